Context: an optimization exercise on an open-source flow, tuned for small area. The choices shown serve that exercise and are no tape-out recipe.
Only simulation tests tie the RTL to the original design; equivalence was not proved.
Order is by start time. A run may have started before the one above it ended, and the first run may already hold edits.
Some runs may be left out. An edit can pass the tests and still lose a function that they never use.
No activity file was given, so power comes from the tool's default toggle rates.

==> config.mk <==
export PLATFORM = sky130hd
export DESIGN_NAME = mic_array_cic
export DESIGN_NICKNAME = mic_array_cic
export VERILOG_FILES = /design/flow/design.v
export SDC_FILE = /design/flow/constraint.sdc
export NUM_CORES = 4
export LEC_CHECK = 0
export CAP_MARGIN = 20
export CORE_MARGIN = 2
export CORE_UTILIZATION = 40
export SLEW_MARGIN = 20
==> constraint.sdc <==
create_clock -name core_clock -period 10.0 [get_ports {clk}]
set_input_delay 2.0000 -clock core_clock [delete_from_list [all_inputs] [get_ports {clk}]]
set_output_delay 2.0000 -clock core_clock [all_outputs]
set_load 0.01 [all_outputs]
==> design.v <==
module cic_filter (
	clk,
	reset_n,
	in_data,
	out_data,
	out_valid);
	input		clk;
	input		reset_n;		 
	input		in_data;		 
	output	[15:0]	out_data;
	output		out_valid;
	localparam W = 17;
	reg [W-1:0] integ1, integ2, integ3, integ4;
	wire [W-1:0] in_ext = {W{in_data}};
	always @(posedge clk) begin
		if (!reset_n) begin
			integ1 <= {W{1'b0}};
			integ2 <= {W{1'b0}};
			integ3 <= {W{1'b0}};
			integ4 <= {W{1'b0}};
		end
		else begin
			integ1 <= integ1 + in_ext;
			integ2 <= integ2 + integ1;
			integ3 <= integ3 + integ2;
			integ4 <= integ4 + integ3;
		end
	end
	reg [3:0] rate_cnt;
	reg       samp_en;
	always @(posedge clk) begin
		if (!reset_n) begin
			rate_cnt <= 4'd0;
			samp_en  <= 1'b0;
		end
		else begin
			if (rate_cnt == 4'd13)
				rate_cnt <= 4'd0;
			else
				rate_cnt <= rate_cnt + 4'd1;
			samp_en <= (rate_cnt == 4'd3);
		end
	end
	reg [W-1:0] comb_in;
	reg [W-1:0] dly1, dly2, dly3, dly4;
	reg [W-1:0] diff1, diff2, diff3, diff4;
	reg [4:0]   vld;
	always @(posedge clk) begin
		if (!reset_n) begin
			comb_in <= {W{1'b0}};
			dly1 <= {W{1'b0}};
			dly2 <= {W{1'b0}};
			dly3 <= {W{1'b0}};
			dly4 <= {W{1'b0}};
			diff1 <= {W{1'b0}};
			diff2 <= {W{1'b0}};
			diff3 <= {W{1'b0}};
			diff4 <= {W{1'b0}};
			vld <= 5'd0;
		end
		else begin
			vld <= {vld[3:0], samp_en};
			if (samp_en)
				comb_in <= integ4;
			if (vld[0]) begin
				diff1 <= comb_in - dly1;
				dly1  <= comb_in;
			end
			if (vld[1]) begin
				diff2 <= diff1 - dly2;
				dly2  <= diff1;
			end
			if (vld[2]) begin
				diff3 <= diff2 - dly3;
				dly3  <= diff2;
			end
			if (vld[3]) begin
				diff4 <= diff3 - dly4;
				dly4  <= diff3;
			end
		end
	end
	reg [15:0] out_reg;
	reg        out_vld;
	always @(posedge clk) begin
		if (!reset_n) begin
			out_reg <= 16'd0;
			out_vld <= 1'b0;
		end
		else begin
			out_vld <= vld[4];
			if (vld[4])
				out_reg <= diff4[W-1:1];
		end
	end
	assign out_data  = out_reg;
	assign out_valid = out_vld;
endmodule
module mic_cicfilter_connection  (clk_in, mic_in, filter_out, switch_reset, out_valid_clk);
	input clk_in;						 
	input mic_in;						 
	output [15:0] filter_out;		 
	input switch_reset;				 
	output out_valid_clk;			 
	reg[0:0] in_data;				 
	wire[15:0] out_data;			 
	wire out_valid;				 
	always @ (posedge clk_in)
	begin
		if (switch_reset == 1'b0)
			in_data <= 1'b0;
		else
			in_data <= mic_in;
	end
	assign filter_out = out_data;
	assign out_valid_clk = out_valid;
	cic_filter cic_filter_inst (
      .clk(clk_in),
      .reset_n(switch_reset),
      .in_data(in_data),
      .out_data(out_data),
      .out_valid(out_valid)
      );
endmodule
module mic_array_cic(clk, rst_n, pdm_in, filter_out, out_valid);
		input clk;				 
		input rst_n;			 
		input [15:0] pdm_in;	 
		output [255:0] filter_out;	 
		output out_valid;
		wire [15:0] valid_ch;
		assign out_valid = valid_ch[0];
		mic_cicfilter_connection  mic_1_cic(clk, pdm_in[0], filter_out[15:0], rst_n, valid_ch[0]);
		mic_cicfilter_connection  mic_2_cic(clk, pdm_in[1], filter_out[31:16], rst_n, valid_ch[1]);
		mic_cicfilter_connection  mic_3_cic(clk, pdm_in[2], filter_out[47:32], rst_n, valid_ch[2]);
		mic_cicfilter_connection  mic_4_cic(clk, pdm_in[3], filter_out[63:48], rst_n, valid_ch[3]);
		mic_cicfilter_connection  mic_5_cic(clk, pdm_in[4], filter_out[79:64], rst_n, valid_ch[4]);
		mic_cicfilter_connection  mic_6_cic(clk, pdm_in[5], filter_out[95:80], rst_n, valid_ch[5]);
		mic_cicfilter_connection  mic_7_cic(clk, pdm_in[6], filter_out[111:96], rst_n, valid_ch[6]);
		mic_cicfilter_connection  mic_8_cic(clk, pdm_in[7], filter_out[127:112], rst_n, valid_ch[7]);
		mic_cicfilter_connection  mic_9_cic(clk, pdm_in[8], filter_out[143:128], rst_n, valid_ch[8]);
		mic_cicfilter_connection  mic_10_cic(clk, pdm_in[9], filter_out[159:144], rst_n, valid_ch[9]);
		mic_cicfilter_connection  mic_11_cic(clk, pdm_in[10], filter_out[175:160], rst_n, valid_ch[10]);
		mic_cicfilter_connection  mic_12_cic(clk, pdm_in[11], filter_out[191:176], rst_n, valid_ch[11]);
		mic_cicfilter_connection  mic_13_cic(clk, pdm_in[12], filter_out[207:192], rst_n, valid_ch[12]);
		mic_cicfilter_connection  mic_14_cic(clk, pdm_in[13], filter_out[223:208], rst_n, valid_ch[13]);
		mic_cicfilter_connection  mic_15_cic(clk, pdm_in[14], filter_out[239:224], rst_n, valid_ch[14]);
		mic_cicfilter_connection  mic_16_cic(clk, pdm_in[15], filter_out[255:240], rst_n, valid_ch[15]);
endmodule
==> run.sh <==
#!/bin/bash
# synth_recipe.tcl (not shown) runs the flow's synth.tcl, then flattens the netlist and writes it again
# the make line also repeats each setting of config.mk as NAME=value (left out here)
make -C /OpenROAD-flow-scripts/flow DESIGN_CONFIG=/design/flow/config.mk WORK_HOME=/design/flow/orfs CLKGATE_MAP_FILE= SYNTH_SCRIPT=/design/flow/synth_recipe.tcl finish
==> results of run 1 <==
## power by group
group / switching (mW) / internal [mW] / leakage [nW]
logic: 4.92 / 4.09 / 56.9
clock network: 6.86 / 10.2 / 7.61
registers: 1.13 / 17.2 / 32.1
## routing by layer
metal	track usage	wire (um)	vias up
met1	0.199	210000	73087
met5	0	0	-
met2	0.252	189000	1406
met4	0.0325	8560	0
met3	0.0207	13200	545
li1	-	-	85035
## worst max-delay path by stage
stage	startpoint	endpoint	cells after the start
2_1_floorplan	rst_n	mic_16_cic.cic_filter_inst.integ4[10]$_SDFF_PN0_	7
3_3_place_gp	rst_n	mic_12_cic.cic_filter_inst.integ4[5]$_SDFF_PN0_	5
3_5_place_dp	rst_n	mic_12_cic.cic_filter_inst.integ4[3]$_SDFF_PN0_	5
4_1_cts	mic_4_cic.cic_filter_inst.out_reg[14]$_SDFFE_PN0P_	filter_out[62]	1
5_1_grt	mic_4_cic.cic_filter_inst.out_reg[14]$_SDFFE_PN0P_	filter_out[62]	1
6_report	mic_4_cic.cic_filter_inst.out_reg[14]$_SDFFE_PN0P_	filter_out[62]	1
## cells in the mapped netlist (all sizes together) (27+ instances only)
| master | number |
|---|---|
| nand3b | 199 |
| clkbuf | 742 |
| o31ai | 67 |
| a41oi | 27 |
| a211o | 58 |
| ha | 2064 |
| nor3b | 45 |
| a221oi | 31 |
| and3 | 113 |
| nor2 | 3986 |
| fa | 128 |
| a21o | 599 |
| o2111ai | 54 |
| nand3 | 415 |
| mux2i | 2134 |
| dfxtp | 3953 |
| or2 | 105 |
| a31o | 76 |
| and4 | 34 |
| o21ai | 963 |
| and2 | 262 |
| a31oi | 229 |
| nand2b | 205 |
| o21bai | 153 |
| nand4 | 201 |
| nand2 | 793 |
| o22ai | 48 |
| o41ai | 32 |
| xnor2 | 1026 |
| nor2b | 284 |
| a2111oi | 65 |
| inv | 1515 |
| a211oi | 265 |
| o311ai | 33 |
| nor3 | 275 |
| o21a | 330 |
| a21oi | 1394 |
| or3 | 109 |
| buf | 99 |
| nand4b | 56 |
| xor2 | 683 |
| o211ai | 136 |
| o31a | 89 |
## area by class of cell
cell class                 instances  area (um2)  area share
multi-input combinational      18038      129000       0.533
sequential                      3953       79200       0.327
clock buffer                     617       12800      0.0527
tap                             7208        9020      0.0372
inverter                        1524        5730      0.0237
timing repair buffer             358        3530      0.0146
clock inverter                   195        2840      0.0117
antenna                            3        7.51   0.0000310
## kinds of logic (layout without fill, tap and decap cells)
group,count (synthesis),in the layout,synth area share
AND/OR/NAND/NOR,7130,7130,0.149
flip-flops,3953,3953,0.364
other,0,3,0
AO/OA/AOI/OAI,4861,4861,0.146
adder cells (fa/ha/maj),2192,2192,0.131
buffers and inverters,2365,2694,0.0413
XOR/XNOR,1709,1709,0.0689
multiplexers,2146,2146,0.0990
## metrics by stage
stage	setup slack [ns]	hold WS (ns)
6_report	5.46	0.427
5_1_grt	5.35	0.455
4_1_cts	5.32	0.407
3_5_place_dp	5.01	0.448
3_3_place_gp	5.06	0.440
2_1_floorplan	6.42	0.425
==> impl_results.md, run 1 <==
- R2R depth: 9
- Number of DRC markers in iteration 0: 6675
- Largest net degree at the start of global routing: 209
- FF+latch count, synth: 3953
- Post-route cell area: 242000 um2
- Final HPWL DP: 294000 um
- Num CTS Buffers: 443
- Worst slew pin tran: 1.12 ns
- FFs w/ async S/R, synth: 0
- Slew headroom: 0.252
- Reg-to-Reg End: mic_4_cic.cic_filter_inst.integ1[15]$_SDFF_PN0_
- Final Power: 44.4 mW
- Chip height: 741 um
- CTS max path bufs: 4
- Slowest cell on crit path: clkdlybuf4s50_1
- Ys Warns: 2
- CP Launch Type: flip-flop
- Number of global-route vias before repair: 152930
- Hold-critical path endpoint: mic_6_cic.cic_filter_inst.rate_cnt[3]$_SDFF_PP0_
- Pwr dens: 183 nW/um2
- Post-CTS Setup Repair Bufs: 0
- NumNets Final: 26528
- Fmax: 0.220 GHz
- Core Rows: 270
- Routability cong.: 0.802
- Synth Flop Type: dfxtp_1
- CP required: 8.00 ns
- Number of H-tree levels: 5
- Most frequent cells in the layout: nor2_1, dfxtp_1, mux2i_1, ha_1, inv_1
- CTS Sinks: 3953
- Initial antenna violation count: 5
- Port buffer count: 274
- First-pass GRT wire length: 725000 um
- Fraction of layout cells with a size suffix above 1: 0.0474
- Post-synth EDFFs: 0
- Final period util: 0.454
- Util after Layout: 0.448
- Clock transition at path regs: 0.06 ns
- Critical path buffers and inverters: 1
- ANT nets after route: 0
- Worst Hold Class: reg2reg
- DR vias: 160073
- Synth area leaders: dfxtp_1, ha_1, mux2i_1
- Final setup viols: 0
- Worst hold path startpoint: mic_6_cic.cic_filter_inst.rate_cnt[1]$_SDFF_PP0_
- Root Buffer: clkbuf_16
- Syn Area/Cell: 8.91 um2
- Max Slew Vio Count: 0
- Outcome: timing/DRC/antenna clean
- Initial DRT Pass Iterations: 6
- Delay of the slowest critical-path stage: 0.96 ns
- Sequential fraction of the synthesis area: 0.364
- Die area: 549000 um2
- R2r startpoint: mic_4_cic.in_data$_SDFF_PN0_
- GRT Total Usage: 0.148
- Critical Setup Path Class: reg2out
- DRT Wirelength: 421000 um
- Area Overhead vs Synth: 11.5%
- Top-area cell type share of the netlist area: 0.364
- Clk Latency, worst-skew pair: 1.05 ns
- Worst Path Max Fanout: 2
- Crit path max-delay family: buffers and inverters
- Core Box Area: 541000 um2
- P_leak: 96.6 nW
- Post-synthesis cell area: 217000 um2
- Cells after Synth: 24356
- Tmin final: 4.54 ns
- Worst-path cell chain: clkdlybuf4s50_1
- Initial core utilization: 0.401
- Max-cap violations: 0
- Residual DRC: 0
- RSZ-0062 raised after global routing: no
- Count of cells resized by post-cts repair: 0
- Placed insts: 31081
- Worst reg2reg setup slack: 6.72 ns
- GR Overflow Total: 0
- FILL cells: 52126
- Number of I/O pins: 275
- Crit path capture type: output pin
- Worst VDD drop: 0.165 mV
- WL/cell: 13.2 um
- Finished Layout Cells: 31896
- DIE WIDTH: 741 um
- Placed Area: 227000 um2
- Cell taking the most area after synthesis: dfxtp_1
- Post-CTS Hold Buffers: 0
- CTS tree: yes
- Setup_tns: 0 ns
- Critical Path AT: 2.54 ns
- Vias per cell: 5.02
- Worst Hold Depth: 2
- Netlist cell types: 100
- Most common cell after layout, fill and taps aside: nor2_1
- Hold Fails Final Rpt: 0
- Clock Skew: 0.121 ns
==> run 2, diff against run 1 <==
==> design.v (replaced) <==
module cic_filter (
	clk,
	in_data,
	load,
	c0, c3, c03,
	c1, c2, c12,
	out_data);
	input		clk;
	input		in_data;		 
	input		load;			 
	input	[9:0]	c0, c3, c03;
	input	[11:0]	c1, c2, c12;
	output	[15:0]	out_data;
	reg [42:0] dl;
	reg [16:0] acc;
	wire b0 = dl[0], b1 = dl[14], b2 = dl[28], b3 = dl[42];
	wire [9:0]  a = ({10{b0 & ~b3}} & c0) | ({10{~b0 & b3}} & c3) | ({10{b0 & b3}} & c03);
	wire [11:0] b = ({12{b1 & ~b2}} & c1) | ({12{~b1 & b2}} & c2) | ({12{b1 & b2}} & c12);
	wire [16:0] p  = load ? 17'd0 : acc;
	wire [16:0] na = ~{7'd0, a};
	wire [16:0] nb = ~{5'd0, b};
	wire [16:0] s  = p ^ na ^ nb;
	wire [16:0] cy = (p & na) | (p & nb) | (na & nb);
	wire [16:0] q  = {cy[15:0], 1'b1};
	wire [17:0] c;
	wire [16:0] sum;
	assign c[0] = 1'b1;
	genvar i;
	generate
		for (i = 0; i < 17; i = i + 1) begin : rc
			assign sum[i]   = s[i] ^ q[i] ^ c[i];
			assign c[i+1] = (s[i] & q[i]) | (s[i] & c[i]) | (q[i] & c[i]);
		end
	endgenerate
	always @(posedge clk) begin
		dl  <= {dl[41:0], in_data};
		acc <= sum;
	end
	assign out_data = acc[16:1];
endmodule
module mic_cicfilter_connection (ph, v, c0, c3, c03, c1, c2, c12);
	input  [3:0]  ph;
	input  [3:0]  v;
	output [9:0]  c0, c3, c03;
	output [11:0] c1, c2, c12;
	reg [10:0] h0, h1, h2, h3;
	always @(*) begin
		case (ph)
		4'd0: begin h0 = 11'd560; h1 = 11'd1820; h2 = 11'd364; h3 = 11'd0; end
		4'd1: begin h0 = 11'd455; h1 = 11'd1834; h2 = 11'd455; h3 = 11'd0; end
		4'd2: begin h0 = 11'd364; h1 = 11'd1820; h2 = 11'd560; h3 = 11'd0; end
		4'd3: begin h0 = 11'd286; h1 = 11'd1781; h2 = 11'd676; h3 = 11'd1; end
		4'd4: begin h0 = 11'd220; h1 = 11'd1720; h2 = 11'd800; h3 = 11'd4; end
		4'd5: begin h0 = 11'd165; h1 = 11'd1640; h2 = 11'd929; h3 = 11'd10; end
		4'd6: begin h0 = 11'd120; h1 = 11'd1544; h2 = 11'd1060; h3 = 11'd20; end
		4'd7: begin h0 = 11'd84; h1 = 11'd1435; h2 = 11'd1190; h3 = 11'd35; end
		4'd8: begin h0 = 11'd56; h1 = 11'd1316; h2 = 11'd1316; h3 = 11'd56; end
		4'd9: begin h0 = 11'd35; h1 = 11'd1190; h2 = 11'd1435; h3 = 11'd84; end
		4'd10: begin h0 = 11'd20; h1 = 11'd1060; h2 = 11'd1544; h3 = 11'd120; end
		4'd11: begin h0 = 11'd10; h1 = 11'd929; h2 = 11'd1640; h3 = 11'd165; end
		4'd12: begin h0 = 11'd4; h1 = 11'd800; h2 = 11'd1720; h3 = 11'd220; end
		4'd13: begin h0 = 11'd1; h1 = 11'd676; h2 = 11'd1781; h3 = 11'd286; end
		default: begin h0 = 11'd0; h1 = 11'd0; h2 = 11'd0; h3 = 11'd0; end
		endcase
	end
	wire [10:0] e0 = v[0] ? h0 : 11'd0;
	wire [10:0] e1 = v[1] ? h1 : 11'd0;
	wire [10:0] e2 = v[2] ? h2 : 11'd0;
	wire [10:0] e3 = v[3] ? h3 : 11'd0;
	wire [11:0] s03 = e0 + e3;
	wire [11:0] s12 = e1 + e2;
	assign c0  = e0[9:0];
	assign c3  = e3[9:0];
	assign c03 = s03[9:0];
	assign c1  = {1'b0, e1};
	assign c2  = {1'b0, e2};
	assign c12 = s12;
endmodule
module mic_array_cic(clk, rst_n, pdm_in, filter_out, out_valid);
	input clk;
	input rst_n;			 
	input [15:0] pdm_in;
	output [255:0] filter_out;
	output out_valid;
	reg [3:0] ph;			 
	reg       first;		 
	reg [3:1] vm;			 
	reg       vld;
	always @(posedge clk) begin
		if (!rst_n) begin
			ph    <= 4'd13;
			first <= 1'b1;
			vm    <= 3'd0;
			vld   <= 1'b0;
		end
		else begin
			ph    <= (ph == 4'd13) ? 4'd0 : ph + 4'd1;
			first <= 1'b0;
			if (ph == 4'd13 && !first)
				vm <= {vm[2:1], 1'b1};
			vld   <= (ph == 4'd13);
		end
	end
	assign out_valid = vld;
	wire load = first | (ph == 4'd0);
	wire [9:0]  c0, c3, c03;
	wire [11:0] c1, c2, c12;
	mic_cicfilter_connection coef(.ph(ph), .v({vm, ~first}),
		.c0(c0), .c3(c3), .c03(c03), .c1(c1), .c2(c2), .c12(c12));
	genvar g;
	generate
		for (g = 0; g < 16; g = g + 1) begin : ch
			cic_filter f(.clk(clk), .in_data(pdm_in[g]), .load(load),
				.c0(c0), .c3(c3), .c03(c03), .c1(c1), .c2(c2), .c12(c12),
				.out_data(filter_out[16*g +: 16]));
		end
	endgenerate
endmodule
==> run 2 against run 1 <==
Effect of this change: first-iteration DRC count decreased by 60%; final area decreased by 81%; count of clock-buffer cells in the layout decreased by 491; setup slack got worse by 4.9 ns; hold slack got worse by 0.12 ns; synthesized cell count decreased by 84%; critical path depth increased by 32; sequential share of layout area increased by 8.4 points; area after synthesis decreased by 81%; register-to-register slack got worse by 6.1 ns; clock skew decreased by 0.085 ns; core utilization increased by 0.93 points; critical endpoint is now ch[11].f.acc[16]$_DFF_P_; largest cell class is now flip-flops and latches.
==> impl_results.md, run 2 <==
- Post-CTS Hold Buffers: 0 (unchanged)
- Synth Flop Type: dfxtp_1
- Clock transition at path regs: 0.07 ns (about the same)
- RSZ-0062 raised after global routing: no
- FFs w/ async S/R, synth: 0 (unchanged)
- Clk Latency, worst-skew pair: 0.70 ns (-0.35 ns)
- DRT Wirelength: 123000 um (-71%)
- Core Box Area: 103000 um2 (-81%)
- Number of global-route vias before repair: 26230 (-83%)
- R2R depth: 33 (+24)
- Synth area leaders: dfxtp_1, fa_1, buf_4
- GRT Total Usage: 0.229 (+0.0807)
- Initial antenna violation count: 6 (+1)
- Number of H-tree levels: 3 (-2)
- Post-route cell area: 47200 um2 (-81%)
- Max Slew Vio Count: 0 (unchanged)
- WL/cell: 23.4 um (+77%)
- Number of flip-flops in the largest register: 688
- Hold Fails Final Rpt: 0 (unchanged)
- Most frequent cells in the layout: dfxtp_1, fa_1, nand2_1, inv_1, clkdlybuf4s50_1
- Number of DRC markers in iteration 0: 2651 (-60%)
- CTS max path bufs: 3 (-1)
- Multi-input gate area: 18100 um2 (-86%)
- Core Rows: 118 (-56%)
- Final setup viols: 0 (unchanged)
- CP Launch Type: flip-flop
- Num CTS Buffers: 95 (-79%)
- N_diodes: 0 (-3)
- Pwr dens: 293 nW/um2 (+60%)
- CTS tree: yes
- Post-CTS Setup Repair Bufs: 0 (unchanged)
- Number of I/O pins: 275 (unchanged)
- CP most frequent cell: fa_1
- Setup_tns: 0 ns (unchanged)
- FILL cells: 9502 (-82%)
- Ys Warns: 3 (+1)
- Worst Path Max Fanout: 13 (+11)
- Most frequent cell after synthesis: dfxtp_1
- Worst Hold Class: reg2reg
- Worst VDD drop: 0.197 mV (+20%)
- Post-synth EDFFs: 0 (unchanged)
- CTS Sinks: 969 (-75%)
- CP required: 10.63 ns (+2.63 ns)
- Reg-to-Reg End: ch[11].f.acc[16]$_DFF_P_
- R2r startpoint: ph[0]$_SDFF_PN1_
- Worst slew pin tran: 1.12 ns (+0.00349 ns)
- First-pass GRT wire length: 177000 um (-76%)
- DIE WIDTH: 326 um (-56%)
- Cell taking the most area after synthesis: dfxtp_1
- Biggest regs: ch.f.dl: 688 flops, ch.f.acc: 272 flops, ph: 4 flops
- Outcome: timing/DRC/antenna clean
- Fmax: 0.106 GHz (-52%)
- Worst Hold Depth: 0 (-2)
- Slowest cell on crit path: dfxtp_1
- Max-cap violations: 0 (unchanged)
- Slew headroom: 0.248 (-0.00414)
- Port buffer count: 274 (unchanged)
- Most common cell after layout, fill and taps aside: dfxtp_1
- Count of cells resized by post-cts repair: 0 (unchanged)
- Area Overhead vs Synth: 13.5%
- Post-place setup slack: 0.554 ns (-4.46 ns)
- Final HPWL DP: 83700 um (-72%)
- Top-area cell type share of the netlist area: 0.467 (+0.103)
- Clock Skew: 0.0363 ns (-0.0851 ns)
- Register Area: 19400 um2 (-76%)
- Netlist cell types: 79 (-21%)
- Syn Area/Cell: 10.9 um2 (+22%)
- Sequential fraction of the synthesis area: 0.467 (+0.103)
- Largest net degree at the start of global routing: 91 (-56%)
- Crit path capture type: flip-flop
- Critical Path AT: 10.04 ns (+7.50 ns)
- Util after Layout: 0.457 (+0.00928)
- Vias per cell: 5.17 (+3.0%)
- Hold-critical path endpoint: ch[3].f.dl[6]$_DFF_P_
- Biggest register: ch.f.dl
- Die area: 106000 um2 (-81%)
- FF+latch count, synth: 969 (-75%)
- Worst reg2reg setup slack: 0.59 ns (-6.13 ns)
- NumNets Final: 4276 (-84%)
- Final period util: 0.941 (+0.487)
- Initial DRT Pass Iterations: 7 (+1)
- Critical Setup Path Class: reg2reg
- Routability cong.: 0.940 (+17%)
- DR vias: 27119 (-83%)
- Placed Area: 43900 um2 (-81%)
- Residual DRC: 0 (unchanged)
- Worst hold path startpoint: ch[3].f.dl[5]$_DFF_P_
- P_leak: 19.4 nW (-80%)
- ANT nets after route: 0 (unchanged)
- Fraction of layout cells with a size suffix above 1: 0.0874 (+0.0400)
- Cells after Synth: 3808 (-84%)
- Post-synthesis cell area: 41500 um2 (-81%)
- Delay of the slowest critical-path stage: 0.63 ns (-0.33 ns)
- GR Overflow Total: 0 (unchanged)
- Tmin final: 9.41 ns (+4.87 ns)
- Worst setup margin: 0.589 ns (-4.87 ns)
- Chip height: 326 um (-56%)
- Initial core utilization: 0.402 (+0.00101)
- Root Buffer: clkbuf_16
- Synth cell count leaders: dfxtp_1, fa_1, nand2_1, inv_1, buf_4
-- run 2: cell families after synthesis --
family | count (synthesis) | share of synthesized area
xor gates and xnor gates | 24 | 0.00524
adders and majority gates | 468 | 0.202
buffers and inverters | 800 | 0.101
muxes | 29 | 0.00729
and+or+nand+nor | 884 | 0.103
AOI/OAI and AO/OA | 634 | 0.115
DFF | 969 | 0.467
-- run 2: stage by stage --
stage	hold WS [ns]	power [mW]	instances
floorplan	0.310	8.41	3808
global placement	0.310	10.2	5073
detailed placement	0.312	10.2	5073
CTS	0.308	14.0	5247
global route	0.315	14.8	5247
finish	0.305	13.8	5247
-- run 2: cell type report --
cell class | instances | share of cell area
multi-input cells | 2039 | 0.384
repair buffers | 362 | 0.0724
flip-flops and latches | 969 | 0.411
well taps | 1380 | 0.0366
clock buffers | 126 | 0.0565
inverters | 323 | 0.0257
clock inverters | 48 | 0.0129
-- run 2: critical path, delay by kind of cell, from the launching register on --
family                   cells  cell delay [ns]
flip-flops                   1             0.63
AO/OA/AOI/OAI                2             0.36
buffers and inverters        8             0.79
XOR/XNOR                     1             0.11
AND/OR/NAND/NOR              1             0.26
multiplexers                 1             0.11
adder cells (fa/ha/maj)     20             7.07
-- run 2: how the worst max path moves through the flow --
| stage | from | endpoint | cells past startpoint |
|---|---|---|---|
| floorplan | ph[1]$_SDFF_PP0_ | ch[11].f.acc[16]$_DFF_P_ | 34 |
| detailed placement | ph[0]$_SDFF_PN1_ | ch[13].f.acc[16]$_DFF_P_ | 33 |
| global placement | ph[0]$_SDFF_PN1_ | ch[10].f.acc[16]$_DFF_P_ | 33 |
| finish | ph[0]$_SDFF_PN1_ | ch[11].f.acc[16]$_DFF_P_ | 33 |
| global route | ph[0]$_SDFF_PN1_ | ch[11].f.acc[16]$_DFF_P_ | 33 |
| CTS | ph[0]$_SDFF_PN1_ | ch[10].f.acc[16]$_DFF_P_ | 33 |
-- run 2: power breakdown --
part	total, mW	internal [mW]	switching, mW
sequential	5.12	4.62	0.503
combinational	5.03	2.25	2.78
clock	3.69	2.09	1.59
-- run 2: layer usage --
layer,vias up,global-route usage,part of all wire
met3,370,0.0809,0.12
met1,13072,0.304,0.41
met5,-,0,0.00021
met2,1517,0.331,0.42
met4,2,0.111,0.054
li1,12158,-,-
==> run 3, diff against run 2 <==
==> design.v (replaced) <==
module cic_filter (
	clk,
	in_data,
	load,
	c0, c3, c03,
	c1, c2, c12,
	out_data);
	input		clk;
	input		in_data;		 
	input		load;			 
	input	[9:0]	c0, c3, c03;
	input	[11:0]	c1, c2, c12;
	output	[15:0]	out_data;
	reg [41:1]  dl;			 
	reg         s0, s3, s03;	 
	reg         s1, s2, s12;	 
	reg [16:0]  acc;
	wire d0  = s0 | s03;		 
	wire d14 = s1 | s12;		 
	wire d28 = s2 | s12;		 
	wire [9:0]  a = ({10{s0}} & c0) | ({10{s3}} & c3) | ({10{s03}} & c03);
	wire [11:0] b = ({12{s1}} & c1) | ({12{s2}} & c2) | ({12{s12}} & c12);
	wire [16:0] p  = load ? 17'd0 : acc;
	wire [16:0] na = ~{7'd0, a};
	wire [16:0] nb = ~{5'd0, b};
	wire [16:0] s  = p ^ na ^ nb;
	wire [16:0] cy = (p & na) | (p & nb) | (na & nb);
	wire [16:0] q  = {cy[15:0], 1'b1};
	wire [17:0] c;
	wire [16:0] sum;
	assign c[0] = 1'b1;
	genvar i;
	generate
		for (i = 0; i < 17; i = i + 1) begin : rc
			assign sum[i]   = s[i] ^ q[i] ^ c[i];
			assign c[i+1] = (s[i] & q[i]) | (s[i] & c[i]) | (q[i] & c[i]);
		end
	endgenerate
	always @(posedge clk) begin
		dl  <= {dl[40:29], d28, dl[27:15], d14, dl[13:1], d0};
		s0  <= in_data & ~dl[41];
		s3  <= ~in_data & dl[41];
		s03 <= in_data & dl[41];
		s1  <= dl[13] & ~dl[27];
		s2  <= ~dl[13] & dl[27];
		s12 <= dl[13] & dl[27];
		acc <= sum;
	end
	assign out_data = acc[16:1];
endmodule
module mic_cicfilter_connection (ph, v, c0, c3, c03, c1, c2, c12);
	input  [3:0]  ph;
	input  [3:0]  v;
	output [9:0]  c0, c3, c03;
	output [11:0] c1, c2, c12;
	reg [9:0]  h0, h3, h03;
	reg [11:0] h1, h2, h12;
	always @(*) begin
		case (ph)
		4'd0: begin h0 = 10'd560; h3 = 10'd0; h03 = 10'd560; h1 = 12'd1820; h2 = 12'd364; h12 = 12'd2184; end
		4'd1: begin h0 = 10'd455; h3 = 10'd0; h03 = 10'd455; h1 = 12'd1834; h2 = 12'd455; h12 = 12'd2289; end
		4'd2: begin h0 = 10'd364; h3 = 10'd0; h03 = 10'd364; h1 = 12'd1820; h2 = 12'd560; h12 = 12'd2380; end
		4'd3: begin h0 = 10'd286; h3 = 10'd1; h03 = 10'd287; h1 = 12'd1781; h2 = 12'd676; h12 = 12'd2457; end
		4'd4: begin h0 = 10'd220; h3 = 10'd4; h03 = 10'd224; h1 = 12'd1720; h2 = 12'd800; h12 = 12'd2520; end
		4'd5: begin h0 = 10'd165; h3 = 10'd10; h03 = 10'd175; h1 = 12'd1640; h2 = 12'd929; h12 = 12'd2569; end
		4'd6: begin h0 = 10'd120; h3 = 10'd20; h03 = 10'd140; h1 = 12'd1544; h2 = 12'd1060; h12 = 12'd2604; end
		4'd7: begin h0 = 10'd84; h3 = 10'd35; h03 = 10'd119; h1 = 12'd1435; h2 = 12'd1190; h12 = 12'd2625; end
		4'd8: begin h0 = 10'd56; h3 = 10'd56; h03 = 10'd112; h1 = 12'd1316; h2 = 12'd1316; h12 = 12'd2632; end
		4'd9: begin h0 = 10'd35; h3 = 10'd84; h03 = 10'd119; h1 = 12'd1190; h2 = 12'd1435; h12 = 12'd2625; end
		4'd10: begin h0 = 10'd20; h3 = 10'd120; h03 = 10'd140; h1 = 12'd1060; h2 = 12'd1544; h12 = 12'd2604; end
		4'd11: begin h0 = 10'd10; h3 = 10'd165; h03 = 10'd175; h1 = 12'd929; h2 = 12'd1640; h12 = 12'd2569; end
		4'd12: begin h0 = 10'd4; h3 = 10'd220; h03 = 10'd224; h1 = 12'd800; h2 = 12'd1720; h12 = 12'd2520; end
		4'd13: begin h0 = 10'd1; h3 = 10'd286; h03 = 10'd287; h1 = 12'd676; h2 = 12'd1781; h12 = 12'd2457; end
		default: begin h0 = 10'd0; h3 = 10'd0; h03 = 10'd0; h1 = 12'd0; h2 = 12'd0; h12 = 12'd0; end
		endcase
	end
	assign c0  = v[0] ? h0 : 10'd0;
	assign c3  = v[3] ? h3 : 10'd0;
	assign c03 = v[3] ? h03 : c0;
	assign c1  = v[1] ? h1 : 12'd0;
	assign c2  = v[2] ? h2 : 12'd0;
	assign c12 = v[2] ? h12 : c1;
endmodule
module mic_array_cic(clk, rst_n, pdm_in, filter_out, out_valid);
	input clk;
	input rst_n;			 
	input [15:0] pdm_in;
	output [255:0] filter_out;
	output out_valid;
	reg [3:0] ph;			 
	reg       first;		 
	reg [3:1] vm;			 
	reg       vld;
	always @(posedge clk) begin
		if (!rst_n) begin
			ph    <= 4'd13;
			first <= 1'b1;
			vm    <= 3'd0;
			vld   <= 1'b0;
		end
		else begin
			ph    <= (ph == 4'd13) ? 4'd0 : ph + 4'd1;
			first <= 1'b0;
			if (ph == 4'd13 && !first)
				vm <= {vm[2:1], 1'b1};
			vld   <= (ph == 4'd13);
		end
	end
	assign out_valid = vld;
	wire load = first | (ph == 4'd0);
	wire [9:0]  c0, c3, c03;
	wire [11:0] c1, c2, c12;
	mic_cicfilter_connection coef(.ph(ph), .v({vm, ~first}),
		.c0(c0), .c3(c3), .c03(c03), .c1(c1), .c2(c2), .c12(c12));
	genvar g;
	generate
		for (g = 0; g < 16; g = g + 1) begin : ch
			cic_filter f(.clk(clk), .in_data(pdm_in[g]), .load(load),
				.c0(c0), .c3(c3), .c03(c03), .c1(c1), .c2(c2), .c12(c12),
				.out_data(filter_out[16*g +: 16]));
		end
	endgenerate
endmodule
==> run 3 against run 2 <==
Effect of this change: still clean on timing, DRC and antenna; area after synthesis decreased by 4.3%; core utilization up 0.70 points; die area fell by 4.3%; cell count down 11%; sequential power increased by 5.3%; power rose by 4.2%; via count decreased by 7.8%; register-to-register slack better by 0.45 ns; maximum frequency increased by 5.1%; global-route usage is 0.43 points higher.
==> impl_results.md, run 3 <==
- Outcome: timing/DRC/antenna clean
- Num CTS Buffers: 98 (+3.2%)
- Largest net degree at the start of global routing: 49 (-46%)
- Final period util: 0.896 (-0.0454)
- Cells after Synth: 3286 (-14%)
- DIE WIDTH: 319 um (-2.2%)
- FILL cells: 8877 (-6.6%)
- Sequential fraction of the synthesis area: 0.504 (+0.0372)
- Initial antenna violation count: 5 (-1)
- Tmin final: 8.96 ns (-0.454 ns)
- Number of flip-flops in the largest register: 624 (-9.3%)
- Critical path endpoint: ch[6].f.acc[16]$_DFF_P_
- Final setup viols: 0 (unchanged)
- GRT Total Usage: 0.233 (+0.00425)
- Die area: 102000 um2 (-4.3%)
- Critical Path AT: 9.51 ns (-0.53 ns)
- Synth Area in Simple Gates: 0.0819 (-0.0211)
- Fraction of layout cells with a size suffix above 1: 0.105 (+0.0178)
- P_leak: 18.7 nW (-3.3%)
- Part of the power in registers: 0.374 (+0.004)
- Worst Path Max Fanout: 16 (+3)
- Ys Warns: 3 (unchanged)
- Adder-cell share of the synthesized area: 0.204 (+0.00180)
- NumNets Final: 3735 (-13%)
- Number of DRC markers in iteration 0: 3484 (+31%)
- Post-synth EDFFs: 0 (unchanged)
- Switching Power: 4.98 mW (+2.1%)
- CTS Sinks: 1001 (+3.3%)
- Pwr dens: 316 nW/um2 (+7.6%)
- Chip height: 319 um (-2.2%)
- Final HPWL DP: 80700 um (-3.5%)
- R2R depth: 22 (-33%)
- Worst slew pin tran: 1.14 ns (+0.0171 ns)
- Port buffer count: 274 (unchanged)
- Slowest cell on crit path: or3_1
- Main combinational cell family by area after synthesis: adder cells
- WL/cell: 26.0 um (+11%)
- Vias per cell: 5.39 (+4.2%)
- Slew headroom: 0.237 (-0.0113)
- Clock transition at path regs: 0.07 ns (about the same)
- Worst reg2reg setup slack: 1.04 ns (+0.45 ns)
- Cell taking the most area after synthesis: dfxtp_1
- CP startpoint: ph[1]$_SDFF_PP0_
- Biggest register: ch.f.dl
- Top-area cell type share of the netlist area: 0.504 (+0.0372)
- Netlist cell types: 72 (-8.9%)
- Hold Fails Final Rpt: 0 (unchanged)
- Final Power: 14.4 mW (+4.2%)
- Number of I/O pins: 275 (unchanged)
- Core Rows: 115 (-2.5%)
- Core Box Area: 98400 um2 (-4.6%)
- Most frequent cell after synthesis: dfxtp_1
- Number of global-route vias before repair: 24836 (-5.3%)
- CTS max path bufs: 3 (unchanged)
- First-pass GRT wire length: 172000 um (-2.6%)
- Clk Latency, worst-skew pair: 0.69 ns (about the same)
- Initial DRT Pass Iterations: 13 (+6)
- Clk pwr share: 0.280 (+0.014)
- Post-synthesis cell area: 39700 um2 (-4.3%)
- Max Slew Vio Count: 0 (unchanged)
- Post-CTS Hold Buffers: 0 (unchanged)
- Internal power: 9.44 mW (+5.3%)
- Residual DRC: 0 (unchanged)
- Number of H-tree levels: 3 (unchanged)
- Synth Flop Type: dfxtp_1
- Worst Hold Class: reg2reg
- DR vias: 25008 (-7.8%)
- Fmax: 0.112 GHz (+5.1%)
- Area Overhead vs Synth: 14.9%
- Worst VDD drop: 0.159 mV (-19%)
- Synth area leaders: dfxtp_1, fa_1, buf_4
- Logic pwr share: 0.346 (-0.018)
- RSZ-0062 raised after global routing: no
- Post-synthesis mux area share: 0.00286 (-0.00443)
- Most common cell after layout, fill and taps aside: dfxtp_1
- Initial core utilization: 0.404 (+0.00136)
- Delay of the slowest critical-path stage: 0.83 ns (+0.20 ns)
- GR Overflow Total: 0 (unchanged)
- Routability cong.: 0.938 (-0.15%)
- Post-CTS Setup Repair Bufs: 0 (unchanged)
- Worst hold path startpoint: ch[3].f.dl[35]$_DFF_P_
- Clock Skew: 0.0361 ns (-0.000153 ns)
- Syn Area/Cell: 12.1 um2 (+11%)
- ANT nets after route: 0 (unchanged)
- Count of cells resized by post-cts repair: 0 (unchanged)
- Synth cell count leaders: dfxtp_1, fa_1, buf_4, inv_1, and2_1
- Crit path capture type: flip-flop
- R2r startpoint: ph[1]$_SDFF_PP0_
- CP required: 10.55 ns (-0.08 ns)
- Post-synthesis compound-gate area fraction: 0.109 (-0.00604)
- Most frequent cells in the layout: dfxtp_1, fa_1, clkdlybuf4s50_1, inv_1, and2_1
- Biggest regs: ch.f.dl: 624 flops, ch.f.acc: 272 flops
- Root Buffer: clkbuf_16
- Worst-path cell chain: inv_1 > ha_1 > or2_1 > nor4_1 > or3_1 > a222oi_1 > fa_1 > fa_1 > fa_1 > fa_1 > fa_1 > fa_1 > fa_1 > fa_1 > fa_1 > fa_1 > fa_1 > inv_1 > ha_1 > ha_1 > ha_1 > xnor2_1
- CP Launch Type: flip-flop
- FF+latch count, synth: 1001 (+3.3%)
- Critical Setup Path Class: reg2reg
- DRT Wirelength: 121000 um (-1.6%)
- CP most frequent cell: fa_1
- Setup_tns: 0 ns (unchanged)
- Sw frac: 0.345 (-0.00705)
- Synth Area in XOR/XNOR: 0.00353 (-0.00172)
- CTS tree: yes
- Max-cap violations: 0 (unchanged)
- Reg-to-Reg End: ch[6].f.acc[16]$_DFF_P_
- FFs w/ async S/R, synth: 0 (unchanged)
## run 3: changes by cell type after synthesis, sizes merged, moves of 48 or more
| cell | delta |
|---|---|
| a222oi | +191 |
| nand2 | -156 |
| nor2 | -147 |
| o21ai | -139 |
| a22oi | -95 |
| inv | -87 |
| a221oi | -77 |
| or2 | +53 |
| o221ai | -48 |
## run 3: logic make-up (layout without fill, tap and decap cells)
group                    after synthesis  count (layout)
other                                  0               1
flip-flops                          1001            1001
multiplexers                           9               9
AND/OR/NAND/NOR                      604             604
adder cells (fa/ha/maj)              446             446
XOR/XNOR                              16              16
buffers and inverters                715             785
AO/OA/AOI/OAI                        495             495
## run 3: layout make-up
class                      count  area (um2)  share of cell area
antenna                        1        2.50           0.0000548
clock buffer                 133        2840              0.0621
clock inverter                52         772              0.0169
inverter                     235         882              0.0193
multi-input combinational   1570       16100               0.352
sequential                  1001       20000               0.439
tap                         1287        1610              0.0353
timing repair buffer         365        3450              0.0756
## run 3: per-stage QoR
stage / hold WS (ns) / area (um2) / util / setup WS (ns) / instances
after floorplan: 0.310 / 39700 / - / 1.94 / 3286
after global placement: 0.310 / 42000 / 0.427 / 1.18 / 4458
after detailed placement: 0.312 / 42000 / 0.427 / 1.15 / 4458
after CTS: 0.306 / 45600 / 0.464 / 1.09 / 4643
after global routing: 0.320 / 45700 / 0.464 / 0.756 / 4643
final: 0.303 / 45700 / 0.464 / 1.04 / 4644
## run 3: how the worst min path moves through the flow
stage	endpoint	slack (ns)	cells after the start
CTS	ch[15].f.dl[41]$_DFF_P_	0.31	0
detailed placement	ch[2].f.dl[30]$_DFF_P_	0.31	0
global route	ch[0].f.dl[32]$_DFF_P_	0.32	0
floorplan	ch[0].f.dl[10]$_DFF_P_	0.31	0
finish	ch[3].f.dl[36]$_DFF_P_	0.30	0
global placement	ch[15].f.dl[25]$_DFF_P_	0.31	0
## run 3: critical path: cells and delay by family (launching register included)
family	cells	cell delay, ns
simple gates	3	1.20
fa+ha+maj	15	6.21
flops	1	0.33
xor+xnor	1	0.06
compound gates	1	0.73
buf+inv	2	0.29
## run 3: power groups by stage
stage / Combinational (mW) / Sequential, mW / Clock [mW]
2_1_floorplan: 3.43 / 5.09 / 0
3_3_place_gp: 4.89 / 5.47 / 0
3_5_place_dp: 4.93 / 5.47 / 0
4_1_cts: 4.99 / 5.40 / 4.11
5_1_grt: 5.51 / 5.46 / 4.28
6_report: 4.99 / 5.39 / 4.04
## run 3: routing by layer
metal	wire, um	part of all wire	global-route usage	up-vias
met5	48	0.00040	0	-
met4	5420	0.045	0.0895	8
met3	15500	0.13	0.0805	370
met2	53100	0.44	0.358	1635
met1	46500	0.39	0.302	12242
li1	-	-	-	10753
==> run 4, diff against run 3 <==
==> flow/run.sh (new file) <==
#!/bin/bash
# The standard layout (standard.sh), with one change: the buffer that
# placement puts on every input and output port is the smallest plain buffer
# (buf_1) instead of the cell buffer_ports picks by itself.
set -euo pipefail
export BUFFER_PORTS_ARGS="-buffer_cell sky130_fd_sc_hd__buf_1"
bash standard.sh > standard.log 2>&1
==> standard.sh (new file) <==
#!/bin/bash
# synth_recipe.tcl (not shown) runs the flow's synth.tcl, then flattens the netlist and writes it again
# the make line also repeats each setting of config.mk as NAME=value (left out here)
make -C /OpenROAD-flow-scripts/flow DESIGN_CONFIG=/design/flow/config.mk WORK_HOME=/design/flow/orfs CLKGATE_MAP_FILE= SYNTH_SCRIPT=/design/flow/synth_recipe.tcl "${@:-finish}"
removed: run.sh
==> run 4 against run 3 <==
Effect of this change: setup slack improved by 0.29 ns; count of clock-buffer cells in the layout down 1; clock skew down 0.0036 ns; core utilization shrank 2.1 points; register-to-register slack gained 0.29 ns; via count is 0.76% lower; largest power group unchanged.
==> impl_results.md, run 4 <==
- Final period util: 0.866 (-0.0295)
- Most frequent cells in the layout: dfxtp_1, fa_1, buf_1, inv_1, and2_1
- Sequential fraction of the synthesis area: 0.504 (unchanged)
- CP most frequent cell: fa_1
- Fmax: 0.115 GHz (+3.4%)
- Placed Area: 40300 um2 (-4.2%)
- Final setup viols: 0 (unchanged)
- Post-synthesis cell area: 39700 um2 (unchanged)
- Number of DRC markers in iteration 0: 3486 (+0.057%)
- Synth cell count leaders: dfxtp_1, fa_1, buf_4, inv_1, and2_1
- Most frequent cell after synthesis: dfxtp_1
- Post-synth EDFFs: 0 (unchanged)
- Max Slew Vio Count: 0 (unchanged)
- Cells after Synth: 3286 (unchanged)
- Clk Latency, worst-skew pair: 0.68 ns (about the same)
- Vias per cell: 5.36 (-0.55%)
- P_leak: 17.8 nW (-4.8%)
- Post-CTS Hold Buffers: 0 (unchanged)
- Number of global-route vias before repair: 24614 (-0.89%)
- Post-CTS Setup Repair Bufs: 0 (unchanged)
- CTS max path bufs: 3 (unchanged)
- Worst-path cell chain: inv_1 > mux4_2 > nor2b_1 > a221o_1 > fa_1 > fa_1 > inv_1 > fa_1 > fa_1 > fa_1 > fa_1 > fa_1 > fa_1 > fa_1 > fa_1 > fa_1 > fa_1 > inv_1 > ha_1 > ha_1 > ha_1 > xnor2_1
- Initial core utilization: 0.404 (unchanged)
- GRT Total Usage: 0.228 (-0.00516)
- FFs w/ async S/R, synth: 0 (unchanged)
- CP required: 10.59 ns (+0.04 ns)
- Fraction of layout cells with a size suffix above 1: 0.102 (-0.00354)
- Top-area cell type share of the netlist area: 0.504 (unchanged)
- Post-route cell area: 43500 um2 (-4.6%)
- Num CTS Buffers: 96 (-2.0%)
- Critical Setup Path Class: reg2reg
- Die area: 102000 um2 (unchanged)
- Worst reg2reg setup slack: 1.34 ns (+0.29 ns)
- CP startpoint: ph[2]$_SDFF_PN1_
- Area Overhead vs Synth: 9.56%
- FF+latch count, synth: 1001 (unchanged)
- First-pass GRT wire length: 169000 um (-2.1%)
- Delay of the slowest critical-path stage: 0.89 ns (+0.06 ns)
- Clock transition at path regs: 0.06 ns (about the same)
- Biggest regs: ch.f.dl: 624 flops, ch.f.acc: 272 flops
- CTS tree: yes
- CTS Sinks: 1001 (unchanged)
- Critical Path AT: 9.25 ns (-0.26 ns)
- Slew headroom: 0.172 (-0.0651)
- Critical path endpoint: ch[9].f.acc[16]$_DFF_P_
- Setup_tns: 0 ns (unchanged)
- DR vias: 24817 (-0.76%)
- Number of I/O pins: 275 (unchanged)
- Max-cap violations: 0 (unchanged)
- Biggest register: ch.f.dl
- DIE WIDTH: 319 um (unchanged)
- Clock Skew: 0.0325 ns (-0.00361 ns)
- Syn Area/Cell: 12.1 um2 (unchanged)
- Port buffer count: 274 (unchanged)
- R2R depth: 22 (unchanged)
- Residual DRC: 0 (unchanged)
- Synth Flop Type: dfxtp_1
- Hold Fails Final Rpt: 0 (unchanged)
- Outcome: timing/DRC/antenna clean
- Worst Hold Class: reg2reg
- Final HPWL DP: 79300 um (-1.7%)
- NumNets Final: 3726 (-0.24%)
- Cell taking the most area after synthesis: dfxtp_1
- Reg-to-Reg End: ch[9].f.acc[16]$_DFF_P_
- Worst Path Max Fanout: 18 (+2)
- Root Buffer: clkbuf_16
- Crit path capture type: flip-flop
- Most common cell after layout, fill and taps aside: dfxtp_1
- RSZ-0062 raised after global routing: no
- R2r startpoint: ph[2]$_SDFF_PN1_
- Tmin final: 8.66 ns (-0.295 ns)
- Slowest cell on crit path: mux4_2
- Chip height: 319 um (unchanged)
- Initial DRT Pass Iterations: 15 (+2)
- CP Launch Type: flip-flop
- Util after Layout: 0.442 (-0.0215)
- Synth area leaders: dfxtp_1, fa_1, buf_4
- Routability cong.: 0.983 (+4.8%)
- Largest net degree at the start of global routing: 90 (+84%)
- Initial antenna violation count: 8 (+3)
- Ys Warns: 3 (unchanged)
- DRT Wirelength: 117000 um (-2.8%)
- Number of flip-flops in the largest register: 624 (unchanged)
- Core Box Area: 98400 um2 (unchanged)
- Netlist cell types: 72 (unchanged)
- Worst VDD drop: 0.204 mV (+29%)
- WL/cell: 25.3 um (-2.6%)
- Worst slew pin tran: 1.24 ns (+0.100 ns)
- Core Rows: 115 (unchanged)
- Number of H-tree levels: 3 (unchanged)
- Count of cells resized by post-cts repair: 0 (unchanged)
- GR Overflow Total: 0 (unchanged)
- Pwr dens: 309 nW/um2 (-2.1%)
- ANT nets after route: 0 (unchanged)
==> run 4: cell counts after synthesis <==
No cell type changed its count.
==> run 4: worst max-delay path: cells and delay by family (launching register included) <==
| kind | cells | cell delay, ns |
|---|---|---|
| and+or+nand+nor | 1 | 0.10 |
| buffers and inverters | 3 | 0.55 |
| AOI/OAI and AO/OA | 1 | 0.31 |
| adders and majority gates | 15 | 5.84 |
| xor gates and xnor gates | 1 | 0.11 |
| DFF | 1 | 0.76 |
| muxes | 1 | 0.89 |
==> run 4: layout make-up <==
type                       count  area, um2
antenna                        2       5.00
clock buffer                 132       2700
clock inverter                49        554
fill                        9166      54900
inverter                     235        882
multi-input combinational   1570      16100
sequential                  1001      20000
tap                         1287       1610
timing repair buffer         358       1680
==> run 4: how the worst min path moves through the flow <==
stage                                  startpoint                 endpoint  slack (ns)  cells past startpoint
after CTS                 ch[13].f.dl[26]$_DFF_P_  ch[13].f.dl[27]$_DFF_P_        0.30                      0
after detailed placement  ch[12].f.dl[17]$_DFF_P_  ch[12].f.dl[18]$_DFF_P_        0.31                      0
after global routing      ch[13].f.dl[26]$_DFF_P_  ch[13].f.dl[27]$_DFF_P_        0.32                      0
after global placement     ch[1].f.dl[26]$_DFF_P_   ch[1].f.dl[27]$_DFF_P_        0.31                      0
after floorplan             ch[0].f.dl[9]$_DFF_P_   ch[0].f.dl[10]$_DFF_P_        0.31                      0
final                     ch[13].f.dl[26]$_DFF_P_  ch[13].f.dl[27]$_DFF_P_        0.30                      0
==> run 4: cell families (layout without fill, tap and decap cells) <==
kind of cell | count (synthesis) | after routing | share of synthesized area
muxes | 9 | 9 | 0.00286
buffers and inverters | 715 | 774 | 0.0949
xor gates and xnor gates | 16 | 16 | 0.00353
DFF | 1001 | 1001 | 0.504
adders and majority gates | 446 | 446 | 0.204
and+or+nand+nor | 604 | 604 | 0.0819
AOI/OAI and AO/OA | 495 | 495 | 0.109
other | 0 | 2 | 0
==> run 4: through the flow <==
stage | hold WS [ns] | total power, mW | worst slack (ns) | cells
floorplan | 0.310 | 8.52 | 1.94 | 3286
global placement | 0.310 | 9.75 | 1.44 | 4450
detailed placement | 0.312 | 9.81 | 1.34 | 4451
CTS | 0.304 | 13.6 | 1.32 | 4632
global route | 0.323 | 14.3 | 0.986 | 4632
finish | 0.300 | 13.5 | 1.34 | 4634
==> run 4: power by group <==
| group | switching, mW | total, mW | internal (mW) | leakage (nW) |
|---|---|---|---|---|
| Clock | 1.57 | 3.70 | 2.12 | 1.59 |
| Sequential | 0.492 | 5.30 | 4.81 | 8.40 |
| Combinational | 2.82 | 4.46 | 1.65 | 7.85 |
==> run 4: routing by layer <==
metal | share of wire | global-route usage | wire [um] | vias up
met5 | 0.00073 | 0 | 86 | -
met4 | 0.051 | 0.107 | 6010 | 12
met3 | 0.13 | 0.0892 | 15800 | 357
met2 | 0.43 | 0.342 | 50500 | 1553
met1 | 0.38 | 0.288 | 44900 | 12157
li1 | - | - | - | 10738
==> run 5, diff against run 4 <==
--- a/design.v
+++ b/design.v
@@ -14,24 +14,24 @@
 	reg [41:1]  dl;			 
 	reg         s0, s3, s03;	 
 	reg         s1, s2, s12;	 
-	reg [16:0]  acc;
+	reg [15:0]  acc;
 	wire d0  = s0 | s03;		 
 	wire d14 = s1 | s12;		 
 	wire d28 = s2 | s12;		 
 	wire [9:0]  a = ({10{s0}} & c0) | ({10{s3}} & c3) | ({10{s03}} & c03);
 	wire [11:0] b = ({12{s1}} & c1) | ({12{s2}} & c2) | ({12{s12}} & c12);
-	wire [16:0] p  = load ? 17'd0 : acc;
-	wire [16:0] na = ~{7'd0, a};
-	wire [16:0] nb = ~{5'd0, b};
-	wire [16:0] s  = p ^ na ^ nb;
-	wire [16:0] cy = (p & na) | (p & nb) | (na & nb);
-	wire [16:0] q  = {cy[15:0], 1'b1};
-	wire [17:0] c;
-	wire [16:0] sum;
+	wire [15:0] p  = load ? 16'd0 : acc;
+	wire [15:0] na = ~{6'd0, a};
+	wire [15:0] nb = ~{4'd0, b};
+	wire [15:0] s  = p ^ na ^ nb;
+	wire [15:0] cy = (p & na) | (p & nb) | (na & nb);
+	wire [15:0] q  = {cy[14:0], 1'b1};
+	wire [16:0] c;
+	wire [15:0] sum;
 	assign c[0] = 1'b1;
 	genvar i;
 	generate
-		for (i = 0; i < 17; i = i + 1) begin : rc
+		for (i = 0; i < 16; i = i + 1) begin : rc
 			assign sum[i]   = s[i] ^ q[i] ^ c[i];
 			assign c[i+1] = (s[i] & q[i]) | (s[i] & c[i]) | (q[i] & c[i]);
 		end
@@ -46,7 +46,7 @@
 		s12 <= dl[13] & dl[27];
 		acc <= sum;
 	end
-	assign out_data = acc[16:1];
+	assign out_data = {acc != 16'd0, acc[15:1]};
 endmodule
 module mic_cicfilter_connection (ph, v, c0, c3, c03, c1, c2, c12);
 	input  [3:0]  ph;
--- a/config.mk
+++ b/config.mk
@@ -8,4 +8,6 @@
 export CAP_MARGIN = 20
 export CORE_MARGIN = 2
 export CORE_UTILIZATION = 40
+export CTS_CLUSTER_DIAMETER = 100
+export CTS_CLUSTER_SIZE = 30
 export SLEW_MARGIN = 20
==> run 5 against run 4 <==
Effect of this change: maximum frequency fell by 2.9%; cell count decreased by 2.2%; sequential share of layout area up 1.7 points; highest routed layer unchanged; critical path depth rose by 4; still clean.
==> impl_results.md, run 5 <==
- Ys Warns: 3 (unchanged)
- Number of I/O pins: 275 (unchanged)
- Biggest register: ch.f.dl
- Synth Area in Simple Gates: 0.0964 (+0.0144)
- Placed Area: 40200 um2 (-0.30%)
- RSZ-0062 raised after global routing: no
- Outcome: timing/DRC/antenna clean
- Synth Flop Type: dfxtp_1
- Multi-input gate area: 16400 um2 (+2.0%)
- Most frequent cell after synthesis: dfxtp_1
- Max-cap violations: 0 (unchanged)
- Number of H-tree levels: 2 (-1)
- DRT Wirelength: 121000 um (+3.2%)
- CP most frequent cell: fa_1
- Register Area: 19700 um2 (-1.6%)
- Final HPWL DP: 81100 um (+2.2%)
- Critical Setup Path Class: reg2reg
- Number of flip-flops in the largest register: 624 (unchanged)
- Max Slew Vio Count: 0 (unchanged)
- Clk Latency, worst-skew pair: 0.63 ns (-0.05 ns)
- Root Buffer: clkbuf_16
- Crit path capture type: flip-flop
- Crit path max-delay family: adder cells
- Final setup viols: 0 (unchanged)
- Port buffer count: 274 (unchanged)
- Initial antenna violation count: 4 (-4)
- Count of cells resized by post-cts repair: 0 (unchanged)
- CP required: 10.54 ns (-0.05 ns)
- Worst Hold Class: reg2reg
- Setup_tns: 0 ns (unchanged)
- Post-CTS Hold Buffers: 0 (unchanged)
- DR vias: 25313 (+2.0%)
- Delay of the slowest critical-path stage: 0.70 ns (-0.19 ns)
- FFs w/ async S/R, synth: 0 (unchanged)
- Fraction of layout cells with a size suffix above 1: 0.0687 (-0.0329)
- Top-area cell type share of the netlist area: 0.501 (-0.00320)
- Post-synthesis compound-gate area fraction: 0.106 (-0.00323)
- NumNets Final: 3688 (-1.0%)
- Die area: 101000 um2 (-0.96%)
- Post-synth EDFFs: 0 (unchanged)
- Biggest regs: ch.f.dl: 624 flops, ch.f.acc: 256 flops
- Core Rows: 115 (unchanged)
- Slowest cell on crit path: nor2_2
- Worst Path Max Fanout: 10 (-8)
- Number of global-route vias before repair: 25087 (+1.9%)
- Worst slew pin tran: 1.27 ns (+0.0295 ns)
- Adder-cell share of the synthesized area: 0.201 (-0.00309)
- Chip height: 318 um (-0.48%)
- Synth Area in XOR/XNOR: 0.00356 (+0.0000345)
- Synth area leaders: dfxtp_1, fa_1, a222oi_1
- Critical Path AT: 9.46 ns (+0.21 ns)
- CTS max path bufs: 3 (unchanged)
- FF+latch count, synth: 985 (-1.6%)
- Largest net degree at the start of global routing: 62 (-31%)
- Most frequent cells in the layout: dfxtp_1, fa_1, buf_1, inv_1, and2_1
- CTS tree: yes
- Initial core utilization: 0.402 (-0.00215)
- WL/cell: 26.7 um (+5.5%)
- First-pass GRT wire length: 175000 um (+3.4%)
- GRT Total Usage: 0.236 (+0.00788)
- Fmax: 0.112 GHz (-2.9%)
- ANT nets after route: 0 (unchanged)
- Sequential fraction of the synthesis area: 0.501 (-0.00320)
- DIE WIDTH: 318 um (-0.48%)
- Residual DRC: 0 (unchanged)
- Post-CTS Setup Repair Bufs: 0 (unchanged)
- P_leak: 16.3 nW (-8.4%)
- Clock transition at path regs: 0.11 ns (+0.05 ns)
- Area Overhead vs Synth: 4.92%
- Post-route cell area: 41300 um2 (-5.2%)
- Num CTS Buffers: 40 (-58%)
- Syn Area/Cell: 11.9 um2 (-1.7%)
- Cells after Synth: 3312 (+0.79%)
- Netlist cell types: 64 (-11%)
- Main combinational cell family by area after synthesis: adder cells
- Post-synthesis mux area share: 0.00270 (-0.000163)
- Most common cell after layout, fill and taps aside: dfxtp_1
- Synth cell count leaders: dfxtp_1, fa_1, buf_4, inv_1, and2_1
- Core Box Area: 98000 um2 (-0.44%)
- Post-synthesis cell area: 39400 um2 (-0.97%)
- Final period util: 0.892 (+0.0258)
- Hold Fails Final Rpt: 0 (unchanged)
- Initial DRT Pass Iterations: 14 (-1)
- FILL cells: 9199 (+0.36%)
- N_diodes: 0 (-2)
- Vias per cell: 5.58 (+4.3%)
- Routability cong.: 0.977 (-0.57%)
- CP Launch Type: flip-flop
- Pwr dens: 288 nW/um2 (-6.9%)
- Cell taking the most area after synthesis: dfxtp_1
- Clock Skew: 0.0322 ns (-0.000328 ns)
- Tmin final: 8.92 ns (+0.258 ns)
- Worst VDD drop: 0.136 mV (-33%)
- GR Overflow Total: 0 (unchanged)
- Critical path buffers and inverters: 7 (+4)
- Number of DRC markers in iteration 0: 3809 (+9.3%)
- CTS Sinks: 985 (-1.6%)
- Slew headroom: 0.152 (-0.0196)
-- run 5: cell count changes after synthesis, sizes merged, moves of 16 or more --
cell,change
ha,-16
nand4,+17
clkbuf,+20
a32o,-16
a21o,-19
buf,-40
o21ai,+33
a222oi,+17
dfxtp,-16
inv,-17
nor4,+63
a221oi,-16
-- run 5: cell type report --
class,count,area share
repair buffers,346,0.0394
clock buffers,42,0.0249
flip-flops and latches,985,0.478
inverters,219,0.0199
well taps,1287,0.0390
multi-input cells,1648,0.397
clock inverters,6,0.00209
-- run 5: final timing paths --
path | startpoint | to | slack (ns) | cells past startpoint
worst max-delay path | ph[1]$_SDFF_PP0_ | ch[6].f.acc[15]$_DFF_P_ | 1.08 | 26
worst min-delay path | ch[15].f.dl[7]$_DFF_P_ | ch[15].f.dl[8]$_DFF_P_ | 0.33 | 0
worst max register to register | ph[1]$_SDFF_PP0_ | ch[6].f.acc[15]$_DFF_P_ | 1.08 | 26
worst min register to register | ch[15].f.dl[7]$_DFF_P_ | ch[15].f.dl[8]$_DFF_P_ | 0.33 | 0
-- run 5: routing by layer --
metal  part of all wire  GRT usage
met1               0.40      0.315
met2               0.42      0.351
met3               0.13     0.0752
met4              0.052      0.105
met5            0.00041    0.00331
-- run 5: report_power, final --
| part | internal [mW] | switching [mW] | total [mW] |
|---|---|---|---|
| Combinational | 1.65 | 2.84 | 4.49 |
| Clock | 0.764 | 1.22 | 1.98 |
| Sequential | 4.72 | 0.691 | 5.41 |
| Total | 7.14 | 4.74 | 11.9 |
-- run 5: kinds of logic after synthesis --
logic type | Yosys count
buf+inv | 679
compound gates | 493
flops | 985
simple gates | 700
fa+ha+maj | 430
mux | 9
xor+xnor | 16
-- run 5: stage by stage --
| stage | power, mW | hold slack [ns] | worst slack, ns | util | instances |
|---|---|---|---|---|---|
| 6_report | 11.9 | 0.325 | 1.08 | 0.421 | 4533 |
| 5_1_grt | 12.7 | 0.335 | 0.737 | 0.421 | 4533 |
| 4_1_cts | 11.9 | 0.328 | 0.964 | 0.421 | 4532 |
| 3_5_place_dp | 9.92 | 0.312 | 0.985 | 0.410 | 4484 |
| 3_3_place_gp | 9.84 | 0.310 | 1.14 | 0.409 | 4482 |
| 2_1_floorplan | 8.51 | 0.310 | 2.02 | - | 3312 |
==> run 6, diff against run 5 <==
--- a/config.mk
+++ b/config.mk
@@ -11,3 +11,4 @@
 export CTS_CLUSTER_DIAMETER = 100
 export CTS_CLUSTER_SIZE = 30
 export SLEW_MARGIN = 20
+export SYNTH_HIERARCHICAL = 1
==> run 6 against run 5 <==
Effect of this change: count of clock-buffer cells in the layout is 2 higher; final area is 1.4% lower; sequential power is 1% higher; via count is 3.3% lower; area after synthesis is 0.82% lower; cell count is 4.1% lower; largest power group unchanged; highest routed layer unchanged.
==> impl_results.md, run 6 <==
- Number of DRC markers in iteration 0: 4427 (+16%)
- Chip height: 316 um (-0.41%)
- Syn Area/Cell: 12.8 um2 (+7.6%)
- First-pass GRT wire length: 166000 um (-5.1%)
- Vias per cell: 5.63 (+0.89%)
- Post-synth EDFFs: 0 (unchanged)
- Port buffer count: 274 (unchanged)
- Final setup viols: 0 (unchanged)
- Synth Flop Type: dfxtp_1
- Critical Setup Path Class: reg2reg
- Area Overhead vs Synth: 4.31%
- Delay of the slowest critical-path stage: 0.89 ns (+0.19 ns)
- Die area: 100000 um2 (-0.81%)
- Count of cells resized by post-cts repair: 0 (unchanged)
- Ys Warns: 9 (+6)
- Synth area leaders: dfxtp_1, fa_1, a222oi_1
- Max Slew Vio Count: 0 (unchanged)
- R2R depth: 22 (-15%)
- NumNets Final: 3505 (-5.0%)
- Most common cell after layout, fill and taps aside: dfxtp_1
- CP Launch Type: flip-flop
- Crit path capture type: flip-flop
- Util after Layout: 0.421 (-0.000425)
- Post-CTS Setup Repair Bufs: 0 (unchanged)
- FFs w/ async S/R, synth: 0 (unchanged)
- Number of I/O pins: 275 (unchanged)
- Worst Path Max Fanout: 30 (+20)
- Worst-path cell chain: buf_4 > inv_2 > nor2_1 > o311a_1 > a21o_1 > a222oi_1 > fa_1 > fa_1 > fa_1 > fa_1 > fa_1 > fa_1 > fa_1 > fa_1 > fa_1 > fa_1 > fa_1 > fa_1 > inv_1 > ha_1 > ha_1 > xnor2_1
- Final period util: 0.898 (+0.00566)
- Routability cong.: 0.955 (-2.3%)
- Synth cell count leaders: dfxtp_1, a222oi_1, fa_1, nor2b_1, buf_4
- Pwr dens: 267 nW/um2 (-7.1%)
- CTS tree: yes
- Clock transition at path regs: 0.12 ns (about the same)
- Setup_tns: 0 ns (unchanged)
- Root Buffer: clkbuf_16
- Crit path max-delay family: adder cells
- FF+latch count, synth: 985 (unchanged)
- Residual DRC: 0 (unchanged)
- Number of H-tree levels: 2 (unchanged)
- DIE WIDTH: 316 um (-0.41%)
- RSZ-0062 raised after global routing: no
- Netlist cell types: 45 (-30%)
- DRT Wirelength: 116000 um (-4.1%)
- Most frequent cell after synthesis: dfxtp_1
- Worst slew pin tran: 1.26 ns (-0.00910 ns)
- Most frequent cells in the layout: dfxtp_1, a222oi_1, fa_1, buf_1, nor2b_1
- CP required: 10.55 ns (about the same)
- Number of flip-flops in the largest register: 624 (unchanged)
- Cells after Synth: 3052 (-7.9%)
- Tmin final: 8.98 ns (+0.0566 ns)
- Biggest register: ch.f.dl
- ANT nets after route: 0 (unchanged)
- Core Box Area: 96700 um2 (-1.3%)
- Fraction of layout cells with a size suffix above 1: 0.0691 (+0.000423)
- Worst Hold Depth: 0 (unchanged)
- Clk Latency, worst-skew pair: 0.63 ns (about the same)
- Outcome: timing/DRC/antenna clean
- Number of global-route vias before repair: 23881 (-4.8%)
- Critical path buffers and inverters: 3 (-4)
- Post-synthesis cell area: 39000 um2 (-0.82%)
- Core Rows: 114 (-0.87%)
- Fmax: 0.111 GHz (-0.63%)
- Initial antenna violation count: 6 (+2)
- Num CTS Buffers: 40 (unchanged)
- Cell taking the most area after synthesis: dfxtp_1
- Critical Path AT: 9.52 ns (+0.06 ns)
- Max-cap violations: 0 (unchanged)
- GR Overflow Total: 0 (unchanged)
- Final HPWL DP: 76000 um (-6.2%)
- Sequential fraction of the synthesis area: 0.505 (+0.00416)
- Levels on crit path: 22 (-15%)
- Largest net degree at the start of global routing: 74 (+19%)
- Worst Hold Class: reg2reg
- P_leak: 15.6 nW (-4.4%)
- Slowest cell on crit path: a21o_1
- Top-area cell type share of the netlist area: 0.505 (+0.00416)
- WL/cell: 26.7 um (about the same)
- Clock Skew: 0.0248 ns (-0.00735 ns)
- Post-CTS Hold Buffers: 0 (unchanged)
- Worst VDD drop: 0.105 mV (-23%)
- DR vias: 24485 (-3.3%)
- Hold Fails Final Rpt: 0 (unchanged)
- CTS max path bufs: 3 (unchanged)
- Biggest regs: ch.f.dl: 624 flops, ch.f.acc: 256 flops
- Initial DRT Pass Iterations: 15 (+1)
- Initial core utilization: 0.404 (+0.00197)
- Slew headroom: 0.158 (+0.00607)
- GRT Total Usage: 0.229 (-0.00719)
- CTS Sinks: 985 (unchanged)
- CP most frequent cell: fa_1
-- run 6: power breakdown --
group / internal (mW) / total (mW) / leakage (nW) / switching (mW)
sequential: 4.72 / 5.49 / 8.28 / 0.764
clock: 0.804 / 2.02 / 0.571 / 1.21
combinational: 1.36 / 3.38 / 6.77 / 2.02
-- run 6: cell type report --
class	count	area [um2]
fillers	9135	56000
repair buffers	335	1490
clock buffers	44	1060
inverters	222	833
flip-flops and latches	985	19700
diodes	3	7.51
clock inverters	8	100
well taps	1276	1600
multi-input cells	1473	15900
-- run 6: worst reg2reg max path: cells and delay by family (launching register included) --
kind	cells	cell delay, ns
and+or+nand+nor	1	0.25
AOI/OAI and AO/OA	3	1.44
buffers and inverters	3	0.70
xor gates and xnor gates	1	0.12
DFF	1	0.85
adders and majority gates	14	5.53
-- run 6: through the flow --
step | instance area, um2 | setup WS [ns] | total power [mW] | hold WS, ns | instances
2_1_floorplan | 39000 | 1.86 | 8.00 | 0.310 | 3054
3_5_place_dp | 39500 | 1.26 | 8.92 | 0.312 | 4290
5_1_grt | 40700 | 0.759 | 11.6 | 0.333 | 4343
6_report | 40700 | 1.02 | 10.9 | 0.321 | 4346
4_1_cts | 40700 | 1.23 | 10.9 | 0.315 | 4342
3_3_place_gp | 39500 | 1.08 | 8.85 | 0.310 | 4290
-- run 6: cells by family (layout without fill, tap and decap cells) --
logic type | after synthesis | in the layout | share of synthesized area
flip-flops | 985 | 985 | 0.505
buffers and inverters | 596 | 609 | 0.0927
AND/OR/NAND/NOR | 589 | 589 | 0.0911
adder cells (fa/ha/maj) | 430 | 430 | 0.202
AO/OA/AOI/OAI | 425 | 425 | 0.102
XOR/XNOR | 16 | 16 | 0.00359
multiplexers | 10 | 10 | 0.00266
other | 1 | 6 | 0.0000961
-- run 6: worst paths after layout --
check | startpoint | slack [ns] | endpoint
setup reg to reg | ph[2]$_SDFF_PN1_ | 1.02 | ch[9].f.acc[15]$_DFF_P_
hold / removal | ch[12].f.dl[26]$_DFF_P_ | 0.32 | ch[12].f.dl[27]$_DFF_P_
setup / recovery | ph[2]$_SDFF_PN1_ | 1.02 | ch[9].f.acc[15]$_DFF_P_
hold reg to reg | ch[12].f.dl[26]$_DFF_P_ | 0.32 | ch[12].f.dl[27]$_DFF_P_
-- run 6: metal layers --
| layer | GRT usage | routed length (um) | share of wire | vias to the layer above |
|---|---|---|---|---|
| met4 | 0.0882 | 5260 | 0.045 | 8 |
| met3 | 0.0824 | 15700 | 0.14 | 271 |
| li1 | - | - | - | 10441 |
| met5 | 0.00142 | 50 | 0.00043 | - |
| met2 | 0.332 | 48800 | 0.42 | 1578 |
| met1 | 0.312 | 46100 | 0.40 | 12187 |
-- run 6: per-module statistics from Yosys, one instance, submodules excluded --
module                    flip-flops and latches  cells inside  copies in the design
mic_array_cic                                  9            37                     1
mic_cicfilter_connection                       0           215                     1
cic_filter                                    61           175                    16
==> run 7, diff against run 6 <==
--- a/design.v
+++ b/design.v
@@ -1,13 +1,13 @@
 module cic_filter (
 	clk,
 	in_data,
-	load,
+	nload,
 	c0, c3, c03,
 	c1, c2, c12,
 	out_data);
 	input		clk;
 	input		in_data;		 
-	input		load;			 
+	input		nload;			 
 	input	[9:0]	c0, c3, c03;
 	input	[11:0]	c1, c2, c12;
 	output	[15:0]	out_data;
@@ -20,7 +20,7 @@
 	wire d28 = s2 | s12;		 
 	wire [9:0]  a = ({10{s0}} & c0) | ({10{s3}} & c3) | ({10{s03}} & c03);
 	wire [11:0] b = ({12{s1}} & c1) | ({12{s2}} & c2) | ({12{s12}} & c12);
-	wire [15:0] p  = load ? 16'd0 : acc;
+	wire [15:0] p  = acc & {16{nload}};
 	wire [15:0] na = ~{6'd0, a};
 	wire [15:0] nb = ~{4'd0, b};
 	wire [15:0] s  = p ^ na ^ nb;
@@ -107,7 +107,7 @@
 		end
 	end
 	assign out_valid = vld;
-	wire load = first | (ph == 4'd0);
+	wire nload = ~(first | (ph == 4'd0));
 	wire [9:0]  c0, c3, c03;
 	wire [11:0] c1, c2, c12;
 	mic_cicfilter_connection coef(.ph(ph), .v({vm, ~first}),
@@ -115,7 +115,7 @@
 	genvar g;
 	generate
 		for (g = 0; g < 16; g = g + 1) begin : ch
-			cic_filter f(.clk(clk), .in_data(pdm_in[g]), .load(load),
+			cic_filter f(.clk(clk), .in_data(pdm_in[g]), .nload(nload),
 				.c0(c0), .c3(c3), .c03(c03), .c1(c1), .c2(c2), .c12(c12),
 				.out_data(filter_out[16*g +: 16]));
 		end
==> run 7 against run 6 <==
Effect of this change: largest power group unchanged; die area is 0.51% lower; clock skew grew 0.0060 ns; critical endpoint is now ch[7].f.acc[15]$_DFF_P_; power is 0.30% higher; count of clock-buffer cells in the layout unchanged.
==> impl_results.md, run 7 <==
- Outcome: timing/DRC/antenna clean
- FFs w/ async S/R, synth: 0 (unchanged)
- Post-synthesis cell area: 38800 um2 (-0.52%)
- Met1 usage: 0.310 (-0.00155)
- FILL cells: 9095 (-0.44%)
- CP Launch Type: flip-flop
- WL/cell: 26.5 um (-0.67%)
- P_leak: 15.7 nW (+0.80%)
- Pwr dens: 269 nW/um2 (+0.52%)
- GRT busiest layer: met2
- CP most frequent cell: fa_1
- Fraction of layout cells with a size suffix above 1: 0.0700 (+0.000910)
- Placed insts: 4289 (-0.023%)
- DR vias: 24487 (+0.0082%)
- Most common cell after layout, fill and taps aside: dfxtp_1
- CP required: 10.54 ns (about the same)
- Core Box Area: 96400 um2 (-0.30%)
- Netlist cell types: 46 (+2.2%)
- Syn Area/Cell: 12.7 um2 (-0.49%)
- Port buffer count: 274 (unchanged)
- Critical path buffers and inverters: 3 (unchanged)
- GR Util met3: 0.0823 (-0.000156)
- Tmin final: 9.01 ns (+0.0369 ns)
- Met2 Usage GRT: 0.329 (-0.00313)
- Worst Hold Class: reg2reg
- CTS max path bufs: 3 (unchanged)
- Synth Flop Type: dfxtp_1
- FF+latch count, synth: 985 (unchanged)
- Slew headroom: 0.183 (+0.0250)
- Synth cell count leaders: dfxtp_1, a222oi_1, fa_1, buf_4, inv_1
- Fmax: 0.111 GHz (-0.41%)
- Finished Layout Cells: 4349 (+0.069%)
- Die area: 99600 um2 (-0.51%)
- Initial antenna violation count: 6 (unchanged)
- CTS Sinks: 985 (unchanged)
- Sequential fraction of the synthesis area: 0.508 (+0.00264)
- Final Hold Slack: 0.306 ns (-0.0145 ns)
- Post-CTS Setup Repair Bufs: 0 (unchanged)
- Post-synth EDFFs: 0 (unchanged)
- Number of I/O pins: 275 (unchanged)
- Slowest cell on crit path: and2_1
- Number of global-route vias before repair: 23838 (-0.18%)
- Most frequent cells in the layout: dfxtp_1, a222oi_1, fa_1, buf_1, inv_1
- Root Buffer: clkbuf_16
- Top-area cell type share of the netlist area: 0.508 (+0.00264)
- Number of DRC markers in iteration 0: 4567 (+3.2%)
- Worst-path cell chain: ha_1 > nand2b_1 > o21ai_1 > and2_1 > a222oi_1 > fa_1 > inv_1 > ha_1 > inv_1 > fa_1 > fa_1 > fa_1 > fa_1 > fa_1 > fa_1 > fa_1 > fa_1 > fa_1 > fa_1 > fa_1 > inv_1 > ha_1 > ha_1 > xnor2_1
- Count of cells resized by post-cts repair: 0 (unchanged)
- Clk Latency, worst-skew pair: 0.62 ns (about the same)
- Crit path max-delay family: adder cells
- Critical Setup Path Class: reg2reg
- Worst slew pin tran: 1.23 ns (-0.0374 ns)
- Final setup viols: 0 (unchanged)
- DRT Wirelength: 115000 um (-0.60%)
- Area Overhead vs Synth: 4.62%
- Largest net degree at the start of global routing: 83 (+12%)
- Core Rows: 114 (unchanged)
- First-pass GRT wire length: 165000 um (-0.42%)
- Setup_tns: 0 ns (unchanged)
- NumNets Final: 3505 (unchanged)
- ANT nets after route: 0 (unchanged)
- Biggest register: ch.f.dl
- Cell taking the most area after synthesis: dfxtp_1
- Final period util: 0.901 (+0.00369)
- Residual DRC: 0 (unchanged)
- Max Slew Vio Count: 0 (unchanged)
- GRT Total Usage: 0.228 (-0.000852)
- Vias per cell: 5.63 (about the same)
- Max-cap violations: 0 (unchanged)
- Clock Skew: 0.0308 ns (+0.00598 ns)
- Routability cong.: 0.995 (+4.2%)
- Ys Warns: 9 (unchanged)
- Worst VDD drop: 0.124 mV (+18%)
- DIE WIDTH: 316 um (-0.26%)
- Chip height: 316 um (-0.26%)
- Worst Path Max Fanout: 21 (-30%)
- Clock transition at path regs: 0.11 ns (about the same)
- Biggest regs: ch.f.dl: 624 flops, ch.f.acc: 256 flops
- Final HPWL DP: 75800 um (-0.35%)
- Initial DRT Pass Iterations: 17 (+2)
- Most frequent cell after synthesis: dfxtp_1
- Delay of the slowest critical-path stage: 0.97 ns (+0.08 ns)
- Num CTS Buffers: 42 (+5.0%)
- Synth area leaders: dfxtp_1, fa_1, a222oi_1
- Hold Fails Final Rpt: 0 (unchanged)
- Cells after Synth: 3051 (-0.033%)
- GR Overflow Total: 0 (unchanged)
- RSZ-0062 raised after global routing: no
- Number of H-tree levels: 2 (unchanged)
- Crit path capture type: flip-flop
- Post-CTS Hold Buffers: 0 (unchanged)
- Number of flip-flops in the largest register: 624 (unchanged)
- CTS tree: yes
- Critical Path AT: 9.55 ns (+0.03 ns)
- Initial core utilization: 0.403 (-0.000908)
==> run 7: cells by family after synthesis <==
group                    count (synthesis)  share of synthesized area
AO/OA/AOI/OAI                          426                      0.103
XOR/XNOR                                16                    0.00361
adder cells (fa/ha/maj)                430                      0.204
buffers and inverters                  596                     0.0932
flip-flops                             985                      0.508
multiplexers                            10                    0.00267
other                                    1                  0.0000966
AND/OR/NAND/NOR                        587                     0.0862
==> run 7: per-stage QoR <==
stage	utilization	area, um2	total power [mW]	worst slack [ns]
floorplan	-	38800	7.96	0.417
global placement	0.408	39400	8.79	1.35
detailed placement	0.408	39400	8.87	1.20
CTS	0.421	40600	11.0	1.15
global route	0.421	40600	11.6	0.783
finish	0.421	40600	10.9	0.986
==> run 7: routing by layer <==
metal | wire length [um] | vias up
met5 | 40 | -
met4 | 5390 | 6
met1 | 45300 | 12029
li1 | - | 10450
met3 | 16100 | 285
met2 | 48400 | 1717
==> run 7: where the power goes <==
part / leakage, nW / switching [mW] / internal (mW)
logic: 6.85 / 2.00 / 1.32
registers: 8.28 / 0.769 / 4.72
clock network: 0.616 / 1.26 / 0.843
==> run 7: area by class of cell <==
class	count	area, um2	area share
timing repair buffer	334	1490	0.0367
tap	1276	1600	0.0393
multi-input combinational	1472	15700	0.387
antenna	3	7.51	0.000185
clock buffer	44	1080	0.0266
clock inverter	13	178	0.00437
inverter	222	833	0.0205
sequential	985	19700	0.485
==> run 7: worst paths after layout <==
kind | start | to | slack (ns) | depth (start not counted)
min reg2reg | ch[0].f.dl[39]$_DFF_P_ | ch[0].f.dl[40]$_DFF_P_ | 0.31 | 0
min | ch[0].f.dl[39]$_DFF_P_ | ch[0].f.dl[40]$_DFF_P_ | 0.31 | 0
max reg2reg | ph[0]$_SDFF_PN1_ | ch[7].f.acc[15]$_DFF_P_ | 0.99 | 24
max | ph[0]$_SDFF_PN1_ | ch[7].f.acc[15]$_DFF_P_ | 0.99 | 24
==> run 7: Yosys stat by module (local to each module, per instance) <==
module / flip-flops and latches / area, um2 / cells inside / copies in the design
mic_cicfilter_connection: 0 / 1290 / 215 / 1
cic_filter: 61 / 2320 / 175 / 16
mic_array_cic: 9 / 363 / 36 / 1
==> run 8, diff against run 7 <==
--- a/config.mk
+++ b/config.mk
@@ -10,5 +10,6 @@
 export CORE_UTILIZATION = 40
 export CTS_CLUSTER_DIAMETER = 100
 export CTS_CLUSTER_SIZE = 30
+export PLACE_DENSITY = 0.75
 export SLEW_MARGIN = 20
 export SYNTH_HIERARCHICAL = 1
==> run 8 against run 7 <==
Effect of this change: global-route usage down 0.14 points; flip-flop and latch count did not move; sequential power barely moved; die area unchanged; final area decreased by 0.44%; still clean; clock power down 7%; clock skew rose by 0.0049 ns; power fell by 0.75%; combinational power grew 2%; setup slack gained 0.035 ns; critical path depth is the same.
==> impl_results.md, run 8 <==
- RSZ-0062 raised after global routing: no
- Crit path max-delay family: adder cells
- FFs w/ async S/R, synth: 0 (unchanged)
- Final period util: 0.898 (-0.00346)
- Part of the power in registers: 0.508 (+0.005)
- Die area: 99600 um2 (unchanged)
- Post-CTS Hold Buffers: 0 (unchanged)
- Pwr dens: 268 nW/um2 (-0.31%)
- Slowest cell on crit path: and2_1
- Worst Path Max Fanout: 16 (-24%)
- Cell taking the most area after synthesis: dfxtp_1
- GRT Total Usage: 0.227 (-0.00144)
- Switching Power: 4.02 mW (-0.13%)
- CP startpoint: ph[0]$_SDFF_PN1_
- Worst Hold Class: reg2reg
- Synth area leaders: dfxtp_1, fa_1, a222oi_1
- DIE WIDTH: 316 um (unchanged)
- Core Box Area: 96400 um2 (unchanged)
- Initial core utilization: 0.403 (unchanged)
- Port buffer count: 274 (unchanged)
- WL/cell: 26.4 um (-0.30%)
- Crit path capture type: flip-flop
- Syn Area/Cell: 12.7 um2 (unchanged)
- Number of H-tree levels: 2 (unchanged)
- Routability cong.: 0.962 (-3.4%)
- Util after Layout: 0.419 (-0.00185)
- Levels on crit path: 24 (unchanged)
- CTS Sinks: 985 (unchanged)
- Most frequent cell after synthesis: dfxtp_1
- Count of cells resized by post-cts repair: 0 (unchanged)
- Synth Flop Type: dfxtp_1
- Clock transition at path regs: 0.12 ns (about the same)
- Clk pwr share: 0.180 (-0.012)
- Worst slew pin tran: 1.25 ns (+0.0288 ns)
- Netlist cell types: 46 (unchanged)
- CTS tree: yes
- Worst reg2reg setup slack: 1.02 ns (+0.03 ns)
- CP most frequent cell: fa_1
- Sw frac: 0.371 (+0.00232)
- Hold Fails Final Rpt: 0 (unchanged)
- Post-synth EDFFs: 0 (unchanged)
- Biggest regs: ch.f.dl: 624 flops, ch.f.acc: 256 flops
- Largest net degree at the start of global routing: 109 (+31%)
- Fmax: 0.111 GHz (+0.38%)
- Critical Path AT: 9.54 ns (about the same)
- Biggest register: ch.f.dl
- Area Overhead vs Synth: 4.16%
- Sequential fraction of the synthesis area: 0.508 (unchanged)
- Final Power: 10.8 mW (-0.75%)
- Logic pwr share: 0.312 (+0.008)
- R2R depth: 24 (unchanged)
- Residual DRC: 0 (unchanged)
- Number of global-route vias before repair: 24762 (+3.9%)
- Multi-input gate area: 15700 um2 (+0.14%)
- Number of I/O pins: 275 (unchanged)
- Internal power: 6.81 mW (-1.1%)
- Vias per cell: 5.74 (+2.0%)
- ANT nets after route: 0 (unchanged)
- R2r startpoint: ph[0]$_SDFF_PN1_
- Outcome: timing/DRC/antenna clean
- Final setup viols: 0 (unchanged)
- Tmin final: 8.98 ns (-0.0346 ns)
- NumNets Final: 3497 (-0.23%)
- Worst VDD drop: 0.142 mV (+15%)
- Number of flip-flops in the largest register: 624 (unchanged)
- Delay of the slowest critical-path stage: 0.96 ns (about the same)
- Initial DRT Pass Iterations: 19 (+2)
- Critical Setup Path Class: reg2reg
- CP Launch Type: flip-flop
- Reg-to-Reg End: ch[7].f.acc[14]$_DFF_P_
- CTS max path bufs: 3 (unchanged)
- First-pass GRT wire length: 165000 um (+0.17%)
- Number of DRC markers in iteration 0: 5212 (+14%)
- P_leak: 15.6 nW (-0.72%)
- DRT Wirelength: 114000 um (-0.69%)
- Setup_tns: 0 ns (unchanged)
- Max-cap violations: 0 (unchanged)
- Post-synthesis cell area: 38800 um2 (unchanged)
- Worst-path cell chain: ha_1 > nand2b_1 > o21ai_1 > and2_1 > a222oi_1 > fa_1 > inv_1 > ha_1 > inv_1 > fa_1 > fa_1 > fa_1 > fa_1 > fa_1 > fa_1 > fa_1 > fa_1 > fa_1 > fa_1 > fa_1 > inv_1 > ha_1 > ha_1 > inv_1
- Slew headroom: 0.163 (-0.0201)
- Top-area cell type share of the netlist area: 0.508 (unchanged)
- Synth cell count leaders: dfxtp_1, a222oi_1, fa_1, buf_4, inv_1
- Register Area: 19700 um2 (unchanged)
- Ys Warns: 9 (unchanged)
- Most frequent cells in the layout: dfxtp_1, a222oi_1, fa_1, buf_1, inv_1
- DR vias: 24875 (+1.6%)
- Post-CTS Setup Repair Bufs: 0 (unchanged)
- Root Buffer: clkbuf_16
- Max Slew Vio Count: 0 (unchanged)
- Most common cell after layout, fill and taps aside: dfxtp_1
- Clk Latency, worst-skew pair: 0.63 ns (about the same)
- FILL cells: 9025 (-0.77%)
- Core Rows: 114 (unchanged)
- Cells after Synth: 3051 (unchanged)
- Clock Skew: 0.0357 ns (+0.00487 ns)
- Fraction of layout cells with a size suffix above 1: 0.0645 (-0.00553)
- CP required: 10.56 ns (+0.02 ns)
- Critical path buffers and inverters: 4 (+1)
- GR Overflow Total: 0 (unchanged)
- Num CTS Buffers: 40 (-4.8%)
- Critical path endpoint: ch[7].f.acc[14]$_DFF_P_
- Initial antenna violation count: 8 (+2)
- Final HPWL DP: 75900 um (+0.16%)
- FF+latch count, synth: 985 (unchanged)
- Chip height: 316 um (unchanged)
-- run 8: stage by stage --
stage | instances | setup WS [ns] | instance area (um2) | hold slack, ns
floorplan | 3053 | 0.417 | 38800 | 0.310
global placement | 4283 | 1.03 | 39300 | 0.310
detailed placement | 4283 | 1.21 | 39300 | 0.312
CTS | 4330 | 1.19 | 40400 | 0.316
global route | 4331 | 0.789 | 40400 | 0.313
finish | 4332 | 1.02 | 40400 | 0.304
-- run 8: final cells by class --
type	count	area share
inverters	222	0.0206
diodes	2	0.000124
well taps	1276	0.0395
flip-flops and latches	985	0.488
repair buffers	328	0.0358
clock inverters	6	0.00192
multi-input cells	1472	0.389
clock buffers	41	0.0254
-- run 8: logic make-up after synthesis --
family          share of synthesized area
xor+xnor                          0.00361
mux                               0.00267
flops                               0.508
compound gates                      0.103
buf+inv                            0.0932
other cells                     0.0000966
simple gates                       0.0862
fa+ha+maj                           0.204
-- run 8: worst reg2reg max path, cell delays in order (launching register included) --
cell	delay, ns
dfxtp_1	0.68
ha_1	0.45
nand2b_1	0.29
o21ai_1	0.21
and2_1	0.96
a222oi_1	0.38
fa_1	0.56
inv_1	0.07
ha_1	0.14
inv_1	0.06
fa_1	0.45
fa_1	0.46
fa_1	0.46
fa_1	0.46
fa_1	0.43
fa_1	0.39
fa_1	0.40
fa_1	0.42
fa_1	0.42
fa_1	0.41
fa_1	0.37
inv_1	0.06
ha_1	0.14
ha_1	0.22
inv_1	0.06
-- run 8: routing by layer --
| metal | global-route usage | vias to the layer above | wire length (um) |
|---|---|---|---|
| met3 | 0.0844 | 384 | 17000 |
| met5 | 0.00663 | - | 134 |
| met1 | 0.302 | 12150 | 43800 |
| li1 | - | 10429 | - |
| met2 | 0.323 | 1898 | 47100 |
| met4 | 0.110 | 14 | 6420 |
-- run 8: power groups by stage --
stage | clock network (mW) | logic, mW | registers (mW)
after global routing | 2.13 | 3.82 | 5.57
after floorplan | 0 | 2.85 | 5.11
final | 1.95 | 3.38 | 5.50
after detailed placement | 0 | 3.34 | 5.57
after global placement | 0 | 3.21 | 5.57
after CTS | 1.99 | 3.36 | 5.49
-- run 8: worst min-delay path by stage --
stage	from	end	cells past startpoint
6_report	ch[14].f.dl[37]$_DFF_P_	ch[14].f.dl[38]$_DFF_P_	0
5_1_grt	ch[5].f.dl[36]$_DFF_P_	ch[5].f.dl[37]$_DFF_P_	0
4_1_cts	ch[5].f.dl[36]$_DFF_P_	ch[5].f.dl[37]$_DFF_P_	0
3_5_place_dp	ch[12].f.dl[30]$_DFF_P_	ch[12].f.dl[31]$_DFF_P_	0
3_3_place_gp	ch[13].f.dl[8]$_DFF_P_	ch[13].f.dl[9]$_DFF_P_	0
2_1_floorplan	ch[0].f.dl[9]$_DFF_P_	ch[0].f.dl[10]$_DFF_P_	0
-- run 8: modules after synthesis, one instance, submodules excluded --
module,flops+latches,cells,times used
cic_filter,61,175,16
mic_array_cic,9,36,1
mic_cicfilter_connection,0,215,1
==> run 9, diff against run 8 <==
--- a/config.mk
+++ b/config.mk
@@ -9,7 +9,7 @@
 export CORE_MARGIN = 2
 export CORE_UTILIZATION = 40
 export CTS_CLUSTER_DIAMETER = 100
-export CTS_CLUSTER_SIZE = 30
+export CTS_CLUSTER_SIZE = 27
 export PLACE_DENSITY = 0.75
 export SLEW_MARGIN = 20
 export SYNTH_HIERARCHICAL = 1
==> run 9 against run 8 <==
Effect of this change: clock power is essentially flat; sequential share of layout area is essentially flat; synthesized cell count unchanged; core utilization is essentially flat; register-to-register slack worse by 0.07 ns; hold slack improved by 0.0046 ns; final area is essentially flat; flip-flop and latch count is the same; first-iteration DRC count is 6.2% lower; non-clock buffer count stayed put; combinational power about the same; largest cell class unchanged.
==> impl_results.md, run 9 <==
- Outcome: timing/DRC/antenna clean
- Clk Latency, worst-skew pair: 0.61 ns (-0.02 ns)
- Worst Path Max Fanout: 16 (unchanged)
- Initial core utilization: 0.403 (unchanged)
- Root Buffer: clkbuf_16
- Clock Skew: 0.0316 ns (-0.00409 ns)
- NumNets Final: 3499 (+0.057%)
- Cell taking the most area after synthesis: dfxtp_1
- Final period util: 0.905 (+0.00717)
- Crit path capture type: flip-flop
- Worst reg2reg setup slack: 0.95 ns (-0.07 ns)
- Chip height: 316 um (unchanged)
- Worst hold path startpoint: ch[13].f.dl[38]$_DFF_P_
- DRT Wirelength: 114000 um (-0.23%)
- R2r startpoint: ph[0]$_SDFF_PN1_
- Number of DRC markers in iteration 0: 4888 (-6.2%)
- Clock transition at path regs: 0.11 ns (about the same)
- Most frequent cell after synthesis: dfxtp_1
- Die area: 99600 um2 (unchanged)
- Slowest cell on crit path: and2_1
- Ys Warns: 9 (unchanged)
- Core Rows: 114 (unchanged)
- P_leak: 15.6 nW (about the same)
- Critical Path AT: 9.61 ns (+0.07 ns)
- Post-CTS Hold Buffers: 0 (unchanged)
- Netlist cell types: 46 (unchanged)
- First-pass GRT wire length: 165000 um (about the same)
- Num CTS Buffers: 42 (+5.0%)
- Fraction of layout cells with a size suffix above 1: 0.0641 (-0.000369)
- Core Box Area: 96400 um2 (unchanged)
- GR Overflow Total: 0 (unchanged)
- WL/cell: 26.3 um (-0.29%)
- Number of I/O pins: 275 (unchanged)
- GRT Total Usage: 0.226 (-0.000361)
- Vias per cell: 5.75 (+0.22%)
- Tmin final: 9.05 ns (+0.0717 ns)
- Worst Hold Class: reg2reg
- CP Launch Type: flip-flop
- CP startpoint: ph[0]$_SDFF_PN1_
- Biggest register: ch.f.dl
- Number of flip-flops in the largest register: 624 (unchanged)
- Hold Fails Final Rpt: 0 (unchanged)
- CTS max path bufs: 3 (unchanged)
- Slew headroom: 0.137 (-0.0257)
- Biggest regs: ch.f.dl: 624 flops, ch.f.acc: 256 flops
- Max-cap violations: 0 (unchanged)
- Routability cong.: 0.962 (unchanged)
- DIE WIDTH: 316 um (unchanged)
- Synth cell count leaders: dfxtp_1, a222oi_1, fa_1, buf_4, inv_1
- Port buffer count: 274 (unchanged)
- Number of H-tree levels: 2 (unchanged)
- Initial DRT Pass Iterations: 12 (-7)
- Count of cells resized by post-cts repair: 0 (unchanged)
- FF+latch count, synth: 985 (unchanged)
- CP required: 10.56 ns (about the same)
- Largest net degree at the start of global routing: 109 (unchanged)
- CP most frequent cell: fa_1
- Sequential fraction of the synthesis area: 0.508 (unchanged)
- Most frequent cells in the layout: dfxtp_1, a222oi_1, fa_1, buf_1, inv_1
- Max Slew Vio Count: 0 (unchanged)
- Cells after Synth: 3051 (unchanged)
- Worst VDD drop: 0.117 mV (-18%)
- Residual DRC: 0 (unchanged)
- Delay of the slowest critical-path stage: 1.03 ns (+0.07 ns)
- Most common cell after layout, fill and taps aside: dfxtp_1
- Top-area cell type share of the netlist area: 0.508 (unchanged)
- Number of global-route vias before repair: 24748 (-0.057%)
- FFs w/ async S/R, synth: 0 (unchanged)
- Setup_tns: 0 ns (unchanged)
- Area Overhead vs Synth: 4.19% (about the same)
- Critical Setup Path Class: reg2reg
- Final HPWL DP: 75900 um (unchanged)
- Final Power: 10.8 mW (about the same)
- Critical path buffers and inverters: 4 (unchanged)
- Worst-path cell chain: ha_1 > nand2b_1 > o21ai_1 > and2_1 > a222oi_1 > fa_1 > inv_1 > ha_1 > inv_1 > fa_1 > fa_1 > fa_1 > fa_1 > fa_1 > fa_1 > fa_1 > fa_1 > fa_1 > fa_1 > fa_1 > inv_1 > ha_1 > ha_1 > inv_1
- Initial antenna violation count: 9 (+1)
- Pwr dens: 268 nW/um2 (about the same)
- DR vias: 24947 (+0.29%)
- RSZ-0062 raised after global routing: no
- Fmax: 0.110 GHz (-0.79%)
- Synth Flop Type: dfxtp_1
- Synth area leaders: dfxtp_1, fa_1, a222oi_1
- Syn Area/Cell: 12.7 um2 (unchanged)
- Final setup viols: 0 (unchanged)
- Post-CTS Setup Repair Bufs: 0 (unchanged)
- Post-synth EDFFs: 0 (unchanged)
- CTS Sinks: 985 (unchanged)
- ANT nets after route: 0 (unchanged)
- Worst slew pin tran: 1.29 ns (+0.0399 ns)
- Post-synthesis cell area: 38800 um2 (unchanged)
- CTS tree: yes
- Crit path max-delay family: adder cells
[run 9: cell counts after synthesis]
No cell type changed its count.
[run 9: per-stage QoR]
stage | cell area [um2] | utilization | hold WS, ns | worst slack, ns | cells
6_report | 40500 | 0.420 | 0.309 | 0.949 | 4335
5_1_grt | 40500 | 0.420 | 0.325 | 0.792 | 4333
4_1_cts | 40500 | 0.420 | 0.318 | 1.19 | 4332
3_5_place_dp | 39300 | 0.408 | 0.312 | 1.21 | 4283
3_3_place_gp | 39300 | 0.408 | 0.310 | 1.03 | 4283
2_1_floorplan | 38800 | - | 0.310 | 0.417 | 3053
[run 9: final timing paths]
check / depth (start not counted) / to
worst max-delay path: 24 / ch[7].f.acc[14]$_DFF_P_
worst min-delay path: 0 / ch[13].f.dl[39]$_DFF_P_
worst max register to register: 24 / ch[7].f.acc[14]$_DFF_P_
worst min register to register: 0 / ch[13].f.dl[39]$_DFF_P_
[run 9: kinds of logic after synthesis]
group	count (synthesis)	share of synthesized area
AND/OR/NAND/NOR	587	0.0862
XOR/XNOR	16	0.00361
AO/OA/AOI/OAI	426	0.103
other	1	0.0000966
multiplexers	10	0.00267
adder cells (fa/ha/maj)	430	0.204
flip-flops	985	0.508
buffers and inverters	596	0.0932
[run 9: Yosys stat by module (local to each module, per instance)]
module | cell area, um2 | flops+latches | times used | cells inside
cic_filter | 2320 | 61 | 16 | 175
mic_array_cic | 363 | 9 | 1 | 36
mic_cicfilter_connection | 1290 | 0 | 1 | 215
[run 9: layout make-up]
type / count / area (um2)
Inverter: 222 / 833
Sequential cell: 985 / 19700
Tap cell: 1276 / 1600
Clock inverter: 3 / 25.0
Fill cell: 9002 / 56000
Timing Repair Buffer: 328 / 1450
Antenna cell: 3 / 7.51
Clock buffer: 46 / 1090
Multi-Input combinational cell: 1472 / 15700
[run 9: report_power, final]
group	switching, mW	leakage, nW	internal (mW)
clock network	1.17	0.542	0.784
logic	2.05	6.82	1.33
registers	0.783	8.28	4.72
total	4.00	15.6	6.84
[run 9: routing by layer]
metal | GRT usage | routed length [um]
met1 | 0.300 | 43800
met2 | 0.323 | 46900
met3 | 0.0874 | 16800
met4 | 0.108 | 6660
met5 | 0 | 78
[run 9: worst reg2reg max path, delay by kind of cell, from the launching register on]
kind,cells,cell delay (ns)
compound gates,2,0.61
fa+ha+maj,16,6.17
buf+inv,4,0.25
flops,1,0.68
simple gates,2,1.31

static timing again, ports no longer ideal:
The flow's constraints put no driver on any port. The routed layouts listed below were extracted and timed again, unchanged, in two steps.
Step 1 assumes that a clkbuf_16 drives the clock port and a buf_2 every other input.
Step 2 also shifts input and output timing later by t, the mid clock arrival at the registers, as if the neighbouring blocks saw the same clock.
Three values: no drivers, after step 1, after step 2; two values: the first two.
run | t (ns) | setup WS [ns] | hold slack, ns | clock arrival spread, ns | pins driven straight from the clock port
run 1 | 1.098 | 5.455 / 5.343 / 5.032 | 0.427 / 0.427 / 0.427 | 0.129 / 0.128 | 1
run 2 | 0.750 | 0.589 / 0.589 / 0.589 | 0.305 / 0.305 / 0.305 | 0.039 / 0.039 | 1
run 3 | 0.738 | 1.043 / 1.043 / 1.043 | 0.303 / 0.303 / 0.303 | 0.039 / 0.040 | 1
run 4 | 0.733 | 1.338 / 1.338 / 1.338 | 0.300 / 0.300 / 0.300 | 0.034 / 0.034 | 1
run 5 | 0.686 | 1.080 / 1.080 / 1.080 | 0.325 / 0.325 / 0.325 | 0.034 / 0.034 | 1
run 6 | 0.685 | 1.023 / 1.023 / 1.023 | 0.321 / 0.321 / 0.321 | 0.033 / 0.033 | 1
run 7 | 0.674 | 0.986 / 0.986 / 0.986 | 0.306 / 0.306 / 0.306 | 0.035 / 0.035 | 1
run 8 | 0.669 | 1.021 / 1.021 / 1.021 | 0.304 / 0.304 / 0.304 | 0.049 / 0.050 | 1
run 9 | 0.666 | 0.949 / 0.949 / 0.949 | 0.309 / 0.309 / 0.309 | 0.042 / 0.042 | 1
After both steps setup and hold are still met in every run listed. The setup slack of run 1, which loses most, moves by -0.112 ns with the drivers and by -0.423 ns with both steps.
